This is an optimization exercise on Yosys and OpenROAD, whose aim is small area and a short achievable clock period, not a production implementation. Where RTL was checked, it was by simulation tests only, not by an equivalence proof against the original. Order is by start time. A run may have started before the one above it ended, and the first run may already hold edits. The series may have gaps, and a smaller design here may also do less where the tests do not look. For run 2, only the layout was checked, not whether the RTL still works. Power and IR drop assume default switching activity.

$ cat design.v
`timescale 1ns / 1ps
module alu(
    input [31:0] in1,
    input [31:0] in2,
    input [3:0] alu_op,
    output zero,
    output reg [31:0] alu_result,
    output reg overflow
);
assign zero = (alu_result == 'h0);
always@(*)
begin
overflow = 1'b0;
    case(alu_op)
        4'h0: {overflow,alu_result} = in1 + in2;
        4'hA: {overflow,alu_result} = in1 - in2;
        4'h7: {overflow,alu_result} = in1 & in2;   
        4'h6:  {overflow,alu_result} = in1 | in2;
        4'h4: {overflow,alu_result} = in1 ^ in2;
        4'h1: {overflow,alu_result} = in1 << in2;
        4'h5: {overflow,alu_result} = in1 >> in2;
        4'hD: {overflow,alu_result} = in1 >>> in2;
        4'h2: alu_result = in1 < in2 ? 'b1 : 'b0;
        4'h3: alu_result = in1 < in2 ? 'b1 : 'b0;
        default: alu_result = in1;
    endcase
end
endmodule
`timescale 1ns / 1ps
module alu_control(
  input [2:0] funct3,
  input [0:0] funct7_5,
  input [1:0] ctrl_alu_op,
  output reg [3:0] alu_ctrl
);
always @ (*)
begin
  casez (ctrl_alu_op)
    2'b10:
    begin
      if (funct3[1:0] == 2'b01)
        alu_ctrl = {funct7_5,funct3};
      else
        alu_ctrl = {1'b0,funct3};
    end
    2'b01: alu_ctrl = 4'hA;
    2'b00: alu_ctrl = 4'h0;
    default:
      alu_ctrl = 4'h0;
  endcase
end
endmodule
`timescale 1ns / 1ps
module control_unit(
    input       [6:0]   opcode,
    output reg          branch,
    output reg          mem_read,
    output reg          mem_to_reg,
    output reg  [1:0]   alu_op,  
    output reg          mem_write,
    output reg          alu_src,
    output reg          reg_write
);
always@(*)
begin
    branch = 'b0;
    mem_read = 'b0;
    mem_to_reg = 'b0;
    alu_op = 'b0;
    mem_write = 'b0;
    alu_src = 'b0;
    reg_write = 'b0;
    case(opcode)
        7'b0000011: 
        begin
            mem_read = 'b1;
            mem_to_reg = 'b1;
            alu_src = 'b1;
            reg_write = 'b1;
        end
        7'b0010011:
        begin
            alu_op = 'b11;
            alu_src = 'b1;
            reg_write = 'b1;
        end
        7'b0010111:
        begin
            reg_write = 'b1;
            alu_src = 'b1;
        end
        7'b0100011:
        begin
            mem_write = 'b1;
            alu_src = 'b1;
        end
        7'b0110011:
        begin
            reg_write = 'b1;
            alu_op = 'b10;
        end
        7'b0110111:
        begin
            reg_write = 'b1;
            alu_src = 'b1;
        end
        7'b1100011:
        begin
            branch = 'b1;
            alu_op = 'b01;
        end
        7'b1100111:
        begin
            reg_write = 'b1;
        end
        7'b1101111:
        begin
            reg_write = 'b1;
        end
        default:
        begin
            branch = 'b0;
            mem_read = 'b0;
            mem_to_reg = 'b0;
            alu_op = 'b0;
            mem_write = 'b0;
            alu_src = 'b0;
            reg_write = 'b0;
        end
    endcase
end
endmodule
`timescale 1ns / 1ps
module reg_file(
    input           clk,
    input [4:0]     read_reg1,
    input [4:0]     read_reg2,
    input [4:0]     write_reg,
    input [31:0]    write_data,
    input           write_reg_enable,
    output [31:0]   read_data1,
    output [31:0]   read_data2
);
reg [31:0] regs [1:31];
assign read_data1 = (read_reg1 == 'h0) ? 'h0 : regs[read_reg1];
assign read_data2 = (read_reg2 == 'h0) ? 'h0 : regs[read_reg2];
always@(posedge clk)
begin
    if (write_reg_enable && write_reg != 5'h0)
        regs[write_reg] <= write_data;
end
endmodule
`timescale 1ns / 1ps
module instr_fetch
(
    input               clk,
    input               rst,
    input               branch_mem_if,
    input       [31:0]  PC_branch_mem_if,
    input               stall,
    output      [31:0]  PC_if_id
);
wire    [31:0]  Next_PC;
reg     [31:0]  PC_reg;
assign PC_if_id = PC_reg;
assign Next_PC = (stall) ? PC_reg : (branch_mem_if) ? PC_branch_mem_if : PC_reg + 4;
always@(posedge clk)
begin
    if (rst)
        PC_reg <= 32'h0;
    else
        PC_reg <= Next_PC;
end
endmodule
`timescale 1ns / 1ps
module decode(
    input               clk,
    input               rst,
    input [31:0]        instr_if_id,
    input [31:0]        PC_if_id,
    input [4:0]         write_reg_wb_id,  
    input [31:0]        write_data_wb_id,  
    input               write_reg_enable_wb_id,  
    output reg [31:0]   rs1_id_exe,
    output reg [31:0]   rs2_id_exe,
    output reg [31:0]   PC_id_exe,
    output reg [31:0]   imm_id_exe,
    output reg [4:0]    write_reg_id_exe,
    output reg [0:0]    ctrl_branch_id_exe,
    output reg [0:0]    ctrl_mem_read_id_exe,
    output reg [0:0]    ctrl_mem_to_reg_id_exe,
    output reg [1:0]    ctrl_alu_op_id_exe,
    output reg [0:0]    ctrl_mem_write_id_exe,
    output reg [0:0]    ctrl_alu_src_id_exe,
    output reg [0:0]    ctrl_write_reg_id_exe,
    output reg [2:0]    funct3_id_exe,
    output reg [0:0]    funct7_5_id_exe,
    output reg [0:0]    stall_out
);
localparam [31:0] STALL_INSTRUCTION =  32'h00000013;   
wire [31:0]     in_instruction;
wire [31:0]     out_instruction;
wire [31:0]     read_data1;
wire [31:0]     read_data2;
wire [6:0]      opcode;
wire [4:0]      rs1;
wire [4:0]      rs2;
wire [4:0]      rd;
wire [2:0]      funct3;
wire [6:0]      out_opcode;
wire [4:0]      out_rs1;
wire [4:0]      out_rs2;
wire [4:0]      out_rd;
wire [2:0]      out_funct3;
reg Next_stall;
assign in_instruction = instr_if_id;
assign out_instruction = stall_out ? STALL_INSTRUCTION : instr_if_id;  
assign opcode   = in_instruction[6:0];
assign rs1      = in_instruction[19:15];
assign rs2      = in_instruction[24:20];
assign rd       = in_instruction[11:7];
assign funct3   = in_instruction[14:12];
assign out_opcode   = out_instruction[6:0];
assign out_rs1      = out_instruction[19:15];
assign out_rs2      = out_instruction[24:20];
assign out_rd       = out_instruction[11:7];
assign out_funct3   = out_instruction[14:12];
wire [0:0] ctrl_branch_id_exe_next;
wire [0:0] ctrl_mem_read_id_exe_next;
wire [0:0] ctrl_mem_to_reg_id_exe_next;
wire [1:0] ctrl_alu_op_id_exe_next;
wire [0:0] ctrl_mem_write_id_exe_next;
wire [0:0] ctrl_alu_src_id_exe_next;
wire [0:0] ctrl_write_reg_id_exe_next;
reg [4:0]       read_reg1;
reg [4:0]       read_reg2;
reg_file u_reg_file (
    .clk(clk),
    .read_reg1(read_reg1),
    .read_reg2(read_reg2),
    .write_reg(write_reg_wb_id),
    .write_data(write_data_wb_id),
    .write_reg_enable(write_reg_enable_wb_id),
    .read_data1(read_data1),
    .read_data2(read_data2)
);
control_unit u_control_unit(
    .opcode(out_opcode),
    .branch(ctrl_branch_id_exe_next),  
    .mem_read(ctrl_mem_read_id_exe_next),  
    .mem_to_reg(ctrl_mem_to_reg_id_exe_next),  
    .alu_op(ctrl_alu_op_id_exe_next),  
    .mem_write(ctrl_mem_write_id_exe_next),  
    .alu_src(ctrl_alu_src_id_exe_next),  
    .reg_write(ctrl_write_reg_id_exe_next)  
);
localparam WRITTEN_REGS_BUF_LEN = 4;
reg [4:0]       Next_written_regs[0:WRITTEN_REGS_BUF_LEN-1];
reg [4:0]       written_regs[0:WRITTEN_REGS_BUF_LEN-1];
localparam JUMPS_BUF_LEN = 6;
reg [0:0]       Next_jumps[0:JUMPS_BUF_LEN-1];
reg [0:0]       jumps[0:JUMPS_BUF_LEN-1];
integer j;
always@(*)
begin
        Next_written_regs[0] = 'h0;  
        for (j = 0; j < WRITTEN_REGS_BUF_LEN-1; j = j + 1)
            Next_written_regs[j+1] = written_regs[j];
        if (stall_out == 0 && ctrl_write_reg_id_exe_next)
            Next_written_regs[0] = rd;
        Next_jumps[0] = 'h0;
        for (j = 0; j < JUMPS_BUF_LEN-1; j = j + 1)
            Next_jumps[j+1] = jumps[j];
        Next_jumps[0] = 0;
        if (stall_out == 0 && (opcode == 7'b1100111 || opcode == 7'b1101111 || opcode == 7'b1100011))
            Next_jumps[0] = 1;
end
reg [4:0]       in_read_reg1;
reg [4:0]       in_read_reg2;
always@(*)
begin
    case (opcode)
        7'b1100111,
        7'b0010011,
        7'b0000011:
        begin
            in_read_reg1 = rs1;
            in_read_reg2 = 'h0;
        end
        7'b0110111,
        7'b0010111:
        begin
            in_read_reg1 = 'h0;
            in_read_reg2 = 'h0;
        end
        default:
        begin
            in_read_reg1 = rs1;
            in_read_reg2 = rs2;
        end
    endcase
end
always@(*)
begin
    case (out_opcode)
        7'b1100111,
        7'b0010011,
        7'b0000011:
        begin
            read_reg1 = out_rs1;
            read_reg2 = 'h0;
        end
        7'b0110111,
        7'b0010111:
        begin
            read_reg1 = 'h0;
            read_reg2 = 'h0;
        end
        default:
        begin
            read_reg1 = out_rs1;
            read_reg2 = out_rs2;
        end
    endcase
end
integer k;
always@(*)
begin
    Next_stall = 0;
    for (k = 0; k < WRITTEN_REGS_BUF_LEN; k = k + 1)
    begin
        if ((Next_written_regs[k] == in_read_reg1 && in_read_reg1 != 0) || (Next_written_regs[k] == in_read_reg2 && in_read_reg2 != 0))
            Next_stall = 1;
    end
    for (k = 0; k < JUMPS_BUF_LEN; k = k + 1)
    begin
        if (Next_jumps[k] == 1)
            Next_stall = 1;
    end
end
reg  [31:0]     Next_imm;
always@(*)
begin
    case (out_opcode)
        7'b1100111,
        7'b0010011,
        7'b0000011:
            Next_imm = {{20{out_instruction[31]}},out_instruction[31:20]};
        7'b1100011:
            Next_imm = {{19{out_instruction[31]}},out_instruction[31],out_instruction[7],out_instruction[30:25],out_instruction[11:8],1'b0};
        7'b0100011:
            Next_imm = {{20{out_instruction[31]}},out_instruction[31:25],out_instruction[11:7]};
        7'b1101111:
            Next_imm = {{11{out_instruction[31]}},out_instruction[31],out_instruction[19:12],out_instruction[20],out_instruction[30:21],1'b0};
        7'b0110111,
        7'b0010111:
            Next_imm = {out_instruction[31:12],12'h000};
        default:
            Next_imm = 'h0;
    endcase
end
integer i;
always@(posedge clk)
begin
    if (rst)
    begin
        rs1_id_exe <= 'h0;
        rs2_id_exe <= 'h0;
        PC_id_exe <= 'h0;
        imm_id_exe <= 'h0;
        write_reg_id_exe <= 'h0;
        ctrl_branch_id_exe <= 'h0;
        ctrl_mem_read_id_exe <= 'h0;
        ctrl_mem_to_reg_id_exe <= 'h0;
        ctrl_alu_op_id_exe <= 'h0;
        ctrl_mem_write_id_exe <= 'h0;
        ctrl_alu_src_id_exe <= 'h0;
        ctrl_write_reg_id_exe <= 'h0;
        funct3_id_exe <= 'h0;
        funct7_5_id_exe <= 'h0;
        stall_out <= 'h0;
        for (i = 0; i < WRITTEN_REGS_BUF_LEN; i = i + 1)
            written_regs[i] <= 'h0;
        for (i = 0; i < JUMPS_BUF_LEN; i = i + 1)
            jumps[i] <= 'h0;
    end
    else
    begin
        rs1_id_exe <= read_data1;
        rs2_id_exe <= read_data2;
        PC_id_exe <= PC_if_id;
        imm_id_exe <= Next_imm;
        write_reg_id_exe <= rd;
        ctrl_branch_id_exe <= ctrl_branch_id_exe_next;
        ctrl_mem_read_id_exe <= ctrl_mem_read_id_exe_next;
        ctrl_mem_to_reg_id_exe <= ctrl_mem_to_reg_id_exe_next;
        ctrl_alu_op_id_exe <= ctrl_alu_op_id_exe_next;
        ctrl_mem_write_id_exe <= ctrl_mem_write_id_exe_next;
        ctrl_alu_src_id_exe <= ctrl_alu_src_id_exe_next;
        ctrl_write_reg_id_exe <= ctrl_write_reg_id_exe_next;
        funct3_id_exe <= out_funct3;
        funct7_5_id_exe <= out_instruction[30];
        stall_out <= Next_stall;
        for (i = 0; i < WRITTEN_REGS_BUF_LEN; i = i + 1)
            written_regs[i] <= Next_written_regs[i];
        for (i = 0; i < JUMPS_BUF_LEN-1; i = i + 1) 
            jumps[i] <= Next_jumps[i];
    end
end
endmodule
`timescale 1ns / 1ps
module execute(
        input               clk,
        input               rst,
        input [31:0]        PC_id_exe,
        input [31:0]        rs1_id_exe,
        input [31:0]        rs2_id_exe,
        input [31:0]        imm_id_exe,
        input               ctrl_alu_src_id_exe,
        input [1:0]         ctrl_alu_op_id_exe,
        input [0:0]         ctrl_branch_id_exe,  
        input [0:0]         ctrl_mem_read_id_exe,  
        input [0:0]         ctrl_mem_to_reg_id_exe,  
        input [0:0]         ctrl_mem_write_id_exe,  
        input [0:0]         ctrl_write_reg_id_exe,  
        input [4:0]         write_reg_id_exe,
        input [2:0]         funct3_id_exe,
        input [0:0]         funct7_5_id_exe,
        output reg [31:0]   alu_result_exe_mem,
        output reg          zero_exe_mem,
        output reg [31:0]   PC_branch_exe_mem,
        output reg [31:0]   rs2_exe_mem,
        output reg [4:0]    write_reg_exe_mem,
        output reg [0:0]    ctrl_branch_exe_mem,  
        output reg [0:0]    ctrl_mem_read_exe_mem,  
        output reg [0:0]    ctrl_mem_to_reg_exe_mem,  
        output reg [0:0]    ctrl_mem_write_exe_mem,  
        output reg [0:0]    ctrl_write_reg_exe_mem  
);
wire [31:0] alu_in1;
wire [31:0] alu_in2;
reg     [31:0]  Next_PC_sum;
wire    [31:0]  Next_alu_result;
wire            Next_zero;
always@(posedge clk)
begin
    if (rst)
    begin
        PC_branch_exe_mem <= 32'h0;
        alu_result_exe_mem <= 32'h0;
        zero_exe_mem <= 1'b0;
        rs2_exe_mem <= 32'h0;
        write_reg_exe_mem <= 5'h0;
        ctrl_branch_exe_mem <= 'h0;
        ctrl_mem_read_exe_mem <= 'h0;
        ctrl_mem_to_reg_exe_mem <= 'h0;
        ctrl_mem_write_exe_mem <= 'h0;
        ctrl_write_reg_exe_mem <= 'h0;
    end
    else
    begin
        PC_branch_exe_mem <= Next_PC_sum; 
        alu_result_exe_mem <= Next_alu_result;
        zero_exe_mem <= Next_zero;
        rs2_exe_mem <= rs2_id_exe;   
        write_reg_exe_mem <= write_reg_id_exe;
        ctrl_branch_exe_mem <= ctrl_branch_id_exe;
        ctrl_mem_read_exe_mem <= ctrl_mem_read_id_exe;
        ctrl_mem_to_reg_exe_mem <= ctrl_mem_to_reg_id_exe;
        ctrl_mem_write_exe_mem <= ctrl_mem_write_id_exe;
        ctrl_write_reg_exe_mem <= ctrl_write_reg_id_exe;
    end
end
always@(*)
begin
    Next_PC_sum = PC_id_exe + (imm_id_exe << 1);
end
assign alu_in1 = rs1_id_exe;
assign alu_in2 = ctrl_alu_src_id_exe ? imm_id_exe : rs2_id_exe;
wire [3:0] alu_ctrl;
alu_control u_alu_control (
   .funct3(funct3_id_exe),
   .funct7_5(funct7_5_id_exe),
   .ctrl_alu_op(ctrl_alu_op_id_exe),
   .alu_ctrl(alu_ctrl)
);
alu u_alu(
    .in1(alu_in1),
    .in2(alu_in2),
    .alu_op(alu_ctrl),
    .zero(Next_zero),
    .alu_result(Next_alu_result),
    .overflow()
);
endmodule
`timescale 1ns / 1ps
module mem_access # (
    parameter AddrWidth = 10,
    parameter DataWidth = 32
) (
    input               clk,
    input               ctrl_branch_exe_mem,
    input               ctrl_mem_read_exe_mem,
    input               ctrl_mem_to_reg_exe_mem,
    input               ctrl_write_reg_exe_mem,
    input       [31:0]  alu_out_exe_mem,
    input       [4:0]   write_reg_exe_mem,
    output reg  [31:0]  reg_out_mem_wb,
    output reg  [4:0]   write_reg_mem_wb,
    output reg          ctrl_branch_mem_wb,
    output reg          ctrl_mem_to_reg_mem_wb,
    output reg          ctrl_write_reg_mem_wb
);
always@(posedge clk)
begin
    begin
        reg_out_mem_wb <= alu_out_exe_mem;
        write_reg_mem_wb <= write_reg_exe_mem;
        ctrl_branch_mem_wb <= ctrl_branch_exe_mem;
        ctrl_mem_to_reg_mem_wb <= ctrl_mem_to_reg_exe_mem;
        ctrl_write_reg_mem_wb <= ctrl_write_reg_exe_mem;
    end
end
endmodule
`timescale 1ns / 1ps
module write_back(
    input clk,
    input       [31:0]  r_data_mem_wb,
    input       [31:0]  reg_out_mem_wb,
    input       [4:0]   write_reg_mem_wb,
    input               ctrl_mem_to_reg_mem_wb,
    input               ctrl_write_reg_mem_wb,
    output      [31:0]  write_data_wb_id,
    output      [4:0]   write_reg_wb_id,
    output      [0:0]   ctrl_write_reg_wb_id
);
assign write_data_wb_id = ctrl_mem_to_reg_mem_wb ? r_data_mem_wb : reg_out_mem_wb;   
assign ctrl_write_reg_wb_id = ctrl_write_reg_mem_wb;
assign write_reg_wb_id = write_reg_mem_wb;
endmodule
`timescale 1ns / 1ps
module cpu(
    input               clk,
    input               rst,
    input  [31:0]       rom_rdata,
    input  [31:0]       ram_rdata,
    output              ram_we,
    output [31:0]       ram_wdata,
    output [31:0]       rom_addr,
    output [31:0]       ram_addr,
    output [15:0]       led
);
wire [31:0] PC_branch_mem_if;
assign PC_branch_mem_if = 0;  
wire        ctrl_branch_mem_if;
wire [31:0] PC_if_id;
wire [31:0] instr_if_id;
instr_fetch u_instr_fetch(
    .clk(clk),
    .rst(rst),
    .branch_mem_if(ctrl_branch_mem_if),
    .PC_branch_mem_if(PC_branch_mem_if),
    .stall(stall_id),
    .PC_if_id(PC_if_id)
);
assign instr_if_id = rom_rdata;
assign rom_addr = PC_if_id;
wire [31:0] rs1_id_exe;
wire [31:0] rs2_id_exe;
wire [31:0] PC_id_exe;
wire [31:0] imm_id_exe;
wire [4:0]  write_reg_wb_id;
wire [31:0] write_data_wb_id;
wire [0:0]  ctrl_write_reg_wb_id;  
wire [4:0]  write_reg_id_exe;
wire [0:0]  stall_id;  
wire [0:0]    ctrl_branch_id_exe;  
wire [0:0]    ctrl_mem_read_id_exe;  
wire [0:0]    ctrl_mem_to_reg_id_exe;  
wire [1:0]    ctrl_alu_op_id_exe;  
wire [0:0]    ctrl_mem_write_id_exe;  
wire [0:0]    ctrl_alu_src_id_exe;  
wire [0:0]    ctrl_write_reg_id_exe;  
wire [2:0]    funct3_id_exe;
wire [0:0]    funct7_5_id_exe;
decode u_decode(
    .clk(clk),
    .rst(rst),
    .instr_if_id(instr_if_id),
    .PC_if_id(PC_if_id),
    .write_reg_wb_id(write_reg_wb_id),
    .write_data_wb_id(write_data_wb_id),
    .write_reg_enable_wb_id(ctrl_write_reg_wb_id),
    .rs1_id_exe(rs1_id_exe),
    .rs2_id_exe(rs2_id_exe),
    .PC_id_exe(PC_id_exe),
    .imm_id_exe(imm_id_exe),
    .write_reg_id_exe(write_reg_id_exe),
    .ctrl_branch_id_exe(ctrl_branch_id_exe),
    .ctrl_mem_read_id_exe(ctrl_mem_read_id_exe),
    .ctrl_mem_to_reg_id_exe(ctrl_mem_to_reg_id_exe),
    .ctrl_alu_op_id_exe(ctrl_alu_op_id_exe),
    .ctrl_mem_write_id_exe(ctrl_mem_write_id_exe),
    .ctrl_alu_src_id_exe(ctrl_alu_src_id_exe),
    .ctrl_write_reg_id_exe(ctrl_write_reg_id_exe),
    .funct3_id_exe(funct3_id_exe),
    .funct7_5_id_exe(funct7_5_id_exe),
    .stall_out(stall_id)
);
wire [31:0] alu_result_exe_mem;
wire        zero_exe_mem;
wire [31:0] PC_branch_exe_mem;
wire [31:0] rs2_exe_mem;
wire [4:0]  write_reg_exe_mem;
wire [0:0]    ctrl_branch_exe_mem;  
wire [0:0]    ctrl_mem_read_exe_mem;  
wire [0:0]    ctrl_mem_to_reg_exe_mem;  
wire [0:0]    ctrl_mem_write_exe_mem;  
wire [0:0]    ctrl_write_reg_exe_mem;  
execute u_execute(
    .clk(clk),
    .rst(rst),
    .PC_id_exe(PC_id_exe),
    .rs1_id_exe(rs1_id_exe),
    .rs2_id_exe(rs2_id_exe),
    .imm_id_exe(imm_id_exe),
    .ctrl_alu_src_id_exe(ctrl_alu_src_id_exe),
    .ctrl_alu_op_id_exe(ctrl_alu_op_id_exe),
    .ctrl_branch_id_exe(ctrl_branch_id_exe),
    .ctrl_mem_read_id_exe(ctrl_mem_read_id_exe),
    .ctrl_mem_to_reg_id_exe(ctrl_mem_to_reg_id_exe),
    .ctrl_mem_write_id_exe(ctrl_mem_write_id_exe),
    .ctrl_write_reg_id_exe(ctrl_write_reg_id_exe),
    .write_reg_id_exe(write_reg_id_exe),
    .funct3_id_exe(funct3_id_exe),
    .funct7_5_id_exe(funct7_5_id_exe),
    .alu_result_exe_mem(alu_result_exe_mem),
    .zero_exe_mem(zero_exe_mem),
    .PC_branch_exe_mem(PC_branch_exe_mem),  
    .rs2_exe_mem(rs2_exe_mem),
    .write_reg_exe_mem(write_reg_exe_mem),
    .ctrl_branch_exe_mem(ctrl_branch_exe_mem),
    .ctrl_mem_read_exe_mem(ctrl_mem_read_exe_mem),
    .ctrl_mem_to_reg_exe_mem(ctrl_mem_to_reg_exe_mem),
    .ctrl_mem_write_exe_mem(ctrl_mem_write_exe_mem),
    .ctrl_write_reg_exe_mem(ctrl_write_reg_exe_mem)
);
wire [31:0] r_data_mem_wb;
wire [31:0] reg_out_mem_wb;
wire [4:0]  write_reg_mem_wb;
wire [0:0]    ctrl_mem_to_reg_mem_wb;  
wire [0:0]    ctrl_write_reg_mem_wb;  
mem_access u_mem_access(
    .clk(clk),
    .ctrl_branch_exe_mem(ctrl_branch_exe_mem),
    .ctrl_mem_read_exe_mem(ctrl_mem_read_exe_mem),
    .ctrl_mem_to_reg_exe_mem(ctrl_mem_to_reg_exe_mem),
    .ctrl_write_reg_exe_mem(ctrl_write_reg_exe_mem),
    .alu_out_exe_mem(alu_result_exe_mem),
    .write_reg_exe_mem(write_reg_exe_mem),
    .reg_out_mem_wb(reg_out_mem_wb),
    .write_reg_mem_wb(write_reg_mem_wb),
    .ctrl_branch_mem_wb(ctrl_branch_mem_if),
    .ctrl_mem_to_reg_mem_wb(ctrl_mem_to_reg_mem_wb),
    .ctrl_write_reg_mem_wb(ctrl_write_reg_mem_wb)
);
assign r_data_mem_wb = ram_rdata;
assign ram_addr = alu_result_exe_mem;
assign ram_we = ctrl_mem_write_exe_mem;
assign ram_wdata = rs2_exe_mem;
write_back u_write_back(
    .clk(clk),
    .r_data_mem_wb(r_data_mem_wb),
    .reg_out_mem_wb(reg_out_mem_wb),
    .write_reg_mem_wb(write_reg_mem_wb),
    .ctrl_mem_to_reg_mem_wb(ctrl_mem_to_reg_mem_wb),
    .ctrl_write_reg_mem_wb(ctrl_write_reg_mem_wb),
    .write_data_wb_id(write_data_wb_id),
    .write_reg_wb_id(write_reg_wb_id),
    .ctrl_write_reg_wb_id(ctrl_write_reg_wb_id)
);
assign led = r_data_mem_wb[15:0];
endmodule
$ cat run.sh
#!/bin/bash
# synth_recipe.tcl (not shown) runs the flow's synth.tcl, then flattens the netlist and writes it again
# the make line also repeats each setting of config.mk as NAME=value (left out here)
make -C /OpenROAD-flow-scripts/flow DESIGN_CONFIG=/design/flow/config.mk WORK_HOME=/design/flow/orfs CLKGATE_MAP_FILE= SYNTH_SCRIPT=/design/flow/synth_recipe.tcl finish
$ cat config.mk
export PLATFORM = sky130hd
export DESIGN_NAME = cpu
export DESIGN_NICKNAME = cpu
export VERILOG_FILES = /design/flow/design.v
export SDC_FILE = /design/flow/constraint.sdc
export NUM_CORES = 4
export LEC_CHECK = 0
export CAP_MARGIN = 20
export CORE_MARGIN = 2
export CORE_UTILIZATION = 40
export SLEW_MARGIN = 20
$ cat constraint.sdc
create_clock -name core_clock -period 5.0 [get_ports {clk}]
set_input_delay 1.0000 -clock core_clock [delete_from_list [all_inputs] [get_ports {clk}]]
set_output_delay 1.0000 -clock core_clock [all_outputs]
set_load 0.01 [all_outputs]
==> summary.md, run 1 <==
| Metric | Value |
|---|---|
| Antenna violations before repair | 14 |
| Core Util, Final | 0.4676 |
| Post-CTS sizing | 0 |
| Post-CTS Setup Bufs | 0 |
| Synth Cell Area | roughly 0.063 mm2 |
| Vias in the first global route | 52,700 |
| Worst hold path stage count | 0 |
| Routed WL | 274,100 um |
| Largest net degree at the start of global routing | just over 100 |
| Reg2Reg Setup Slack | approximately 0.37 ns |
| Tmin final | 4.633 ns |
| Max reg flops | 992 |
| Synth async-reset ratio | 0 |
| Avg Vias per Cell | approximately 6.7 |
| Placed Area | between 0.06 and 0.07 mm2 |
| Worst slew margin | 0.1886 |
| Clock root buffer | clkbuf_16 |
| VDD IR-drop max | between 0.0003 and 0.0004 V |
| Critical Path RT | between 5 and 6 ns |
| Maxcap violations | 0 |
| Core area | roughly 0.16 mm2 |
| Area delta synth->final | 16.48% |
| Clk slew on worst S/H paths | ~0.06 ns |
| Hold crit path type | reg -> reg |
| Initial DRT Pass Iterations | 8 |
| Synth Flop Type | edfxtp_1 |
| I/O Buffers | around 180 |
| Final #Nets | ~6,400 |
| Post-synthesis sequential area ratio | 0.5567 |
| Hold EP | u_mem_access.ctrl_mem_to_reg_mem_wb |
| Final Cell Area | roughly 0.074 mm2 |
| Pwr Density | just over 400 mW/mm2 |
| Mean post-synth cell area | ~10 um2 |
| # rows | around 150 |
| Layout cell share with drive strength beyond 1 | 0.1152 |
| Critical Path End Type | flop |
| Final setup TNS | 0 ns |
| Yosys reg bits | roughly 1,300 |
| Final Cycle Share | 0.9267 |
| Post-DRT Antenna Nets | 0 |
| Initial Utilization | 0.4014 |
| Die Ht | about 400 um |
| Crit path kind | reg -> reg |
| Worst r2r dst | u_execute.alu_result_exe_mem[20] |
| Min Hold Slack | approximately 0.32 ns |
| Worst reg2reg path depth | 16 |
| CTS tree | done |
| Reg-to-Reg Start | u_decode.rs1_id_exe[0] |
| Post-DP HPWL | 175,700 um |
| Worst hold start | u_execute.ctrl_mem_to_reg_exe_mem |
| Leakage | approximately 0.025 uW |
| GRT overflow | 0 |
| Clock Sinks | 1,268 |
| 1st-iter DRT viols | just under 9,000 |
| H-tree levels | 4 |
| RSZ-0062 raised after global routing | false |
| First-pass GRT wire length | slightly below 400,000 um |
| Largest Register | u_decode.u_reg_file.regs |
| Fin. max-slew vios | 0 |
| Final Hold Viols | 0 |
| Crit path arrival time | approximately 5.3 ns |
| Crit path max fanout | 7 |
| Sequential Area | 0.03532 mm2 |
| Area occupied by multi-input gates | 0.02596 mm2 |
| DR vias | approximately 56,000 |
| Clk_skew | between 0.04 and 0.05 ns |
| Status | finished clean |
| Post-cts hold buffer count | 0 |
| EDFF count, synth | 992 |
| I/O Pins | about 180 |
| Remaining DRCs | 0 |
| Yosys Warn Count | 12 |
| Worst setup SP type | flop |
| GPL Wtd Cong | 0.9858 |
| Chip Width | 402.2 um |
| Setup Viol. Count Final | 0 |
| Wire length per cell | 32.67 um |
| CTS max path bufs | 3 |
| Max frequency | 0.2158 GHz |
| Gr usage total | 0.3272 |
| CTS Buf Count | between 100 and 150 |
| Tightest Pin Transition | around 1.2 ns |
| Distinct cell type count after synthesis | 91 |
| Crit path from | u_decode.rs1_id_exe[0] |
| Clock insertion delay at the later pin of the skew report | 0.82 ns |
| Die Footprint | 0.1618 mm2 |
| Filler Cells Inserted | 14,290 |
| Post-Synthesis Cells | just over 6,000 |
worst max-delay path by stage:
| stage | to | slack, ns | cells past startpoint |
|---|---|---|---|
| floorplan | u_execute.alu_result_exe_mem[31] | 0.54 | 19 |
| global placement | u_decode.rs1_id_exe[2] | -1.45 | 12 |
| detailed placement | u_decode.rs2_id_exe[1] | 0.05 | 12 |
| CTS | u_execute.alu_result_exe_mem[20] | 0.38 | 16 |
| global route | u_execute.alu_result_exe_mem[20] | 0.05 | 16 |
| finish | u_execute.alu_result_exe_mem[20] | 0.37 | 16 |
report_power, final:
| group | switching, uW | total, uW | internal (uW) | leakage, uW |
|---|---|---|---|---|
| Sequential | 417 | 12500 | 12100 | 0.0114 |
| Clock | 4460 | 10500 | 6050 | 0.00227 |
| Combinational | 4840 | 7070 | 2230 | 0.0116 |
layout make-up:
type / count / area share
diodes: 12 / 0.0004064
clock buffers: 178 / 0.05156
clock inverters: 79 / 0.01087
inverters: 99 / 0.005063
multi-input cells: 4158 / 0.3513
flip-flops and latches: 1268 / 0.4780
well taps: 2072 / 0.03509
repair buffers: 522 / 0.06770
layer usage:
layer	vias to the layer above	track usage	wire length, um
li1	23600	-	-
met1	27500	0.4276	103200
met2	4226	0.4941	119900
met3	819	0.08763	34090
met4	8	0.1778	16760
met5	-	0	182
critical path, stage by stage, from the launching register on:
cell and delay [ns]:
dfxtp_1 0.99, inv_1 0.39, ha_1 0.34, inv_1 0.09, fa_1 0.25, nand2b_1 0.09
a221oi_1 0.30, buf_4 0.18, o21ai_2 0.11, o41a_2 0.40, buf_4 0.16, o21bai_2 0.16
a2111oi_2 0.11, o41ai_2 0.32, mux2i_1 0.12, a2111oi_0 0.36, a211oi_1 0.11
per-stage QoR:
step	std cells	worst slack (ns)	power [uW]
after CTS	8376	0.3753	29890
final	8388	0.3665	30070
after global placement	8117	-1.454	19500
after floorplan	6074	0.5376	16340
after detailed placement	8119	0.04848	19530
after global routing	8376	0.05178	30870
cells in the final DEF, fill, tap and decap left out, types with 175 or more instances in the layout:
| master | count |
|---|---|
| nand2_1 | 1114 |
| edfxtp_1 | 992 |
| o221ai_1 | 325 |
| buf_4 | 295 |
| o21ai_0 | 294 |
| dfxtp_1 | 273 |
| a31oi_1 | 256 |
| a21oi_1 | 251 |
| nor2_1 | 244 |
| o22ai_1 | 207 |
| clkdlybuf4s50_1 | 175 |
Yosys cell counts (all sizes together), types with 13 or more instances:
cell type / count / area share
a2111oi: 15 / 0.0025
a211oi: 104 / 0.012
a21o: 17 / 0.0020
a21oi: 252 / 0.020
a221oi: 40 / 0.0056
a311oi: 165 / 0.023
a31oi: 256 / 0.025
a32oi: 30 / 0.0041
and2: 19 / 0.0019
and3: 68 / 0.0067
buf: 185 / 0.014
clkbuf: 364 / 0.022
dfxtp: 276 / 0.087
edfxtp: 992 / 0.47
ha: 101 / 0.020
inv: 97 / 0.0058
mux2: 40 / 0.0071
mux2i: 139 / 0.023
mux4: 19 / 0.0067
nand2: 1127 / 0.067
nand2b: 18 / 0.0018
nand3: 153 / 0.012
nor2: 270 / 0.016
nor2b: 84 / 0.0083
nor3: 83 / 0.0068
nor4: 41 / 0.0041
nor4bb: 16 / 0.0025
o211ai: 21 / 0.0025
o21ai: 308 / 0.024
o21bai: 13 / 0.0016
o221ai: 325 / 0.045
o22ai: 207 / 0.020
o32ai: 13 / 0.0018
or3: 21 / 0.0021
xnor2: 35 / 0.0048
xor2: 24 / 0.0033
cell families (layout without fill, tap and decap cells):
group,count (synthesis),count (layout),synth area share
AND/OR/NAND/NOR,1940,1940,0.1337
AO/OA/AOI/OAI,1856,1856,0.2027
flip-flops,1268,1268,0.5567
buffers and inverters,648,878,0.04176
multiplexers,198,198,0.03637
adder cells (fa/ha/maj),103,103,0.02055
XOR/XNOR,59,59,0.008146
other,1,14,0.00005912
==> run 2, diff against run 1 <==
==> design.v (replaced) <==
`timescale 1ns / 1ps
module cpu(
    input               clk,
    input               rst,
    input  [31:0]       rom_rdata,
    input  [31:0]       ram_rdata,
    output              ram_we,
    output [31:0]       ram_wdata,
    output [31:0]       rom_addr,
    output [31:0]       ram_addr,
    output [15:0]       led
);
localparam [6:0] OP_LOAD   = 7'b0000011;
localparam [6:0] OP_MATHI  = 7'b0010011;
localparam [6:0] OP_AUIPC  = 7'b0010111;
localparam [6:0] OP_STORE  = 7'b0100011;
localparam [6:0] OP_MATHR  = 7'b0110011;
localparam [6:0] OP_LUI    = 7'b0110111;
localparam [6:0] OP_BRANCH = 7'b1100011;
localparam [6:0] OP_JALR   = 7'b1100111;
localparam [6:0] OP_JAL    = 7'b1101111;
reg  [31:2] pc;
reg         stall;               
reg  [4:0]  wregs0, wregs1, wregs2;    
reg  [4:0]  jumps;               
reg  [31:0] ex_a, ex_b, ex_d;    
reg         ex_inv;              
reg         ex_s_add, ex_s_slt, ex_s_xor, ex_s_or, ex_s_and, ex_s_sh, ex_s_left;
reg  [4:0]  ex_wr;               
reg         ex_m2r, ex_mw, ex_br;
reg  [31:0] mem_alu, mem_d;
reg  [4:0]  mem_wr;
reg         mem_m2r, mem_mw, mem_br;
reg  [31:0] wb_alu;
reg  [4:0]  wb_wr;
reg         wb_m2r, wb_br;
reg  [31:0] regs [1:31];
always @(posedge clk) begin
    if (rst)
        pc <= 30'd0;
    else if (!stall)
        pc <= wb_br ? 30'd0 : pc + 30'd1;
end
assign rom_addr = {pc, 2'b00};
wire [31:0] ins   = rom_rdata;
wire [6:0]  op    = ins[6:0];
wire [4:0]  f_rd  = ins[11:7];
wire [2:0]  f3    = ins[14:12];
wire [4:0]  f_rs1 = ins[19:15];
wire [4:0]  f_rs2 = ins[24:20];
wire is_load   = op == OP_LOAD;
wire is_mathi  = op == OP_MATHI;
wire is_auipc  = op == OP_AUIPC;
wire is_store  = op == OP_STORE;
wire is_mathr  = op == OP_MATHR;
wire is_lui    = op == OP_LUI;
wire is_branch = op == OP_BRANCH;
wire is_jalr   = op == OP_JALR;
wire is_jal    = op == OP_JAL;
wire uses_rs1  = !(is_lui | is_auipc);
wire uses_rs2  = !(is_lui | is_auipc | is_jalr | is_mathi | is_load);
wire writes_rd = is_load | is_mathi | is_auipc | is_mathr | is_lui | is_jalr | is_jal;
wire is_jump   = is_jalr | is_jal | is_branch;
wire [4:0] hz_r1 = uses_rs1 ? f_rs1 : 5'd0;
wire [4:0] hz_r2 = uses_rs2 ? f_rs2 : 5'd0;
wire [4:0] nwregs0 = (!stall && writes_rd) ? f_rd : 5'd0;
function hz_match(input [4:0] w, input [4:0] r1, input [4:0] r2);
    hz_match = (w != 5'd0) && (w == r1 || w == r2);
endfunction
wire next_stall = hz_match(nwregs0, hz_r1, hz_r2) | hz_match(wregs0, hz_r1, hz_r2) |
                  hz_match(wregs1, hz_r1, hz_r2)  | hz_match(wregs2, hz_r1, hz_r2) |
                  (!stall && is_jump) | (|jumps);
always @(posedge clk) begin
    if (rst) begin
        stall  <= 1'b0;
        wregs0 <= 5'd0;
        wregs1 <= 5'd0;
        wregs2 <= 5'd0;
        jumps  <= 5'd0;
    end else begin
        stall  <= next_stall;
        wregs0 <= nwregs0;
        wregs1 <= wregs0;
        wregs2 <= wregs1;
        jumps  <= {jumps[3:0], !stall && is_jump};
    end
end
wire live = !stall && !rst;
wire a_en = live && uses_rs1 && f_rs1 != 5'd0;
wire d_en = live && uses_rs2 && f_rs2 != 5'd0;
wire [31:0] rd1 = regs[f_rs1];
wire [31:0] rd2 = regs[f_rs2];
wire sel_imm = is_load | is_mathi | is_auipc | is_store | is_lui;
wire m_slt   = is_mathr && f3[2:1] == 2'b01;
wire m_pass  = is_mathr && f3 == 3'b001 && ins[30];
wire m_sll   = is_mathr && f3 == 3'b001 && !ins[30];
wire m_srl   = is_mathr && f3 == 3'b101;
wire m_xor   = is_mathr && f3 == 3'b100;
wire m_or    = is_mathr && f3 == 3'b110;
wire m_and   = is_mathr && f3 == 3'b111;
reg [31:0] imm;
always @(*) begin
    if (is_load | is_mathi)
        imm = {{20{ins[31]}}, ins[31:20]};
    else if (is_store)
        imm = {{20{ins[31]}}, ins[31:25], ins[11:7]};
    else
        imm = {ins[31:12], 12'h000};
end
wire b_imm = live && sel_imm;
wire b_reg = d_en && !sel_imm && !m_pass;
always @(posedge clk) begin
    ex_a      <= a_en  ? rd1 : 32'd0;
    ex_d      <= d_en  ? rd2 : 32'd0;
    ex_b      <= (b_imm ? imm : 32'd0) | (b_reg ? rd2 : 32'd0);
    ex_inv    <= live && (is_branch || m_slt);
    ex_s_slt  <= live && m_slt;
    ex_s_xor  <= live && m_xor;
    ex_s_or   <= live && m_or;
    ex_s_and  <= live && m_and;
    ex_s_sh   <= live && (m_sll || m_srl);
    ex_s_left <= m_sll;
    ex_s_add  <= !(live && (m_slt || m_xor || m_or || m_and || m_sll || m_srl));
    ex_wr     <= (!rst && (stall || writes_rd)) ? f_rd : 5'd0;
    ex_m2r    <= live && is_load;
    ex_mw     <= live && is_store;
    ex_br     <= live && is_branch;
end
wire [31:0] bx = ex_b ^ {32{ex_inv}};
wire [32:0] sum = {1'b0, ex_a} + {1'b0, bx} + {32'd0, ex_inv};
function [31:0] rev32(input [31:0] x);
    integer i;
    for (i = 0; i < 32; i = i + 1) rev32[i] = x[31-i];
endfunction
wire [31:0] sh_in  = ex_s_left ? rev32(ex_a) : ex_a;
wire [31:0] sh_r   = sh_in >> ex_b[4:0];
wire [31:0] sh_out = (|ex_b[31:5]) ? 32'd0 : (ex_s_left ? rev32(sh_r) : sh_r);
wire [31:0] result = ({32{ex_s_add}} & sum[31:0])
                   | {31'd0, ex_s_slt & !sum[32]}
                   | ({32{ex_s_xor}} & (ex_a ^ ex_b))
                   | ({32{ex_s_or}}  & (ex_a | ex_b))
                   | ({32{ex_s_and}} & (ex_a & ex_b))
                   | ({32{ex_s_sh}}  & sh_out);
always @(posedge clk) begin
    if (rst) begin
        mem_alu <= 32'd0;
        mem_d   <= 32'd0;
        mem_wr  <= 5'd0;
        mem_m2r <= 1'b0;
        mem_mw  <= 1'b0;
        mem_br  <= 1'b0;
    end else begin
        mem_alu <= result;
        mem_d   <= ex_d;
        mem_wr  <= ex_wr;
        mem_m2r <= ex_m2r;
        mem_mw  <= ex_mw;
        mem_br  <= ex_br;
    end
end
assign ram_addr  = mem_alu;
assign ram_we    = mem_mw;
assign ram_wdata = mem_d;
assign led       = ram_rdata[15:0];
always @(posedge clk) begin
    wb_alu <= mem_alu;
    wb_wr  <= mem_wr;
    wb_m2r <= mem_m2r;
    wb_br  <= mem_br;
end
wire [31:0] wb_data = wb_m2r ? ram_rdata : wb_alu;
always @(posedge clk) begin
    if (wb_wr != 5'd0)
        regs[wb_wr] <= wb_data;
end
endmodule
==> summary.md, run 2 <==
| Metric | Value |
|---|---|
| Comb power frac | 0.118 |
| I/O Pins | about 180 |
| Reg-to-Reg Start | ex_inv |
| Clock insertion delay at the later pin of the skew report | just under 0.8 ns |
| Worst r2r dst | mem_alu[31] |
| Worst reg2reg path depth | 11 |
| CTS tree | done |
| Core area | 0.1515 mm2 |
| Vias in the first global route | 37,950 |
| H-tree levels | 4 |
| Post-DP HPWL | roughly 130,000 um |
| Initial DRT Pass Iterations | 6 |
| Most common cell after layout, fill and taps aside | edfxtp_1 |
| Dominant cell type by area after synthesis | edfxtp_1 |
| Clock root buffer | clkbuf_16 |
| # rows | between 100 and 150 |
| Clock power frac | 0.405 |
| Sequential Area | 0.03528 mm2 |
| Tightest Pin Transition | ~1.0 ns |
| Reg2Reg Setup Slack | 1.15 ns |
| RSZ-0062 raised after global routing | false |
| Hold crit path type | reg -> reg |
| GPL Wtd Cong | approximately 0.92 |
| Final Cycle Share | 0.7704 |
| Largest net degree at the start of global routing | 97 |
| Sw Share | 0.2526 |
| Worst setup SP type | flop |
| VDD IR-drop max | between 0.0003 and 0.0004 V |
| Synth async-reset ratio | 0 |
| Clk slew on worst S/H paths | roughly 0.06 ns |
| Final setup TNS | 0 ns |
| DR vias | roughly 38,000 |
| 1st-iter DRT viols | between 5,000 and 6,000 |
| I/O Buffers | between 150 and 200 |
| Mean post-synth cell area | around 16 um2 |
| Initial Utilization | 0.4019 |
| Status | finished clean |
| Crit path max fanout | 18 |
| Remaining DRCs | 0 |
| EDFF count, synth | a little under 1,000 |
| Maxcap violations | 0 |
| Area occupied by multi-input gates | 0.02428 mm2 |
| Pwr Density | around 360 mW/mm2 |
| Max reg flops | about 990 |
| Post-CTS sizing | 0 |
| Chip Width | between 300 and 400 um |
| Post-Synthesis Cells | 3,880 |
| Hold EP | wb_m2r |
| Critical Path RT | about 5.6 ns |
| Distinct cell type count after synthesis | 84 |
| Final #Nets | between 4,000 and 5,000 |
| Setup Viol. Count Final | 0 |
| Core Util, Final | 0.4638 |
| Synth top cells by count | edfxtp_1, mux4_2, dfxtp_1 |
| Final Hold Viols | 0 |
| Switch Pwr | 6427 uW |
| Worst slew margin | 0.3025 |
| Die Ht | approximately 400 um |
| Antenna violations before repair | 11 |
| Post-synthesis sequential area ratio | 0.5791 |
| Post-cts hold buffer count | 0 |
| Fin. max-slew vios | 0 |
| Post-DRT Antenna Nets | 0 |
| Worst hold start | mem_m2r |
| Die Footprint | around 0.16 mm2 |
| CTS max path bufs | 3 |
| Yosys Warn Count | 1 |
| Clk_skew | ~0.052 ns |
| Yosys reg bits | approximately 1,300 |
| Wire length per cell | ~32 um |
| Clock Sinks | around 1,300 |
| Gr usage total | 0.2531 |
| Avg Vias per Cell | between 6 and 7 |
| CTS Buf Count | approximately 130 |
| GRT overflow | 0 |
| Synth top area share | 0.4891 |
| Max frequency | around 0.26 GHz |
| Synth top area cells | edfxtp_1, mux4_2, dfxtp_1, mux2i_1, mux2_2 |
| Routed WL | between 150,000 and 200,000 um |
| Largest Register | regs |
| Synth Cell Area | 0.06091 mm2 |
| Crit path kind | reg -> reg |
| Synth Flop Type | edfxtp_1 |
| Post-CTS Setup Bufs | 0 |
| Most frequent cell after synthesis | edfxtp_1 |
| Reg power frac | 0.476 |
| Tmin final | around 3.9 ns |
| Layout cell share with drive strength beyond 1 | 0.2610 |
| Tot Pwr | 25,450 uW |
| Crit path arrival time | 4.46 ns |
| Most frequent cells in the layout | edfxtp_1, mux4_2, dfxtp_1 |
| Critical Path End Type | flop |
| Area delta synth->final | 15.40% |
| P_int | 19,020 uW |
| Filler Cells Inserted | 12,980 |
| First-pass GRT wire length | approximately 280,000 um |
| Leakage | 0.02382 uW |
| Worst hold path stage count | 0 |
## run 2: worst max path at each step
stage | startpoint | endpoint | slack [ns]
final | ex_inv | mem_alu[31] | 1.15
after CTS | ex_inv | mem_alu[31] | 1.21
after global placement | rom_rdata[6] | ex_b[21] | 1.17
after global routing | ex_inv | mem_alu[29] | 0.97
after floorplan | ex_b[2] | mem_alu[21] | 1.62
after detailed placement | rom_rdata[15] | ex_a[1] | 1.18
## run 2: kinds of logic (layout without fill, tap and decap cells)
logic type,count (synthesis),in the layout,share of synthesized area
AOI/OAI and AO/OA,531,531,0.05602
xor gates and xnor gates,104,104,0.01526
adders and majority gates,97,97,0.02005
buffers and inverters,385,677,0.02697
DFF,1266,1266,0.5791
muxes,819,819,0.2494
other,1,4,0.00006157
and+or+nand+nor,677,677,0.05318
## run 2: per-layer routing
layer / track usage / part of all wire
met1: 0.3514 / 0.41
met2: 0.3901 / 0.46
met3: 0.06020 / 0.10
met4: 0.08860 / 0.034
met5: 0 / 0.00014
## run 2: metrics by stage
step	instance area [um2]	setup WS [ns]	hold WS, ns	std cells
4_1_cts	70290	1.208	0.3226	6203
6_report	70290	1.148	0.3237	6205
2_1_floorplan	60910	1.620	0.3096	3881
3_3_place_gp	65660	1.167	0.3096	5956
3_5_place_dp	65720	1.183	0.3120	5958
5_1_grt	70290	0.9651	0.3225	6203
## run 2: power by group through the flow
stage | combinational [uW] | sequential [uW] | clock (uW)
2_1_floorplan | 1870 | 12200 | 0
3_3_place_gp | 2960 | 12300 | 0
3_5_place_dp | 2980 | 12300 | 0
4_1_cts | 2990 | 12100 | 10400
5_1_grt | 3200 | 12100 | 10900
6_report | 3000 | 12100 | 10300
## run 2: worst max-delay path, cell delays in order (launching register included)
cell and delay, ns:
dfxtp_2 0.67, buf_4 0.41, xor2_1 0.22, ha_1 0.35, a21o_1 0.25, a31oi_1 0.23, nand2_1 0.12, nor3b_2 0.34
o21ai_0 0.34, a311oi_1 0.44, mux2i_1 0.21, o21ai_0 0.10
## run 2: area by class of cell
type | instances | share of cell area
Clock buffer | 175 | 0.05297
Sequential cell | 1266 | 0.5019
Tap cell | 2030 | 0.03613
Multi-Input combinational cell | 2230 | 0.3454
Antenna cell | 2 | 0.00007120
Timing Repair Buffer | 343 | 0.04676
Inverter | 89 | 0.004752
Clock inverter | 70 | 0.01203
==> run 3, diff against run 2 <==
--- a/design.v
+++ b/design.v
@@ -21,7 +21,7 @@
 localparam [6:0] OP_JAL    = 7'b1101111;
 reg  [31:2] pc;
 reg         stall;               
-reg  [4:0]  wregs0, wregs1, wregs2;    
+reg         hk0, hk1, hk2;       
 reg  [4:0]  jumps;               
 reg  [31:0] ex_a, ex_b, ex_d;    
 reg         ex_inv;              
@@ -33,6 +33,9 @@
 reg         mem_m2r, mem_mw, mem_br;
 reg  [31:0] wb_alu;
 reg  [4:0]  wb_wr;
+reg  [3:0]  wb_wr_hi;            
+reg  [7:0]  wb_wr_lo;            
+integer     kw, kr;
 reg         wb_m2r, wb_br;
 reg  [31:0] regs [1:31];
 always @(posedge clk) begin
@@ -64,6 +67,9 @@
 wire [4:0] hz_r1 = uses_rs1 ? f_rs1 : 5'd0;
 wire [4:0] hz_r2 = uses_rs2 ? f_rs2 : 5'd0;
 wire [4:0] nwregs0 = (!stall && writes_rd) ? f_rd : 5'd0;
+wire [4:0] wregs0 = hk0 ? 5'd0 : ex_wr;
+wire [4:0] wregs1 = hk1 ? 5'd0 : mem_wr;
+wire [4:0] wregs2 = hk2 ? 5'd0 : wb_wr;
 function hz_match(input [4:0] w, input [4:0] r1, input [4:0] r2);
     hz_match = (w != 5'd0) && (w == r1 || w == r2);
 endfunction
@@ -73,23 +79,31 @@
 always @(posedge clk) begin
     if (rst) begin
         stall  <= 1'b0;
-        wregs0 <= 5'd0;
-        wregs1 <= 5'd0;
-        wregs2 <= 5'd0;
+        hk0    <= 1'b0;
+        hk1    <= 1'b0;
+        hk2    <= 1'b1;
         jumps  <= 5'd0;
     end else begin
         stall  <= next_stall;
-        wregs0 <= nwregs0;
-        wregs1 <= wregs0;
-        wregs2 <= wregs1;
+        hk0    <= stall;
+        hk1    <= hk0;
+        hk2    <= hk1;
         jumps  <= {jumps[3:0], !stall && is_jump};
     end
 end
 wire live = !stall && !rst;
 wire a_en = live && uses_rs1 && f_rs1 != 5'd0;
 wire d_en = live && uses_rs2 && f_rs2 != 5'd0;
-wire [31:0] rd1 = regs[f_rs1];
-wire [31:0] rd2 = regs[f_rs2];
+reg [31:0] rd1, rd2;
+integer k;
+always @(*) begin
+    rd1 = 32'd0;
+    rd2 = 32'd0;
+    for (k = 1; k < 32; k = k + 1) begin
+        rd1 = rd1 | ({32{f_rs1 == k}} & regs[k]);
+        rd2 = rd2 | ({32{f_rs2 == k}} & regs[k]);
+    end
+end
 wire sel_imm = is_load | is_mathi | is_auipc | is_store | is_lui;
 wire m_slt   = is_mathr && f3[2:1] == 2'b01;
 wire m_pass  = is_mathr && f3 == 3'b001 && ins[30];
@@ -109,11 +123,12 @@
 end
 wire b_imm = live && sel_imm;
 wire b_reg = d_en && !sel_imm && !m_pass;
+wire b_inv = live && (is_branch || m_slt);
 always @(posedge clk) begin
     ex_a      <= a_en  ? rd1 : 32'd0;
     ex_d      <= d_en  ? rd2 : 32'd0;
-    ex_b      <= (b_imm ? imm : 32'd0) | (b_reg ? rd2 : 32'd0);
-    ex_inv    <= live && (is_branch || m_slt);
+    ex_b      <= b_imm ? imm : ((b_reg ? rd2 : 32'd0) ^ {32{b_inv}});
+    ex_inv    <= b_inv;
     ex_s_slt  <= live && m_slt;
     ex_s_xor  <= live && m_xor;
     ex_s_or   <= live && m_or;
@@ -126,8 +141,29 @@
     ex_mw     <= live && is_store;
     ex_br     <= live && is_branch;
 end
-wire [31:0] bx = ex_b ^ {32{ex_inv}};
-wire [32:0] sum = {1'b0, ex_a} + {1'b0, bx} + {32'd0, ex_inv};
+wire [31:0] pg_p = ex_a ^ ex_b;
+wire [31:0] pg_g = ex_a & ex_b;
+wire [31:0] kg [0:5];
+wire [31:0] kp [0:5];
+assign kg[0] = pg_g;
+assign kp[0] = pg_p;
+genvar gl, gi;
+generate
+    for (gl = 0; gl < 5; gl = gl + 1) begin : ks_level
+        for (gi = 0; gi < 32; gi = gi + 1) begin : ks_bit
+            if (gi >= (1 << gl)) begin : ks_merge
+                assign kg[gl+1][gi] = kg[gl][gi] | (kp[gl][gi] & kg[gl][gi - (1 << gl)]);
+                assign kp[gl+1][gi] = kp[gl][gi] & kp[gl][gi - (1 << gl)];
+            end else begin : ks_pass
+                assign kg[gl+1][gi] = kg[gl][gi];
+                assign kp[gl+1][gi] = kp[gl][gi];
+            end
+        end
+    end
+endgenerate
+wire [31:0] carry = kg[5] | (kp[5] & {32{ex_inv}});
+wire [31:0] sum_lo = pg_p ^ {carry[30:0], ex_inv};
+wire        cout = carry[31];
 function [31:0] rev32(input [31:0] x);
     integer i;
     for (i = 0; i < 32; i = i + 1) rev32[i] = x[31-i];
@@ -135,22 +171,27 @@
 wire [31:0] sh_in  = ex_s_left ? rev32(ex_a) : ex_a;
 wire [31:0] sh_r   = sh_in >> ex_b[4:0];
 wire [31:0] sh_out = (|ex_b[31:5]) ? 32'd0 : (ex_s_left ? rev32(sh_r) : sh_r);
-wire [31:0] result = ({32{ex_s_add}} & sum[31:0])
-                   | {31'd0, ex_s_slt & !sum[32]}
-                   | ({32{ex_s_xor}} & (ex_a ^ ex_b))
-                   | ({32{ex_s_or}}  & (ex_a | ex_b))
-                   | ({32{ex_s_and}} & (ex_a & ex_b))
-                   | ({32{ex_s_sh}}  & sh_out);
-always @(posedge clk) begin
+wire g_add = ex_s_add & !rst;
+wire g_slt = ex_s_slt & !rst;
+wire g_xor = ex_s_xor & !rst;
+wire g_or  = ex_s_or  & !rst;
+wire g_and = ex_s_and & !rst;
+wire g_sh  = ex_s_sh  & !rst;
+wire [31:0] result = ({32{g_add}} & sum_lo)
+                   | {31'd0, g_slt & !cout}
+                   | ({32{g_xor}} & pg_p)
+                   | ({32{g_or}}  & (pg_p | pg_g))
+                   | ({32{g_and}} & pg_g)
+                   | ({32{g_sh}}  & sh_out);
+always @(posedge clk) begin
+    mem_alu <= result;
     if (rst) begin
-        mem_alu <= 32'd0;
         mem_d   <= 32'd0;
         mem_wr  <= 5'd0;
         mem_m2r <= 1'b0;
         mem_mw  <= 1'b0;
         mem_br  <= 1'b0;
     end else begin
-        mem_alu <= result;
         mem_d   <= ex_d;
         mem_wr  <= ex_wr;
         mem_m2r <= ex_m2r;
@@ -165,12 +206,15 @@
 always @(posedge clk) begin
     wb_alu <= mem_alu;
     wb_wr  <= mem_wr;
+    for (kw = 0; kw < 4; kw = kw + 1) wb_wr_hi[kw] <= mem_wr[4:3] == kw;
+    for (kw = 0; kw < 8; kw = kw + 1) wb_wr_lo[kw] <= mem_wr[2:0] == kw;
     wb_m2r <= mem_m2r;
     wb_br  <= mem_br;
 end
 wire [31:0] wb_data = wb_m2r ? ram_rdata : wb_alu;
 always @(posedge clk) begin
-    if (wb_wr != 5'd0)
-        regs[wb_wr] <= wb_data;
+    for (kr = 1; kr < 32; kr = kr + 1)
+        if (wb_wr_hi[kr >> 3] && wb_wr_lo[kr & 7])
+            regs[kr] <= wb_data;
 end
 endmodule
==> flow/run.sh (new file) <==
#!/bin/bash
# Layout flow: the standard ORFS flow (standard synthesis unchanged), with
# plain buffers on the ports, footprint-free resizing and a leaner clock tree.
set -euo pipefail
bash standard.sh \
  "BUFFER_PORTS_ARGS=-buffer_cell sky130_fd_sc_hd__buf_2" \
  "MATCH_CELL_FOOTPRINT=0" \
  "CTS_ARGS=-sink_clustering_enable -repair_clock_nets -dont_use_dummy_load -sink_clustering_size 24 -sink_clustering_max_diameter 80 -buf_list {sky130_fd_sc_hd__clkbuf_8 sky130_fd_sc_hd__clkbuf_16}" \
  finish > standard.log 2>&1
==> standard.sh (new file) <==
#!/bin/bash
# synth_recipe.tcl (not shown) runs the flow's synth.tcl, then flattens the netlist and writes it again
# the make line also repeats each setting of config.mk as NAME=value (left out here)
make -C /OpenROAD-flow-scripts/flow DESIGN_CONFIG=/design/flow/config.mk WORK_HOME=/design/flow/orfs CLKGATE_MAP_FILE= SYNTH_SCRIPT=/design/flow/synth_recipe.tcl "${@:-finish}"
==> config.mk (replaced) <==
export PLATFORM = sky130hd
export DESIGN_NAME = cpu
export DESIGN_NICKNAME = cpu
export VERILOG_FILES = /design/flow/design.v
export SDC_FILE = /design/flow/constraint.sdc
export NUM_CORES = 4
export LEC_CHECK = 0
export ABC_AREA = 1
export CAP_MARGIN = 10
export CORE_MARGIN = 2
export CORE_UTILIZATION = 42
export SETUP_SLACK_MARGIN = 2.4
export SLEW_MARGIN = 10
removed: run.sh
==> summary.md, run 3 <==
| Metric | Value |
|---|---|
| Routed WL | about 350,000 um |
| I/O Pins | 179 |
| Maxcap violations | 0 |
| Crit path max fanout | 16 |
| EDFF count, synth | roughly 990 |
| H-tree levels | 3 |
| Synth top cells by count | nand2_1, edfxtp_1, inv_1 |
| Largest family of logic cells by synthesized area | simple AND/OR/NAND/NOR gates |
| Crit path arrival time | 3.21 ns |
| RSZ-0062 raised after global routing | true |
| Cell Chain, Critical Path | clkbuf_4 -> inv_1 -> nand2_1 -> nor2_1 -> nand2_1 -> bufinv_8 -> nand2_1 -> nand4_1 -> nor2_1 -> a21oi_4 |
| Post-DP HPWL | between 200,000 and 250,000 um |
| Worst r2r dst | mem_alu[18] |
| Synth Cell Area | between 0.05 and 0.06 mm2 |
| Clk_skew | approximately 0.086 ns |
| Final #Nets | 6,726 |
| Post-DRT Antenna Nets | 0 |
| Setup Viol. Count Final | 0 |
| Simple-gate share of the synthesized area | 0.1794 |
| Reg power frac | 0.564 |
| Synth top area share | 0.4991 |
| Clock insertion delay at the later pin of the skew report | ~0.74 ns |
| Leakage | 0.02593 uW |
| Fin. max-slew vios | 0 |
| Worst hold path stage count | 0 |
| GRT overflow | 0 |
| Post-Synthesis Cells | about 6,300 |
| Worst setup SP type | input port |
| Post-synthesis adder-cell area fraction | 0.01396 |
| Reg2Reg Setup Slack | approximately 2.3 ns |
| Critical Path End Type | flop |
| Wire length per cell | around 41 um |
| Synth Flop Type | edfxtp_1 |
| Hold EP | wb_br |
| Critical Path Most Common Cell | nand2_1 |
| CTS max path bufs | 3 |
| Status | finished clean |
| Crit path largest cell delay | 0.47 ns |
| Final Cycle Share | 0.5310 |
| Post-synthesis sequential area ratio | 0.5910 |
| Yosys Warn Count | 2 |
| Dominant cell type by area after synthesis | edfxtp_1 |
| Largest Register | regs |
| Reg-to-Reg Start | ex_b[8] |
| Comb power frac | 0.135 |
| Remaining DRCs | 0 |
| Gr usage total | 0.4632 |
| Worst reg2reg path depth | 12 |
| CTS tree | done |
| Worst hold start | mem_br |
| Max reg flops | slightly below 1,000 |
| First-pass GRT wire length | between 400,000 and 500,000 um |
| Most frequent cells in the layout | nand2_1, edfxtp_1, inv_1 |
| Tmin final | 2.655 ns |
| 1st-iter DRT viols | about 12,000 |
| Clock power frac | 0.302 |
| Core area | 0.1412 mm2 |
| Largest net degree at the start of global routing | 65 |
| Vias in the first global route | between 50,000 and 60,000 |
| Tightest Pin Transition | 1.206 ns |
| Most frequent cell after synthesis | nand2_1 |
| Synth top area cells | edfxtp_1, dfxtp_1, nand2_1, inv_1, o21ai_0 |
| Yosys reg bits | about 1,300 |
| Post-cts hold buffer count | 0 |
| Sw Share | 0.2821 |
| Critical Path RT | around 5.6 ns |
| P_int | ~15,000 uW |
| Hold crit path type | reg -> reg |
| Crit path kind | in -> reg |
| XOR/XNOR Fraction of Synth Area | 0.003816 |
| Compound-gate portion of the synthesized area | 0.1265 |
| Mux share of post-synthesis cell area | 0.007883 |
| Min Hold Slack | 0.3044 ns |
| Chip Width | 381.0 um |
| Initial DRT Pass Iterations | 10 |
| Synth async-reset ratio | 0 |
| Mean post-synth cell area | 9.484 um2 |
| # rows | around 140 |
| Die Ht | roughly 380 um |
| Switch Pwr | ~6000 uW |
| Antenna violations before repair | 48 |
| Clk slew on worst S/H paths | approximately 0.09 ns |
| Filler Cells Inserted | roughly 13,000 |
| Distinct cell type count after synthesis | 59 |
| Final Hold Viols | 0 |
| Area delta synth->final | 14.13% |
| Max frequency | ~0.38 GHz |
| Most common cell after layout, fill and taps aside | nand2_1 |
| Layout cell share with drive strength beyond 1 | 0.1478 |
| Avg Vias per Cell | 6.708 |
| Clock Sinks | ~1,300 |
| Die Footprint | approximately 0.15 mm2 |
| Clock root buffer | clkbuf_16 |
| GPL Wtd Cong | 1.034 |
| Initial Utilization | 0.4225 |
| I/O Buffers | between 150 and 200 |
| Worst slew margin | 0.1960 |
| CTS Buf Count | 80 |
| Final setup TNS | 0 ns |
| Pwr Density | 314.2 mW/mm2 |
| DR vias | between 50,000 and 60,000 |
| CP max stage cell | bufinv_8 |
| VDD IR-drop max | between 0.0002 and 0.0003 V |
==> run 3: cell count changes in the layout (fill, tap and decap cells not counted), moves of 157 or more <==
cell and change:
inv_1 +693, nor2_1 +242, o22ai_1 +223, nand3_1 +259, buf_2 +166, mux4_2 -527
mux2i_1 -157, nand2_1 +1247, clkdlybuf4s50_1 -165, o21ai_0 +185
==> run 3: kinds of logic after synthesis <==
logic type      Yosys count
compound gates         1203
xor+xnor                 26
fa+ha+maj                66
buf+inv                1156
flops                  1266
mux                      43
other cells               1
simple gates           2532
==> run 3: layout make-up <==
cell class,instances,area (um2),area share
clock buffer,80,2002,0.02939
multi-input combinational,3872,20660,0.3033
sequential,1266,35400,0.5198
antenna,57,142.6,0.002094
tap,1890,2365,0.03472
inverter,882,3636,0.05338
timing repair buffer,492,3909,0.05738
==> run 3: layer usage <==
layer / vias up / part of all wire / track usage
met2: 5954 / 0.40 / 0.6504
met1: 27200 / 0.34 / 0.5690
met5: - / 0.00036 / 0
met3: 1680 / 0.16 / 0.1846
met4: 18 / 0.099 / 0.3519
li1: 22430 / - / -
==> run 3: critical path: cells and delay by family <==
kind | cells | cell delay, ns
buf+inv | 3 | 0.81
simple gates | 6 | 0.95
compound gates | 1 | 0.39
==> run 3: repair_timing <==
item / 4_1_cts / 5_1_grt
buffers inserted: 59 / 43
hold endpoints to repair: 0 / 0
cloned: 0 / 1
gates resized for setup: 305 / 245
setup endpoints to repair: 143 / 108
pin swaps: 6 / 24
==> run 3: metrics by stage <==
step	std cells	util	total power [uW]	instance area [um2]	worst slack, ns
floorplan	6294	-	13470	59680	2.488
global placement	8299	0.4492	14790	63440	0.6682
detailed placement	8299	0.4492	14780	63440	0.7501
CTS	8438	0.4729	21090	66800	2.238
global route	8484	0.4813	21770	67980	2.286
finish	8539	0.4823	21400	68120	2.345
==> run 3: power by group through the flow <==
stage	logic [uW]	clock network, uW	registers (uW)
after floorplan	1360	0	12100
after global placement	2520	0	12300
after detailed placement	2510	0	12300
after CTS	2630	6430	12000
after global routing	2970	6740	12100
final	2880	6460	12100
==> run 3: how the worst max path moves through the flow <==
stage | startpoint | to | slack [ns]
floorplan | rom_rdata[22] | ex_b[28] | 2.49
global placement | rom_rdata[16] | ex_a[5] | 0.67
detailed placement | rom_rdata[15] | ex_a[5] | 0.75
CTS | rom_rdata[1] | ex_b[14] | 2.24
global route | ex_b[4] | mem_alu[20] | 2.29
finish | rom_rdata[16] | ex_a[5] | 2.34
==> run 4, diff against run 3 <==
--- a/config.mk
+++ b/config.mk
@@ -9,5 +9,5 @@
 export CAP_MARGIN = 10
 export CORE_MARGIN = 2
 export CORE_UTILIZATION = 42
-export SETUP_SLACK_MARGIN = 2.4
+export SETUP_SLACK_MARGIN = 2.6
 export SLEW_MARGIN = 10
==> summary.md, run 4 <==
| Metric | Value |
|---|---|
| Leakage | roughly 0.027 uW |
| Wire length per cell | approximately 41 um |
| Post-synthesis adder-cell area fraction | 0.01396 |
| Critical Path End Type | flop |
| Initial DRT Pass Iterations | 14 |
| Synth top cells by count | nand2_1, edfxtp_1, inv_1 |
| First-pass GRT wire length | 455,400 um |
| XOR/XNOR Fraction of Synth Area | 0.003816 |
| Setup Viol. Count Final | 0 |
| H-tree levels | 3 |
| Die Footprint | 0.1451 mm2 |
| Most common cell after layout, fill and taps aside | nand2_1 |
| Reg power frac | 0.556 |
| Max frequency | 0.3933 GHz |
| Tmin final | ~2.5 ns |
| Synth top area cells | edfxtp_1, dfxtp_1, nand2_1, inv_1, o21ai_0 |
| Mean post-synth cell area | 9.484 um2 |
| Final WS setup | about 2.5 ns |
| Post-Synthesis Cells | ~6,300 |
| # rows | between 100 and 150 |
| Dominant cell type by area after synthesis | edfxtp_1 |
| Most frequent cells in the layout | nand2_1, edfxtp_1, inv_1 |
| Crit path arrival time | 3.08 ns |
| GPL Wtd Cong | roughly 1.1 |
| Largest Register | regs |
| Distinct cell type count after synthesis | 59 |
| Final setup TNS | 0 ns |
| 1st-iter DRT viols | around 13,000 |
| Critical path capture point | ex_a[31] |
| Most frequent cell after synthesis | nand2_1 |
| Reg-to-Reg Start | ex_b[4] |
| Largest family of logic cells by synthesized area | simple AND/OR/NAND/NOR gates |
| Sw Share | 0.2844 |
| Layout cell share with drive strength beyond 1 | 0.1799 |
| Crit path max fanout | 15 |
| Post-DP HPWL | roughly 220,000 um |
| DR vias | approximately 59,000 |
| Dpl ws | around 0.83 ns |
| Final Hold Viols | 0 |
| CTS tree | done |
| Worst r2r dst | mem_alu[8] |
| Crit path kind | in -> reg |
| Synth top area share | 0.4991 |
| Critical Path RT | about 5.5 ns |
| CTS max path bufs | 3 |
| Switch Pwr | 6166 uW |
| Remaining DRCs | 0 |
| Area delta synth->final | 17.60% |
| Post-cts hold buffer count | 0 |
| RSZ-0062 raised after global routing | true |
| Avg Vias per Cell | 6.845 |
| Fin. max-slew vios | 0 |
| Antenna violations before repair | between 50 and 60 |
| Min Hold Slack | around 0.3 ns |
| Core Util, Final | 0.4969 |
| Routed WL | about 350,000 um |
| Clk slew on worst S/H paths | 0.08 ns |
| Largest net degree at the start of global routing | 42 |
| Filler Cells Inserted | about 13,000 |
| Synth async-reset ratio | 0 |
| I/O Buffers | 176 |
| I/O Pins | 179 |
| Comb power frac | 0.146 |
| Max reg flops | 992 |
| Worst setup SP type | input port |
| Status | finished clean |
| Chip Width | ~380 um |
| Mux share of post-synthesis cell area | 0.007883 |
| Gr usage total | 0.4663 |
| Clock Sinks | 1,266 |
| Clock root buffer | clkbuf_16 |
| Worst reg2reg path depth | 14 |
| Crit path from | rom_rdata[15] |
| Post-synthesis sequential area ratio | 0.5910 |
| Final #Nets | ~6,800 |
| Hold crit path type | reg -> reg |
| Clock insertion delay at the later pin of the skew report | roughly 0.76 ns |
| Clk_skew | between 0.1 and 0.15 ns |
| CTS Buf Count | 80 |
| Vias in the first global route | around 52,000 |
| Clock power frac | 0.298 |
| EDFF count, synth | between 900 and 1,000 |
| Final Cycle Share | 0.5086 |
| Post-DRT Antenna Nets | 0 |
| Synth Cell Area | between 0.05 and 0.06 mm2 |
| Yosys Warn Count | 2 |
| P_int | approximately 16,000 uW |
| Simple-gate share of the synthesized area | 0.1794 |
| Compound-gate portion of the synthesized area | 0.1265 |
| Die Ht | ~380 um |
| Maxcap violations | 0 |
| Tot Pwr | roughly 22,000 uW |
| Tightest Pin Transition | 1.201 ns |
| GRT overflow | 0 |
| Pwr Density | ~300 mW/mm2 |
| VDD IR-drop max | 0.0002861 V |
| Core area | ~0.14 mm2 |
| Worst slew margin | 0.1994 |
| Reg2Reg Setup Slack | between 2 and 2.5 ns |
| Synth Flop Type | edfxtp_1 |
| Initial Utilization | 0.4225 |
| Yosys reg bits | 1,266 |
[run 4: cell types whose count changed in the layout (fill, tap and decap cells not counted), moves of 20 or more]
cell / previous run / this run
diode_2: 57 / 84
inv_1: 778 / 758
nand2_2: 41 / 61
nor2_1: 440 / 417
nand2_1: 1404 / 1372
buf_4: 242 / 288
[run 4: worst min path at each step]
stage | start | endpoint | slack, ns | cells after the start
after CTS | mem_alu[22] | wb_alu[22] | 0.30 | 0
after floorplan | mem_br | wb_br | 0.31 | 0
after global routing | mem_alu[22] | wb_alu[22] | 0.31 | 0
final | mem_alu[22] | wb_alu[22] | 0.30 | 0
after detailed placement | mem_br | wb_br | 0.31 | 0
after global placement | mem_m2r | wb_m2r | 0.31 | 0
[run 4: kinds of logic after synthesis]
group	Yosys count
buffers and inverters	1156
AO/OA/AOI/OAI	1203
multiplexers	43
other	1
adder cells (fa/ha/maj)	66
XOR/XNOR	26
flip-flops	1266
AND/OR/NAND/NOR	2532
[run 4: metrics by stage]
stage               cell area [um2]  std cells
floorplan                     59900       6294
global placement              63650       8314
detailed placement            63650       8314
CTS                           68310       8496
global route                  69990       8580
finish                        70180       8656
[run 4: cell type report]
class / instances / area (um2) / area share
Sequential cell: 1266 / 35440 / 0.5049
Multi-Input combinational cell: 3872 / 21490 / 0.3062
Timing Repair Buffer: 581 / 5014 / 0.07143
Inverter: 882 / 3655 / 0.05207
Tap cell: 1890 / 2365 / 0.03369
Clock buffer: 80 / 2002 / 0.02852
Antenna cell: 84 / 210.2 / 0.002995
Timing Repair inverter: 1 / 7.507 / 0.0001070
[run 4: power by group through the flow]
stage | Sequential, uW | Clock (uW) | Combinational, uW
detailed placement | 12300 | 0 | 2520
finish | 12000 | 6470 | 3170
global route | 12000 | 6720 | 3240
CTS | 12000 | 6400 | 2830
floorplan | 12100 | 0 | 1380
global placement | 12300 | 0 | 2520
[run 4: what timing repair did]
| action | in CTS | in global routing |
|---|---|---|
| buffers inserted | 98 | 73 |
| setup endpoints to repair | 144 | 123 |
| resized for setup | 554 | 287 |
| pin swaps | 38 | 62 |
| gates cloned | 4 | 3 |
[run 4: worst max-delay path, cell delays in order]
cell	delay [ns]
buf_12	0.13
nor2_4	0.27
buf_12	0.15
nand3_2	0.10
inv_4	0.44
buf_4	0.34
nand2_1	0.10
nand4_1	0.10
nor2_1	0.05
a21oi_1	0.36
[run 4: metal layers]
metal  part of all wire  wire [um]  vias to the layer above  GRT usage
li1                   -          -                    22630          -
met1               0.33     115300                    27870     0.5426
met2               0.40     139800                     6483     0.6453
met3               0.16      57590                     2222     0.2236
met4               0.11      38830                       42     0.3826
met5             0.0025        894                        -    0.02679
==> run 5, diff against run 4 <==
--- a/design.v
+++ b/design.v
@@ -112,15 +112,12 @@
 wire m_xor   = is_mathr && f3 == 3'b100;
 wire m_or    = is_mathr && f3 == 3'b110;
 wire m_and   = is_mathr && f3 == 3'b111;
-reg [31:0] imm;
-always @(*) begin
-    if (is_load | is_mathi)
-        imm = {{20{ins[31]}}, ins[31:20]};
-    else if (is_store)
-        imm = {{20{ins[31]}}, ins[31:25], ins[11:7]};
-    else
-        imm = {ins[31:12], 12'h000};
-end
+wire        fmt_u = op[2];
+wire        fmt_s = op[5];
+wire [31:0] imm = {ins[31],
+                   fmt_u ? ins[30:12] : {19{ins[31]}},
+                   fmt_u ? 7'd0 : ins[31:25],
+                   fmt_u ? 5'd0 : (fmt_s ? ins[11:7] : ins[24:20])};
 wire b_imm = live && sel_imm;
 wire b_reg = d_en && !sel_imm && !m_pass;
 wire b_inv = live && (is_branch || m_slt);
--- a/config.mk
+++ b/config.mk
@@ -8,6 +8,6 @@
 export ABC_AREA = 1
 export CAP_MARGIN = 10
 export CORE_MARGIN = 2
-export CORE_UTILIZATION = 42
-export SETUP_SLACK_MARGIN = 2.6
+export CORE_UTILIZATION = 40
+export SETUP_SLACK_MARGIN = 2.5
 export SLEW_MARGIN = 10
==> summary.md, run 5 <==
| Metric | Value |
|---|---|
| Status | finished clean |
| Worst hold start | mem_m2r |
| Worst reg2reg path depth | 15 |
| First-pass GRT wire length | between 400,000 and 500,000 um |
| Die Footprint | 0.1524 mm2 |
| Gr usage total | 0.4335 |
| Max frequency | 0.3700 GHz |
| Largest Register | regs |
| Remaining DRCs | 0 |
| Reg2Reg Setup Slack | 2.46 ns |
| GPL Wtd Cong | ~1.0 |
| Worst slew margin | 0.08055 |
| Initial DRT Pass Iterations | 13 |
| Maxcap violations | 0 |
| Tightest Pin Transition | roughly 1.4 ns |
| Critical Path End Type | flop |
| Critical Path RT | around 5.7 ns |
| Mean post-synth cell area | approximately 9.5 um2 |
| VDD IR-drop max | between 0.0002 and 0.0003 V |
| CTS tree | done |
| # rows | around 140 |
| Synth top area cells | edfxtp_1, dfxtp_1, nand2_1, inv_1, nor2_1 |
| Yosys Warn Count | 2 |
| Largest net degree at the start of global routing | 65 |
| Worst setup SP type | input port |
| Post-Synthesis Cells | around 6,300 |
| Placed Area | 0.06372 mm2 |
| Worst r2r dst | mem_alu[20] |
| Clock root buffer | clkbuf_16 |
| Crit path max fanout | 9 |
| Fin. max-slew vios | 0 |
| Most frequent cell after synthesis | nand2_1 |
| Crit path arrival time | approximately 3.4 ns |
| Hold EP | wb_m2r |
| Final Hold Viols | 0 |
| Tmin final | approximately 2.7 ns |
| Layout cell share with drive strength beyond 1 | 0.1657 |
| DR vias | roughly 58,000 |
| Avg Vias per Cell | about 6.7 |
| Most common cell after layout, fill and taps aside | nand2_1 |
| EDFF count, synth | a little under 1,000 |
| Pwr Density | about 310 mW/mm2 |
| Final Cell Area | roughly 0.07 mm2 |
| Initial Utilization | 0.4034 |
| Clock insertion delay at the later pin of the skew report | around 0.76 ns |
| Core area | roughly 0.15 mm2 |
| Setup Viol. Count Final | 0 |
| Final Cycle Share | 0.5406 |
| H-tree levels | 3 |
| Post-cts hold buffer count | 0 |
| Area delta synth->final | 16.55% |
| Post-synthesis sequential area ratio | 0.5908 |
| Synth Cell Area | ~0.06 mm2 |
| Worst hold path stage count | 0 |
| RSZ-0062 raised after global routing | true |
| Synth async-reset ratio | 0 |
| Vias in the first global route | around 51,000 |
| Synth Flop Type | edfxtp_1 |
| I/O Buffers | 176 |
| Die Ht | 390.3 um |
| Yosys reg bits | around 1,300 |
| Max reg flops | about 990 |
| Crit path kind | in -> reg |
| Final setup TNS | 0 ns |
| Min Hold Slack | ~0.30 ns |
| Post-DP HPWL | about 220,000 um |
| Reg-to-Reg Start | ex_a[11] |
| CTS max path bufs | 3 |
| Routed WL | 345,400 um |
| Antenna violations before repair | 50 |
| Post-DRT Antenna Nets | 0 |
| Synth top area share | 0.4989 |
| I/O Pins | around 180 |
| Chip Width | a little under 400 um |
| Most frequent cells in the layout | nand2_1, edfxtp_1, inv_1 |
| Distinct cell type count after synthesis | 60 |
| Leakage | ~0.026 uW |
| Clk slew on worst S/H paths | about 0.1 ns |
| GRT overflow | 0 |
| Final #Nets | about 6,800 |
| Dominant cell type by area after synthesis | edfxtp_1 |
| Synth top cells by count | nand2_1, edfxtp_1, inv_1 |
| CTS Buf Count | 84 |
| Clock Sinks | about 1,300 |
| Hold crit path type | reg -> reg |
| 1st-iter DRT viols | 12,760 |
| Wire length per cell | roughly 40 um |
| Clk_skew | ~0.12 ns |
## run 5: changes by cell type after synthesis, sizes merged, moves of 11 or more
cell and change:
clkbuf +15, o21ai -20, nand4 +18, a22oi -19, nand3 -11, a21oi +13
## run 5: how the worst max path moves through the flow
stage / from / end / slack [ns] / cells after the start
2_1_floorplan: rom_rdata[21] / ex_b[11] / 2.51 / 12
3_3_place_gp: rom_rdata[19] / ex_a[14] / 0.76 / 10
3_5_place_dp: rom_rdata[19] / ex_a[14] / 0.85 / 10
4_1_cts: rom_rdata[16] / ex_a[14] / 2.33 / 12
5_1_grt: rom_rdata[16] / ex_a[21] / 2.38 / 12
6_report: rom_rdata[16] / ex_a[14] / 2.30 / 12
## run 5: timing repair
| action | in CTS | in global routing |
|---|---|---|
| setup endpoints to repair | 129 | 105 |
| endpoints found under the hold margin | 0 | 0 |
| setup buffers | 62 | 67 |
| pin swaps | 11 | 46 |
| cloned | 0 | 7 |
| resized for setup | 386 | 322 |
## run 5: layout make-up
type | count | area (um2)
Fill cell | 13950 | 78430
Sequential cell | 1266 | 35400
Multi-Input combinational cell | 3863 | 21110
Timing Repair Buffer | 550 | 4730
Inverter | 895 | 3643
Tap cell | 1930 | 2415
Clock buffer | 84 | 2102
Antenna cell | 74 | 185.2
## run 5: per-stage QoR
stage / std cells / utilization / power [uW] / worst slack, ns
after global placement: 8368 / 0.4305 / 14730 / 0.7643
after detailed placement: 8368 / 0.4305 / 14730 / 0.8471
after floorplan: 6306 / - / 13460 / 2.505
after CTS: 8514 / 0.4563 / 21250 / 2.333
final: 8662 / 0.4701 / 21700 / 2.297
after global routing: 8596 / 0.4690 / 22050 / 2.378
## run 5: per-layer routing
layer / vias to the layer above / share of wire / track usage
li1: 22560 / - / -
met1: 27420 / 0.34 / 0.5255
met2: 6232 / 0.40 / 0.5996
met3: 1922 / 0.16 / 0.1844
met4: 30 / 0.10 / 0.3435
met5: - / 0.00091 / 0.01435
## run 5: report_power, final
part           switching, uW  leakage, uW  total [uW]  internal [uW]
clock                   3680      0.00104        6650           2970
combinational           2190       0.0141        3010            822
sequential               249       0.0114       12000          11800
## run 5: kinds of logic (layout without fill, tap and decap cells)
family,Yosys count,in the layout,share of synthesized area
buffers and inverters,1177,1529,0.07817
AO/OA/AOI/OAI,1197,1197,0.1254
other,1,76,0.00006281
adder cells (fa/ha/maj),66,66,0.01396
multiplexers,43,43,0.007880
AND/OR/NAND/NOR,2531,2531,0.1802
XOR/XNOR,24,24,0.003521
flip-flops,1266,1266,0.5908
## run 5: worst max-delay path, stage by stage
cell and delay [ns]:
clkbuf_4 0.20, nor2_4 0.31, nand3_2 0.28, inv_1 0.15, buf_4 0.36, nand2_1 0.12, o21ai_2 0.19, a221oi_4 0.12
nand4_1 0.12, nor2_1 0.05, a21oi_1 0.19, buf_4 0.23
==> run 6, diff against run 5 <==
--- a/config.mk
+++ b/config.mk
@@ -9,5 +9,5 @@
 export CAP_MARGIN = 10
 export CORE_MARGIN = 2
 export CORE_UTILIZATION = 40
-export SETUP_SLACK_MARGIN = 2.5
+export SETUP_SLACK_MARGIN = 2.75
 export SLEW_MARGIN = 10
==> summary.md, run 6 <==
| Metric | Value |
|---|---|
| Most frequent cell after synthesis | nand2_1 |
| Most common cell after layout, fill and taps aside | nand2_1 |
| Largest Register | regs |
| Yosys Warn Count | 2 |
| Final Cycle Share | 0.4935 |
| CP max stage cell | dfxtp_4 |
| Clock root buffer | clkbuf_16 |
| Clk_skew | ~0.13 ns |
| Post-DP HPWL | between 200,000 and 250,000 um |
| Critical Path RT | 5.59 ns |
| Crit path arrival time | ~3 ns |
| Remaining DRCs | 0 |
| Die Ht | 390.3 um |
| Worst slew margin | -0.02963 |
| Post-cts hold buffer count | 0 |
| Tmin final | ~2.5 ns |
| Max frequency | 0.4053 GHz |
| Dominant cell type by area after synthesis | edfxtp_1 |
| Dpl ws | about 0.86 ns |
| VDD IR-drop max | roughly 0.00027 V |
| Core area | ~0.15 mm2 |
| Antenna violations before repair | 61 |
| Tightest Pin Transition | ~1.5 ns |
| Synth async-reset ratio | 0 |
| Leakage | roughly 0.03 uW |
| Pwr Density | ~290 mW/mm2 |
| Synth Flop Type | edfxtp_1 |
| CTS tree | done |
| Hold crit path type | reg -> reg |
| WP buf/inv | 3 |
| Vias in the first global route | 52,210 |
| CTS Buf Count | just over 80 |
| Final setup TNS | 0 ns |
| Worst setup SP type | flop |
| Wire length per cell | between 40 and 50 um |
| Max reg flops | 992 |
| Post-DRT Antenna Nets | 0 |
| Yosys reg bits | roughly 1,300 |
| Avg Vias per Cell | around 6.7 |
| Routed WL | 365,900 um |
| Final Hold Viols | 0 |
| Post-synthesis sequential area ratio | 0.5908 |
| Sequential Area | ~0.036 mm2 |
| Cell Chain, Critical Path | inv_2 -> ha_4 -> nand2_2 -> nor2_4 -> and3_4 -> nand2_4 -> nand3_4 -> inv_2 -> o21bai_4 -> nand2_1 -> nand2_1 -> nor2_1 -> nor3_1 -> buf_4 -> nand2_2 |
| Reg2Reg Setup Slack | approximately 2.5 ns |
| 1st-iter DRT viols | ~12,000 |
| Crit path max fanout | 5 |
| Synth Cell Area | about 0.06 mm2 |
| Die Footprint | between 0.15 and 0.2 mm2 |
| Final WS setup | around 2.5 ns |
| I/O Buffers | between 150 and 200 |
| EDFF count, synth | between 900 and 1,000 |
| Distinct cell type count after synthesis | 60 |
| Clk slew on worst S/H paths | 0.09 ns |
| Chip Width | 390.3 um |
| Synth top cells by count | nand2_1, edfxtp_1, inv_1 |
| Critical Path End Type | flop |
| Synth top area cells | edfxtp_1, dfxtp_1, nand2_1, inv_1, nor2_1 |
| Status | complete, but fails checks |
| Largest net degree at the start of global routing | 39 |
| Placed Area | roughly 0.064 mm2 |
| Initial Utilization | 0.4034 |
| Gr usage total | 0.4551 |
| Fin. max-slew vios | 3 |
| Area delta synth->final | 26.18% |
| Final Cell Area | about 0.075 mm2 |
| I/O Pins | ~180 |
| Setup Viol. Count Final | 0 |
| Clock Sinks | around 1,300 |
| Final #Nets | approximately 7,000 |
| DR vias | 60,240 |
| Filler Cells Inserted | 13,490 |
| Cell family with most CP delay | simple AND/OR/NAND/NOR gates |
| Mean post-synth cell area | between 9 and 10 um2 |
| # rows | around 140 |
| Layout cell share with drive strength beyond 1 | 0.2528 |
| Area occupied by multi-input gates | approximately 0.023 mm2 |
| Crit path largest cell delay | ~0.45 ns |
| Initial DRT Pass Iterations | 10 |
| Clock insertion delay at the later pin of the skew report | approximately 0.80 ns |
| Maxcap violations | 1 |
| GPL Wtd Cong | around 1.1 |
| RSZ-0062 raised after global routing | true |
| Synth top area share | 0.4989 |
| H-tree levels | 3 |
| Most frequent cells in the layout | nand2_1, edfxtp_1, inv_1 |
| Crit path kind | reg -> reg |
| Blocking Checks | max-capacitance violations, max-slew violations |
| First-pass GRT wire length | 463,200 um |
| GRT overflow | 0 |
| Post-Synthesis Cells | 6,305 |
| CTS max path bufs | 3 |
[run 6: cell counts after synthesis]
No cell type changed its count.
[run 6: cell families after synthesis]
| logic type | share of synthesized area |
|---|---|
| xor gates and xnor gates | 0.003521 |
| AOI/OAI and AO/OA | 0.1254 |
| other | 0.00006281 |
| and+or+nand+nor | 0.1802 |
| DFF | 0.5908 |
| buffers and inverters | 0.07817 |
| adders and majority gates | 0.01396 |
| muxes | 0.007880 |
[run 6: path summary, 6_finish.rpt]
kind,from,endpoint,depth (start not counted)
max,ex_b[7],mem_alu[20],15
min,mem_br,wb_br,0
max reg2reg,ex_b[7],mem_alu[20],15
min reg2reg,mem_br,wb_br,0
[run 6: final cells by class]
class | instances | share of cell area
Timing Repair inverter | 7 | 0.0009966
Multi-Input combinational cell | 3864 | 0.3063
Antenna cell | 74 | 0.002458
Timing Repair Buffer | 825 | 0.1074
Clock buffer | 82 | 0.02724
Sequential cell | 1266 | 0.4716
Tap cell | 1930 | 0.03206
Inverter | 895 | 0.05200
[run 6: stage by stage]
stage	total power (uW)	hold WS [ns]	utilization	std cells
floorplan	13500	0.3096	-	6306
detailed placement	14770	0.3202	0.4330	8377
global placement	14770	0.3101	0.4330	8377
global route	22530	0.3168	0.5079	8883
CTS	21540	0.3155	0.4797	8669
finish	22210	0.3074	0.5089	8943
[run 6: routing by layer]
layer	share of wire	vias to the layer above	wire, um	track usage
li1	-	23170	-	-
met1	0.33	28690	121700	0.5323
met2	0.39	6306	143400	0.6252
met3	0.16	2039	60260	0.2169
met4	0.11	44	39560	0.3819
met5	0.0028	-	1016	0.01116
[run 6: worst reg2reg max path: cells and delay by family (launching register included)]
kind / cells / cell delay [ns]
AO/OA/AOI/OAI: 1 / 0.16
adder cells (fa/ha/maj): 1 / 0.32
buffers and inverters: 3 / 0.37
flip-flops: 1 / 0.45
AND/OR/NAND/NOR: 10 / 0.99
[run 6: power breakdown]
group	switching, uW	leakage (uW)	internal (uW)
combinational	2400	0.0167	1110
clock	3690	0.00101	2900
sequential	320	0.0114	11800
[run 6: what timing repair did]
action,4_1_cts,5_1_grt
setup buffers,200,184
pin swaps,88,190
resized for setup,916,544
setup endpoints to repair,892,172
cloned,10,16
==> run 7, diff against run 6 <==
--- a/config.mk
+++ b/config.mk
@@ -8,6 +8,6 @@
 export ABC_AREA = 1
 export CAP_MARGIN = 10
 export CORE_MARGIN = 2
-export CORE_UTILIZATION = 40
-export SETUP_SLACK_MARGIN = 2.75
+export CORE_UTILIZATION = 42
+export SETUP_SLACK_MARGIN = 2.6
 export SLEW_MARGIN = 10
==> summary.md, run 7 <==
| Metric | Value |
|---|---|
| Final Cycle Share | 0.4939 |
| Tot Pwr | 21,620 uW |
| Most common cell after layout, fill and taps aside | nand2_1 |
| Tightest Pin Transition | ~1.2 ns |
| Die Footprint | 0.1452 mm2 |
| Largest net degree at the start of global routing | 65 |
| GPL Wtd Cong | between 1 and 1.5 |
| CP max stage cell | nor2_2 |
| Dominant cell type by area after synthesis | edfxtp_1 |
| XOR/XNOR Fraction of Synth Area | 0.003521 |
| Switch Pwr | 6141 uW |
| Post-Synthesis Cells | roughly 6,300 |
| Final #Nets | ~6,900 |
| # rows | ~140 |
| Die Ht | between 300 and 400 um |
| Clock power frac | 0.293 |
| Largest Register | regs |
| Worst slew margin | 0.1919 |
| Critical Path End Type | flop |
| Placed cells | 8,329 |
| Synth async-reset ratio | 0 |
| Synth top area cells | edfxtp_1, dfxtp_1, nand2_1, inv_1, nor2_1 |
| Compound-gate portion of the synthesized area | 0.1254 |
| Setup Viol. Count Final | 0 |
| Reg power frac | 0.556 |
| Worst setup SP type | input port |
| Distinct cell type count after synthesis | 60 |
| Critical Path RT | approximately 5.6 ns |
| Clk_skew | 0.1132 ns |
| Post-synthesis sequential area ratio | 0.5908 |
| RSZ-0062 raised after global routing | true |
| Chip Width | between 300 and 400 um |
| Final setup TNS | 0 ns |
| P_int | around 15,000 uW |
| Antenna violations before repair | 37 |
| Dpl ws | about 0.94 ns |
| Clock Sinks | ~1,300 |
| Gr usage total | 0.4639 |
| First-pass GRT wire length | roughly 450,000 um |
| Wire length per cell | roughly 40 um |
| Fin. max-slew vios | 0 |
| Cell Chain, Critical Path | buf_8 -> inv_2 -> nand2_4 -> nor2_4 -> nand2_4 -> clkinvlp_4 -> buf_12 -> buf_12 -> a22oi_1 -> o2111ai_1 -> nor2_2 -> nand2_1 -> nand3_1 -> nand3_1 |
| Remaining DRCs | 0 |
| Crit path arrival time | approximately 3.1 ns |
| Leakage | 0.02735 uW |
| Initial Utilization | 0.4227 |
| Final WS setup | roughly 2.5 ns |
| Synth Cell Area | ~0.06 mm2 |
| Area occupied by multi-input gates | approximately 0.022 mm2 |
| Max reg flops | 992 |
| Finished Layout Cells | 8,682 |
| Status | finished clean |
| Pwr Density | 302.3 mW/mm2 |
| Vias in the first global route | a little over 50,000 |
| CTS tree | done |
| EDFF count, synth | between 900 and 1,000 |
| Yosys reg bits | ~1,300 |
| Post-DP HPWL | 217,900 um |
| Post-synthesis adder-cell area fraction | 0.01396 |
| Sw Share | 0.2841 |
| Area delta synth->final | 19.77% |
| Clock root buffer | clkbuf_16 |
| Met2 Usage GRT | 0.6499 |
| Mux share of post-synthesis cell area | 0.007880 |
| Met3 Usage GRT | 0.1906 |
| Core area | between 0.1 and 0.15 mm2 |
| GRT overflow | 0 |
| Crit path largest cell delay | 0.29 ns |
| Yosys Warn Count | 2 |
| CTS Buf Count | between 70 and 80 |
| Initial DRT Pass Iterations | 10 |
| I/O Pins | roughly 180 |
| Maxcap violations | 0 |
| Layout cell share with drive strength beyond 1 | 0.1987 |
| Avg Vias per Cell | approximately 6.7 |
| 1st-iter DRT viols | 11,700 |
| Synth top area share | 0.4989 |
| Max frequency | about 0.4 GHz |
| Filler Cells Inserted | 13,280 |
| Comb power frac | 0.151 |
| Clk slew on worst S/H paths | approximately 0.09 ns |
| Post-DRT Antenna Nets | 0 |
| VDD IR-drop max | around 0.00028 V |
| Sequential Area | about 0.035 mm2 |
| Most frequent cell after synthesis | nand2_1 |
| Mean post-synth cell area | roughly 9.5 um2 |
| Hold crit path type | reg -> reg |
| Final Hold Viols | 0 |
| Most frequent cells in the layout | nand2_1, edfxtp_1, inv_1 |
| Met1 Resource Use GR | 0.5636 |
| Largest family of logic cells by synthesized area | simple AND/OR/NAND/NOR gates |
| DR vias | about 58,000 |
| CTS max path bufs | 3 |
| Synth top cells by count | nand2_1, edfxtp_1, inv_1 |
| I/O Buffers | 176 |
| H-tree levels | 3 |
| Min Hold Slack | around 0.32 ns |
| Crit path kind | in -> reg |
| Tmin final | approximately 2.5 ns |
| Crit path max fanout | 9 |
| Gr busiest metal | met2 |
| Clock insertion delay at the later pin of the skew report | 0.77 ns |
| Synth Flop Type | edfxtp_1 |
| Simple-gate share of the synthesized area | 0.1802 |
| Routed WL | about 350,000 um |
## run 7: worst paths after layout
kind	start	endpoint	slack (ns)	cells past startpoint
hold reg to reg	mem_alu[23]	wb_alu[23]	0.32	0
hold / removal	mem_alu[23]	wb_alu[23]	0.32	0
setup / recovery	rom_rdata[21]	ex_b[9]	2.53	14
setup reg to reg	ex_a[27]	mem_alu[29]	2.53	11
## run 7: logic make-up (layout without fill, tap and decap cells)
kind of cell,count (synthesis),after routing
buf+inv,1177,1619
mux,43,43
flops,1266,1266
fa+ha+maj,66,66
xor+xnor,24,24
other cells,1,46
simple gates,2531,2531
compound gates,1197,1197
## run 7: repair_timing
action / 4_1_cts / 5_1_grt
buffers inserted: 112 / 105
pin swaps: 45 / 92
setup endpoints to repair: 129 / 102
gates cloned: 3 / 12
resized for setup: 591 / 349
hold buffers: 0 / 0
## run 7: final cells by class
type	count	share of cell area
Timing Repair inverter	2	0.0002800
Timing Repair Buffer	645	0.08348
Sequential cell	1266	0.4954
Multi-Input combinational cell	3863	0.3071
Tap cell	1890	0.03307
Clock buffer	77	0.02695
Inverter	895	0.05216
Antenna cell	44	0.001540
## run 7: per-stage QoR
step,area [um2],utilization
floorplan,59990,-
global placement,63900,0.4524
detailed placement,63900,0.4524
CTS,68810,0.4872
global route,71400,0.5056
finish,71500,0.5063
## run 7: worst max-delay path, delay by kind of cell
kind	cells	cell delay, ns
and+or+nand+nor	7	0.85
AOI/OAI and AO/OA	2	0.31
buffers and inverters	5	0.86
## run 7: layer usage
metal,routed length [um],up-vias,part of all wire
met5,499,-,0.0014
met3,54710,1808,0.16
met4,35930,26,0.10
met1,119900,27780,0.34
met2,141200,5919,0.40
li1,-,22710,-
## run 7: power groups by stage
stage | logic [uW] | registers [uW] | clock network [uW]
after floorplan | 1380 | 12100 | 0
after detailed placement | 2550 | 12200 | 0
after CTS | 2840 | 12000 | 6280
after global placement | 2540 | 12200 | 0
after global routing | 3360 | 12000 | 6610
final | 3270 | 12000 | 6330
==> run 8, diff against run 7 <==
--- a/config.mk
+++ b/config.mk
@@ -8,6 +8,6 @@
 export ABC_AREA = 1
 export CAP_MARGIN = 10
 export CORE_MARGIN = 2
-export CORE_UTILIZATION = 42
+export CORE_UTILIZATION = 45
 export SETUP_SLACK_MARGIN = 2.6
 export SLEW_MARGIN = 10
==> summary.md, run 8 <==
| Metric | Value |
|---|---|
| Vias in the first global route | just over 50,000 |
| Crit path max fanout | 7 |
| Dominant cell type by area after synthesis | edfxtp_1 |
| Fin. max-slew vios | 0 |
| Hold EP | wb_alu[1] |
| Routed WL | roughly 340,000 um |
| Worst hold path stage count | 0 |
| Critical Path Most Common Cell | nand3_1 |
| Most frequent cell after synthesis | nand2_1 |
| Synth top cells by count | nand2_1, edfxtp_1, inv_1 |
| Antenna violations before repair | 55 |
| Clk_skew | between 0.1 and 0.15 ns |
| I/O Buffers | around 180 |
| Reg-to-Reg Start | ex_a[21] |
| I/O Pins | around 180 |
| Final Hold Viols | 0 |
| CP max stage cell | dfxtp_4 |
| H-tree levels | 3 |
| EDFF count, synth | ~990 |
| Synth async-reset ratio | 0 |
| Tmin final | roughly 2.7 ns |
| Clock insertion delay at the later pin of the skew report | 0.77 ns |
| Yosys Warn Count | 2 |
| Hold crit path type | reg -> reg |
| Post-DP HPWL | ~210,000 um |
| Maxcap violations | 0 |
| GRT overflow | 0 |
| Yosys reg bits | 1,266 |
| Final setup TNS | 0 ns |
| Layout cell share with drive strength beyond 1 | 0.1937 |
| Clk slew on worst S/H paths | roughly 0.080 ns |
| Wl on met1 | approximately 120,000 um |
| Worst slew margin | 0.1709 |
| Post-DRT Antenna Nets | 0 |
| Largest Register | regs |
| Initial DRT Pass Iterations | 12 |
| P_int | 15,360 uW |
| Pwr Density | approximately 300 mW/mm2 |
| Most frequent cells in the layout | nand2_1, edfxtp_1, inv_1 |
| RSZ-0062 raised after global routing | true |
| 1st-iter DRT viols | between 10,000 and 15,000 |
| Final Cycle Share | 0.5319 |
| Post-Synthesis Cells | around 6,300 |
| Max reg flops | 992 |
| Clock power frac | 0.291 |
| Largest net degree at the start of global routing | 65 |
| Crit path kind | reg -> reg |
| Worst reg2reg path depth | 11 |
| Crit path largest cell delay | roughly 0.5 ns |
| Cell family with most CP delay | simple AND/OR/NAND/NOR gates |
| Final #Nets | 6,841 |
| Wire length per cell | 40.24 um |
| CTS Buf Count | between 70 and 80 |
| Synth top area cells | edfxtp_1, dfxtp_1, nand2_1, inv_1, nor2_1 |
| Avg Vias per Cell | 6.910 |
| First-pass GRT wire length | approximately 440,000 um |
| Worst r2r dst | mem_alu[29] |
| Core Util, Final | 0.5381 |
| Max frequency | ~0.38 GHz |
| Critical Path End Type | flop |
| Cell Chain, Critical Path | clkinvlp_4 -> ha_4 -> nand2_2 -> nor2_2 -> inv_2 -> nor4_4 -> nand4_1 -> nand3_1 -> nand2_1 -> nand3_1 -> nand3_2 |
| Clock root buffer | clkbuf_16 |
| Chip Width | between 300 and 400 um |
| Initial Utilization | 0.4536 |
| Filler Cells Inserted | between 10,000 and 15,000 |
| VDD IR-drop max | roughly 0.00036 V |
| Most common cell after layout, fill and taps aside | nand2_1 |
| Distinct cell type count after synthesis | 60 |
| Sw Share | 0.2835 |
| Leakage | 0.02714 uW |
| Crit path arrival time | around 3.2 ns |
| Uppermost layer routed | met5 |
| Synth Cell Area | approximately 0.060 mm2 |
| Routed wl met2 | 136,500 um |
| Setup Viol. Count Final | 0 |
| CTS tree | done |
| CTS max path bufs | 3 |
| WP buf/inv | 2 |
| Mean post-synth cell area | between 9 and 10 um2 |
| Switch Pwr | just over 6000 uW |
| Die Ht | between 300 and 400 um |
| # rows | 133 |
| Remaining DRCs | 0 |
| Core area | 0.1316 mm2 |
| Worst setup SP type | flop |
| Worst hold start | mem_alu[1] |
| Die Footprint | 0.1356 mm2 |
| Clock Sinks | 1,266 |
| Area delta synth->final | 18.64% |
| Reg2Reg Setup Slack | about 2.3 ns |
| Synth Flop Type | edfxtp_1 |
| DR vias | just under 60,000 |
| Status | finished clean |
| Comb power frac | 0.148 |
| Synth top area share | 0.4989 |
| Met3 routed WL | roughly 57,000 um |
| Post-synthesis sequential area ratio | 0.5908 |
| Critical Path RT | 5.57 ns |
| GPL Wtd Cong | about 1.1 |
| Tightest Pin Transition | about 1.2 ns |
| Reg power frac | 0.561 |
| Gr usage total | 0.4864 |
## run 8: worst reg2reg max path, cell delays in order, from the launching register on
cell and delay, ns:
dfxtp_4 0.50, clkinvlp_4 0.27, ha_4 0.39, nand2_2 0.09, nor2_2 0.14, inv_2 0.08, nor4_4 0.39, nand4_1 0.26
nand3_1 0.15, nand2_1 0.06, nand3_1 0.07, nand3_2 0.10
## run 8: timing repair
action                     4_1_cts  5_1_grt
hold buffers                     0        0
resized for setup              532      428
gates cloned                     4       11
pin swaps                       36       90
setup endpoints to repair      143      116
buffers inserted               100       81
## run 8: per-layer routing
metal / vias to the layer above / track usage
li1: 22680 / -
met3: 1941 / 0.2327
met5: - / 0.01531
met2: 6406 / 0.6695
met1: 27970 / 0.5817
met4: 30 / 0.3721
## run 8: kinds of logic after synthesis
| kind of cell | count (synthesis) | share of synthesized area |
|---|---|---|
| other | 1 | 0.00006281 |
| adders and majority gates | 66 | 0.01396 |
| DFF | 1266 | 0.5908 |
| buffers and inverters | 1177 | 0.07817 |
| xor gates and xnor gates | 24 | 0.003521 |
| AOI/OAI and AO/OA | 1197 | 0.1254 |
| and+or+nand+nor | 2531 | 0.1802 |
| muxes | 43 | 0.007880 |
## run 8: final cells by class
| type | instances | area (um2) | share of cell area |
|---|---|---|---|
| well taps | 1755 | 2196 | 0.03100 |
| repair buffers | 608 | 5464 | 0.07714 |
| flip-flops and latches | 1266 | 35410 | 0.4998 |
| inverters | 895 | 3771 | 0.05324 |
| diodes | 81 | 202.7 | 0.002862 |
| multi-input cells | 3863 | 21920 | 0.3094 |
| clock buffers | 75 | 1877 | 0.02650 |
## run 8: how the worst max path moves through the flow
stage | from | end | slack (ns) | cells past startpoint
global placement | rom_rdata[24] | ex_b[20] | 1.03 | 14
detailed placement | rom_rdata[24] | ex_b[20] | 1.04 | 14
finish | ex_a[21] | mem_alu[29] | 2.34 | 11
global route | ex_b[2] | mem_alu[20] | 2.40 | 15
floorplan | rom_rdata[22] | ex_b[9] | 2.59 | 16
CTS | ex_a[13] | mem_alu[20] | 2.43 | 12
## run 8: power by group through the flow
| stage | sequential, uW | combinational, uW | clock, uW |
|---|---|---|---|
| floorplan | 12100 | 1380 | 0 |
| global placement | 12200 | 2510 | 0 |
| detailed placement | 12200 | 2510 | 0 |
| CTS | 12000 | 2750 | 6180 |
| global route | 12000 | 3260 | 6540 |
| finish | 12000 | 3180 | 6240 |
## run 8: through the flow
step	setup slack, ns	hold slack, ns	area (um2)	cells	power (uW)
after floorplan	2.589	0.3096	59990	6306	13480
after global placement	1.033	0.3111	63600	8191	14740
after detailed placement	1.042	0.3146	63600	8191	14740
after CTS	2.430	0.3113	68190	8370	20930
after global routing	2.395	0.3227	70670	8478	21820
final	2.340	0.3221	70830	8543	21440

what the ideal ports hide:
How much do the figures lean on ideal ports? The routed layouts below were timed once more, with nothing changed but the port constraints.
Step 1 (the two cells are an assumption about what drives the block):
set clk [get_ports {clk}]
set_driving_cell -lib_cell sky130_fd_sc_hd__clkbuf_16 $clk
set_driving_cell -lib_cell sky130_fd_sc_hd__buf_2 [delete_from_list [all_inputs] $clk]
Step 2 times the ports against the registers' clock, not the clock port: input delays grow and output delays shrink by t, the midpoint of the rising clock arrivals with the driver on.
Three values: no drivers, after step 1, after step 2; two values: the first two.
run	t, ns	setup WS [ns]	latest minus earliest clock arrival (ns)
run 1	0.875	0.367 / 0.367 / -0.217	0.047 / 0.047
run 2	0.833	1.148 / 1.148 / 1.108	0.053 / 0.053
run 3	0.779	2.345 / 2.310 / 1.531	0.086 / 0.087
run 4	0.783	2.457 / 2.481 / 1.704	0.111 / 0.112
run 5	0.781	2.297 / 2.356 / 1.575	0.118 / 0.118
run 6	0.816	2.533 / 2.431 / 1.615	0.135 / 0.134
run 7	0.795	2.531 / 2.396 / 1.601	0.113 / 0.113
run 8	0.790	2.340 / 2.340 / 1.612	0.125 / 0.125
With both steps, setup timing fails in run 1, where it was met with ideal ports. For run 7, which loses most, drivers alone change the setup slack by -0.135 ns; drivers and shift together by -0.930 ns.
